Source: an optimization exercise on an open RTL-to-GDS flow (aim: small area). Production flows keep margins and buffers that such runs may drop.
In this exercise RTL edits were held to simulation tests only and were not proved equivalent to the original.
The runs stand in the order in which they began. Some may have run side by side, so a run need not build on the results above it, and the first need not be the original design.
Not every run is shown, and edits may drop behaviour that the tests do not exercise.
Power figures rest on the tool's default switching activity, not on a simulated workload.

--- flow/run.sh ---
#!/bin/bash
# synth_recipe.tcl (not shown) runs the flow's synth.tcl, then flattens the netlist and writes it again
# the make line also repeats each setting of config.mk as NAME=value (left out here)
make -C /OpenROAD-flow-scripts/flow DESIGN_CONFIG=/design/flow/config.mk WORK_HOME=/design/flow/orfs CLKGATE_MAP_FILE= SYNTH_SCRIPT=/design/flow/synth_recipe.tcl finish
--- flow/config.mk ---
export PLATFORM = sky130hd
export DESIGN_NAME = ram
export DESIGN_NICKNAME = ram
export VERILOG_FILES = /design/flow/design.v
export SDC_FILE = /design/flow/constraint.sdc
export NUM_CORES = 4
export LEC_CHECK = 0
export CAP_MARGIN = 20
export CORE_MARGIN = 2
export CORE_UTILIZATION = 40
export SLEW_MARGIN = 20
--- flow/constraint.sdc ---
create_clock -name core_clock -period 3.0 [get_ports {clk}]
set_input_delay 0.6000 -clock core_clock [delete_from_list [all_inputs] [get_ports {clk}]]
set_output_delay 0.6000 -clock core_clock [all_outputs]
set_load 0.01 [all_outputs]
--- flow/design.v ---
`timescale 1ns / 1ps
module ram(
    input clk,
    input we,
    input rst,
    input [5:0] addr,
    input [7:0] din,
    output [7:0] dout
    );
 reg [7:0] mem [63:0];
 reg [7:0] temp;
 integer i;
 always@(posedge clk)
 begin   
    if(rst == 1'b1)
     begin
      for(i=0; i< 64; i = i + 1)
       begin
       mem[i] <= 8'h00;
       end
      temp <= 8'h00;
     end
     else
       begin
         if(we == 1'b1)
           mem[addr] <= din;
         else
           temp  <= mem[addr];     
       end   
 end   
 assign dout = temp;
endmodule
==> results of run 1 <==
## through the flow
| stage | instances | hold slack (ps) |
|---|---|---|
| CTS | 2743 | 451 |
| finish | 2743 | 493 |
| global placement | 2647 | 587 |
| detailed placement | 2647 | 565 |
| floorplan | 1811 | 491 |
| global route | 2743 | 507 |
## logic make-up after synthesis
kind of cell           Yosys count  share of synthesized area
and+or+nand+nor                754                      0.181
DFF                            520                      0.640
AOI/OAI and AO/OA              249                     0.0761
buffers and inverters          154                     0.0300
muxes                          134                     0.0727
## worst min-delay path: cells and delay by family
family,cells,cell delay [ps]
AO/OA/AOI/OAI,1,80
buffers and inverters,1,220
AND/OR/NAND/NOR,1,110
## layout make-up
class / count / share of cell area
repair buffers: 198 / 0.0628
multi-input cells: 1137 / 0.286
inverters: 10 / 0.00133
clock buffers: 67 / 0.0520
flip-flops and latches: 520 / 0.552
clock inverters: 29 / 0.0113
well taps: 782 / 0.0348
## worst max-delay path by stage
stage | start | end | slack (ps) | cells past startpoint
finish | addr[4] | mem[39][3]$_SDFFCE_PN0P_ | 580 | 6
global route | addr[5] | temp[5]$_SDFFE_PP0N_ | 530 | 8
CTS | temp[4]$_SDFFE_PP0N_ | dout[4] | 670 | 1
detailed placement | addr[1] | temp[5]$_SDFFE_PP0N_ | 90 | 8
global placement | addr[5] | mem[32][4]$_SDFFCE_PN0P_ | 90 | 5
floorplan | addr[2] | mem[0][0]$_SDFFCE_PN0P_ | 610 | 8
## cell usage in the layout, fill, tap and decap left out, types with 11 or more instances in the layout
master / n
a31oi_1: 15
or2_2: 66
o21ai_0: 24
nand2_1: 36
a22oi_1: 37
clkdlybuf4s50_1: 12
buf_12: 21
mux2_2: 40
buf_4: 157
mux4_2: 29
nand3_1: 11
a21oi_1: 33
a221oi_1: 55
clkinv_1: 12
a22o_1: 18
clkbuf_16: 57
and2_1: 516
nor2_1: 87
o22ai_1: 14
edfxtp_1: 512
mux2i_1: 62
## layer usage
metal  vias up  track usage  part of all wire
li1       6869            -                 -
met1      7958        0.328              0.42
met2       706        0.371              0.46
met3       140       0.0469             0.084
met4         2       0.0754             0.034
met5         -            0           0.00022
## sequential cells by signal (all words and copies together) (netlist names)
name and flops:
temp 8, mem 512
## power by group through the flow
stage	Clock, uW	Sequential, uW	Combinational [uW]
after CTS	6950	8510	1370
after global placement	0	8650	1360
after floorplan	0	8560	768
after detailed placement	0	8650	1370
after global routing	7210	8530	1450
final	6860	8510	1380
==> metrics.md, run 1 <==
| Metric | Value |
|---|---|
| Run status | `complete, no violations` |
| Hold-critical path depth | `3` |
| Final period util | `0.808` |
| FFs w/ async S/R, synth | `0` |
| Port-buffer cells | `24` |
| CTS root buf | `clkbuf_16` |
| Worst vdd ir | `0.000388 V` |
| Io pins | `25` |
| Clk sinks | `520` |
| Hpwl dp | `49100 um` |
| Nets | `1939` |
| Fillers | `~5400` |
| Post-CTS sizing | `0` |
| Vias in the first global route | `roughly 15000` |
| Netlist cell types | `61` |
| DRT antenna net count | `0` |
| Final Power | `approximately 17000 uW` |
| Sequential share of the synthesized area | `0.640` |
| Cell Int Power | `12900 uW` |
| Remaining Overflow, GRT | `0` |
| H-Tree Depth | `2` |
| Iteration-0 DRC Markers | `1667` |
| CP bufs+invs | `3` |
| Die height | `250 um` |
| Combinational power share | `0.083` |
| Fin. Hold Viols | `0` |
| Utilization after layout | `0.468` |
| Via count | `approximately 16000` |
| Synth Cell Area | `0.0243 mm2` |
| Die ar. | `0.0627 mm2` |
| Synth Warn # | `1` |
| Clock latency on the worst-skew pair | `610 ps` |
| R2R setup slack | `810 ps` |
| Placer Congestion | `about 0.90` |
| Data arrival time of the worst path | `2720 ps` |
| Hold path startpoint | `addr[0]` |
| DP Area | `roughly 0.026 mm2` |
| Dominant synthesized flop cell | `edfxtp_1` |
| Worst-path clk slew | `~60 ps` |
| Hold EP | `temp[5]$_SDFFE_PP0N_` |
| FF/Latch Area | `0.0155 mm2` |
| Initial antenna violation count | `2` |
| #FFs+latches synth | `520` |
| First drt pass iteration count | `5` |
| Die W | `250 um` |
| Share of the synthesized area in the top cell type | `0.633` |
| Fin. max-slew vios | `0` |
| Clk buf depth | `3` |
| N_diodes | `0` |
| Endpoint of the lowest-slack register-to-register path | `temp[5]$_SDFFE_PP0N_` |
| Switching share of power | `0.231` |
| Worst Path Max Fanout | `11` |
| Final setup vio count | `0` |
| Crit. End Element | `flop` |
| Unrepaired setup endpoints after global routing | `false` |
| Critical-path top delay cell | `clkdlybuf4s50_1` |
| Post-CTS Hold Buffers | `0` |
| Most common cell in the netlist | `and2_1` |
| Sw power | `3870 uW` |
| Multi-input gate area | `0.00803 mm2` |
| Top post-synthesis cells by count | `and2_1 (516), edfxtp_1 (512), nor2_1 (89)` |
| Final worst slack | `576 ps` |
| WL final | `73200 um` |
| Worst endpoint required time | `3290 ps` |
| Top cells by area, synth | `edfxtp_1 (63%), and2_1 (13%), mux4_2 (2.7%)` |
| Mean Syn Cell Area | `13.4 um2` |
| Row cnt | `90` |
| Hold Crit Class | `input pin to flop` |
| Reg-to-Reg Start | `mem[24][5]$_SDFFCE_PN0P_` |
| Total CTS buffers | `between 50 and 60` |
| Initial Utilization | `0.404` |
| WS Path Type | `input pin to flop` |
| Total GRT Usage | `0.235` |
| Wire per inst | `around 27 um` |
| Max_cap viols | `0` |
| Area growth syn-to-layout | `15.8%` |
| Setup TNS | `0 ps` |
| Largest net degree at the start of global routing | `65` |
| Rel. slew slack | `0.382` |
| CTS tree | `done` |
| Vias per inst | `5.71` |
| Cell mode on critical path | `buf_4` |
| Clk pwr share | `0.410` |
| Startpoint Class | `input pin` |
| Power density over the cells | `595 mW/mm2` |
| Crit path max-delay family | `simple AND/OR/NAND/NOR gates` |
| Tmin final | `2420 ps` |
| Core area | `0.0601 mm2` |
| EDFF count, synth | `around 510` |
| Synth area leader | `edfxtp_1` |
| Flop pwr share | `0.508` |
| Pre-CTS WS | `88.0 ps` |
| Fmax | `413 MHz` |
| Pleak | `0.0101 uW` |
| Crit-path cells | `clkdlybuf4s50_1 -> buf_4 -> or3b_2 -> buf_4 -> nor2_1 -> or2_2` |
| Setup bufs post-CTS | `0` |
| First-pass GRT wire length | `108000 um` |
| Layout cells sized above 1 | `0.207` |
| Setup Skew | `18.5 ps` |
| Post-route DRC | `0` |
| Synth Instances | `approximately 1800` |
| CP peak stage delay | `540 ps` |
| Cell depth of the worst flop-to-flop path | `6` |
| Worst-Margin Slew | `928 ps` |
| Fin area | `0.0281 mm2` |
==> run 2: changes to the inputs <==
==> flow/design.v (replaced) <==
`timescale 1ns / 1ps
module ram_oai22(input a1, input a2, input b1, input b2, output y);
  assign y = ~((a1 | a2) & (b1 | b2));
endmodule
module ram_aoi222(input a1, input b1, input a2, input b2, input a3, input b3,
                  output y);
  assign y = ~((a1 & b1) | (a2 & b2) | (a3 & b3));
endmodule
module ram_aoi21(input a1, input a2, input b1, output y);
  assign y = ~((a1 & a2) | b1);
endmodule
module ram_nand4(input a, input b, input c, input d, output y);
  assign y = ~(a & b & c & d);
endmodule
module ram_nand2(input a, input b, output y);
  assign y = ~(a & b);
endmodule
module ram_nor3(input a, input b, input c, output y);
  assign y = ~(a | b | c);
endmodule
module ram(
    input clk,
    input we,
    input rst,
    input [5:0] addr,
    input [7:0] din,
    output [7:0] dout
    );
  reg          p;          
  reg  [511:0] s;          
  reg  [7:0]   temp;       
  wire [7:0] hi = 8'd1 << addr[5:3];
  wire [7:0] lo = 8'd1 << addr[2:0];
  wire [7:0] whi = hi & {8{we}};
  wire [63:0] rs;          
  wire [63:0] wd;          
  wire [63:0] nwd;
  genvar w, b;
  generate
    for (w = 0; w < 64; w = w + 1) begin : g_dec
      assign rs[w] = hi[w/8] & lo[w%8];
      ram_aoi21 u_nwd (.a1(whi[w/8]), .a2(lo[w%8]), .b1(rst), .y(nwd[w]));
      assign wd[w] = ~nwd[w];
    end
  endgenerate
  wire [7:0] x = rst ? 8'hff : (din ^ {8{p}});
  wire [511:0] s_next;
  generate
    for (w = 0; w < 64; w = w + 1) begin : g_w
      for (b = 0; b < 8; b = b + 1) begin : g_b
        ram_oai22 u_nx (.a1(s[8*w+b]), .a2(wd[w]), .b1(nwd[w]), .b2(x[b]),
                        .y(s_next[8*w+b]));
      end
    end
  endgenerate
  wire [7:0] rd;
  generate
    for (b = 0; b < 8; b = b + 1) begin : g_rd
      wire [21:0] t;
      wire [5:0]  u;
      wire [1:0]  n;
      for (w = 0; w < 21; w = w + 1) begin : g_t
        ram_aoi222 u_rd (.a1(rs[3*w]),   .b1(s[8*(3*w)+b]),
                         .a2(rs[3*w+1]), .b2(s[8*(3*w+1)+b]),
                         .a3(rs[3*w+2]), .b3(s[8*(3*w+2)+b]),
                         .y(t[w]));
      end
      assign t[21] = ~(rs[63] & s[8*63+b]);
      for (w = 0; w < 5; w = w + 1) begin : g_u
        ram_nand4 u_u (.a(t[4*w]), .b(t[4*w+1]), .c(t[4*w+2]), .d(t[4*w+3]),
                       .y(u[w]));
      end
      ram_nand2 u_u5 (.a(t[20]), .b(t[21]), .y(u[5]));
      ram_nor3 u_n0 (.a(u[0]), .b(u[1]), .c(u[2]), .y(n[0]));
      ram_nor3 u_n1 (.a(u[3]), .b(u[4]), .c(u[5]), .y(n[1]));
      assign rd[b] = ~(n[0] & n[1]);
    end
  endgenerate
  always @(posedge clk) begin
    p <= ~(rst | p);
    s <= s_next;
    if (rst)
      temp <= 8'h00;
    else if (!we)
      temp <= rd ^ {8{p}};
  end
  assign dout = temp;
endmodule
==> flow/flow/run.sh (new file) <==
#!/bin/bash
# Standard ORFS flow (standard.sh, standard synthesis unchanged) with:
#  - port buffers of the smallest plain buffer instead of a delay cell,
#  - a clock tree of small clock buffers without dummy balancing loads.
set -euo pipefail
B=sky130_fd_sc_hd
bash standard.sh finish \
  "BUFFER_PORTS_ARGS=-buffer_cell ${B}__buf_1" \
  "CTS_ARGS=-sink_clustering_enable -repair_clock_nets -buf_list ${B}__clkbuf_4 -root_buf ${B}__clkbuf_8 -sink_clustering_size 16 -dont_use_dummy_load" \
  > flow_make.log 2>&1
==> flow/standard.sh (new file) <==
#!/bin/bash
# synth_recipe.tcl (not shown) runs the flow's synth.tcl, then flattens the netlist and writes it again
# the make line also repeats each setting of config.mk as NAME=value (left out here)
make -C /OpenROAD-flow-scripts/flow DESIGN_CONFIG=/design/flow/config.mk WORK_HOME=/design/flow/orfs CLKGATE_MAP_FILE= SYNTH_SCRIPT=/design/flow/synth_recipe.tcl "${@:-finish}"
--- a/flow/config.mk
+++ b/flow/config.mk
@@ -9,3 +9,5 @@
 export CORE_MARGIN = 2
 export CORE_UTILIZATION = 40
+export GPL_TIMING_DRIVEN = 0
 export SLEW_MARGIN = 20
+export SYNTH_HIERARCHICAL = 1
removed: flow/run.sh
==> run 2 against run 1 <==
Compared with the run above: the layout now fails its checks (setup timing); via count shrank 1.5%; critical endpoint is now temp[4]$_SDFFE_PP0N_; final area fell by 30%; power decreased by 14%; critical path depth increased by 2; register-to-register slack better by 130 ps; non-clock buffer count down 151; largest power group unchanged; synthesized cell count down 14%; sequential power decreased by 2.5%; worst hold slack got worse by 170 ps; sequential share of layout area down 2.3 points; area after synthesis decreased by 27%; highest routed layer is now met4; clock-buffer cell count up 65.
==> metrics.md, run 2 <==
| Metric | Value |
|---|---|
| Fillers | `between 4000 and 5000` |
| FFs w/ async S/R, synth | `0` |
| Crit-path cells | `buf_2 -> nand3b_1 -> nor2_1 -> a222oi_1 -> nand4_1 -> nor3_2 -> nor4bb_1 -> a2111oi_2` |
| Synth Instances | `1566` |
| Initial antenna violation count | `1` |
| Cells after DPL | `approximately 2200` |
| Post-CTS Hold Buffers | `0` |
| Top post-synthesis cells by count | `dfxtp_1 (521), o22ai_1 (512), a222oi_1 (168)` |
| Total GRT Usage | `0.248` |
| Clk buf depth | `3` |
| Fmax | `330 MHz` |
| Synth area leader | `dfxtp_1` |
| Multi-input gate area | `just under 0.007 mm2` |
| Hpwl dp | `36900 um` |
| First drt pass iteration count | `7` |
| Most common cell in the netlist | `dfxtp_1` |
| Sw power | `a little under 4000 uW` |
| Final setup vio count | `1` |
| Vias in the first global route | `14700` |
| Layout cells sized above 1 | `0.155` |
| Startpoint Class | `input pin` |
| Worst-Margin Slew | `1030 ps` |
| Max_cap viols | `0` |
| SO Viols | `setup timing` |
| Clk sinks | `521` |
| Pre-CTS WS | `-558 ps` |
| Setup Skew | `49.8 ps` |
| Placer Congestion | `0.880` |
| Share of the synthesized area in the top cell type | `0.592` |
| Hold Crit Class | `input pin to flop` |
| R2R setup slack | `940 ps` |
| EDFF count, synth | `0` |
| Most common cell after layout, fill and taps aside | `dfxtp_1` |
| DP Area | `around 0.019 mm2` |
| WS Path Type | `input pin to flop` |
| Port-buffer cells | `18` |
| Via count | `15400` |
| Nets | `~1700` |
| Vias per inst | `about 6.7` |
| Endpoint of the lowest-slack register-to-register path | `temp[0]$_SDFFE_PP0N_` |
| Die W | `between 200 and 250 um` |
| Dominant synthesized flop cell | `dfxtp_1` |
| Worst-path clk slew | `60 ps` |
| Tmin final | `3030 ps` |
| Rel. slew slack | `0.314` |
| Largest net degree at the start of global routing | `51` |
| Netlist cell types | `27` |
| First-pass GRT wire length | `87100 um` |
| Initial Utilization | `0.407` |
| Fin area | `0.0197 mm2` |
| #FFs+latches synth | `~520` |
| Fin. Hold Viols | `0` |
| Reg-to-Reg Start | `s[312]$_DFF_P_` |
| Critical Path End | `temp[4]$_SDFFE_PP0N_` |
| Crit. End Element | `flop` |
| Wire per inst | `roughly 25 um` |
| Io pins | `25` |
| Post-route DRC | `0` |
| Fin. max-slew vios | `0` |
| Clock latency on the worst-skew pair | `680 ps` |
| Row cnt | `76` |
| Setup bufs post-CTS | `0` |
| Power density over the cells | `~730 mW/mm2` |
| WL final | `57000 um` |
| Unrepaired setup endpoints after global routing | `false` |
| Area growth syn-to-layout | `12.0%` |
| Setup TNS | `-27.6 ps` |
| Biggest register | `s` |
| Sequential share of the synthesized area | `0.592` |
| Post-CTS sizing | `0` |
| Data arrival time of the worst path | `3560 ps` |
| Clk pwr share | `0.310` |
| Mean Syn Cell Area | `11.2 um2` |
| Biggest regs | `s (512), temp (8), p (1)` |
| Top cells by area, synth | `dfxtp_1 (59%), o22ai_1 (18%), a222oi_1 (9.6%)` |
| Run status | `finished with violations` |
| Die height | `214 um` |
| Critical-path top delay cell | `nand3b_1` |
| Pleak | `around 0.0073 uW` |
| DRT antenna net count | `0` |
| Combinational power share | `0.111` |
| Number of flip-flops in the largest register | `slightly above 500` |
| Cell depth of the worst flop-to-flop path | `5` |
| Worst endpoint required time | `between 3000 and 4000 ps` |
| Remaining Overflow, GRT | `0` |
| H-Tree Depth | `4` |
| Die ar. | `0.0457 mm2` |
| CP peak stage delay | `740 ps` |
| Final period util | `1.01` |
| Core area | `0.0433 mm2` |
| Cell Int Power | `10400 uW` |
| Worst vdd ir | `roughly 0.00037 V` |
| FF/Latch Area | `0.0104 mm2` |
| Total CTS buffers | `roughly 130` |
| Commonest cells after routing, fill and taps aside | `dfxtp_1 (521), o22ai_1 (512), a222oi_1 (168)` |
| CTS tree | `done` |
| Synth Warn # | `7` |
| Synth Cell Area | `about 0.018 mm2` |
| Final worst slack | `-27.6 ps` |
| Iteration-0 DRC Markers | `2184` |
| CTS root buf | `clkbuf_8` |
| Flop pwr share | `0.579` |
| Worst Path Max Fanout | `9` |
| Switching share of power | `0.272` |
| Post-route insts no fill | `2313` |
| Critical Path Source | `addr[1]` |
## run 2: cell types whose count changed after synthesis, moves of 64 or more
cell      change
edfxtp_1    -512
dfxtp_1     +513
or2_2        -66
clkbuf_1     -77
a222oi_1    +166
and2_1      -516
a21oi_2      +64
o22ai_1     +498
## run 2: area by class of cell
cell class,instances,share of cell area
Clock buffer,132,0.0506
Inverter,73,0.0139
Tap cell,585,0.0371
Antenna cell,1,0.000127
Timing Repair Buffer,29,0.0162
Buffer,18,0.00704
Sequential cell,521,0.529
Multi-Input combinational cell,954,0.346
## run 2: modules after synthesis (local to each module, per instance)
module,times used,cells
ram_nor3,16,1
ram_nand4,40,1
ram_aoi222,168,1
ram_oai22,512,1
ram,1,758
ram_nand2,8,1
ram_aoi21,64,1
## run 2: through the flow
step,total power (uW),hold slack (ps),util
floorplan,9320,421,-
finish,14300,321,0.456
global placement,9880,428,0.425
global route,15000,304,0.456
CTS,14400,293,0.456
detailed placement,9980,436,0.433
## run 2: critical path, delay by kind of cell
family | cells | cell delay (ps)
compound gates | 2 | 690
buf+inv | 1 | 170
simple gates | 5 | 2080
## run 2: power groups by stage
stage | Sequential [uW] | Combinational [uW] | Clock [uW]
CTS | 8280 | 1560 | 4570
floorplan | 8270 | 1060 | 0
finish | 8300 | 1590 | 4450
global route | 8380 | 1710 | 4930
global placement | 8410 | 1470 | 0
detailed placement | 8420 | 1560 | 0
## run 2: worst min path at each step
stage,from,end,depth (start not counted)
floorplan,s[0]$_DFF_P_,s[0]$_DFF_P_,1
global placement,s[220]$_DFF_P_,s[220]$_DFF_P_,1
detailed placement,s[341]$_DFF_P_,s[341]$_DFF_P_,1
CTS,rst,s[198]$_DFF_P_,3
global route,rst,s[198]$_DFF_P_,3
finish,rst,s[198]$_DFF_P_,3
## run 2: cell families (layout without fill, tap and decap cells)
logic type / Yosys count / count (layout) / share of synthesized area
AOI/OAI and AO/OA: 752 / 752 / 0.316
DFF: 521 / 521 / 0.592
and+or+nand+nor: 194 / 194 / 0.0641
buffers and inverters: 91 / 252 / 0.0235
xor gates and xnor gates: 8 / 8 / 0.00398
other: 0 / 1 / 0
## run 2: layer usage
layer  wire, um  global-route usage
met1      25600               0.351
met2      24700               0.366
met3       5250              0.0637
met4       1450              0.0833
met5          0                   0
==> run 3: changes to the inputs <==
==> flow/flow/run.sh (replaced) <==
#!/bin/bash
# Standard ORFS flow (standard.sh, standard synthesis unchanged) with:
#  - port buffers of the smallest plain buffer instead of a delay cell,
#  - a clock tree of clkbuf_8 cells on small sink clusters, without dummy
#    balancing loads,
#  - downsizing of gates off the critical paths after global routing.
# make's output goes to flow_make.log; each step's tool log is under orfs/logs.
set -euo pipefail
B=sky130_fd_sc_hd
bash standard.sh finish \
  "BUFFER_PORTS_ARGS=-buffer_cell ${B}__buf_1" \
  "CTS_ARGS=-sink_clustering_enable -repair_clock_nets -buf_list ${B}__clkbuf_8 -root_buf ${B}__clkbuf_8 -sink_clustering_size 18 -sink_clustering_max_diameter 50 -sink_buffer_max_cap_derate 1.0 -dont_use_dummy_load" \
  RECOVER_POWER=100 \
  > flow_make.log 2>&1
--- a/flow/config.mk
+++ b/flow/config.mk
@@ -8,6 +8,8 @@
 export CAP_MARGIN = 20
 export CORE_MARGIN = 2
-export CORE_UTILIZATION = 40
+export CORE_UTILIZATION = 65
 export GPL_TIMING_DRIVEN = 0
+export PLACE_DENSITY = 0.75
+export SETUP_SLACK_MARGIN = 0.2
 export SLEW_MARGIN = 20
 export SYNTH_HIERARCHICAL = 1
==> run 3 against run 2 <==
Compared with the run above: now clean on timing, DRC and antenna; worst hold slack better by 120 ps; via count down 0.80%; fmax up 8.9%; cell count down 14%; register-to-register slack worse by 140 ps; critical path depth up 1.
==> metrics.md, run 3 <==
| Metric | Value |
|---|---|
| Cell depth of the worst flop-to-flop path | `5` |
| Top post-synthesis cells by count | `dfxtp_1 (521), o22ai_1 (512), a222oi_1 (168)` |
| Initial antenna violation count | `0` |
| Netlist cell types | `27` |
| Final period util | `0.927` |
| Setup TNS | `0 ps` |
| Remaining Overflow, GRT | `0` |
| WL final | `53600 um` |
| H-Tree Depth | `2` |
| Vias per inst | `7.72` |
| Post-route insts no fill | `1984` |
| N_diodes | `0` |
| Hold-critical path depth | `1` |
| Run status | `complete, no violations` |
| First drt pass iteration count | `9` |
| Most common cell in the netlist | `dfxtp_1` |
| Initial Utilization | `0.657` |
| Number of flip-flops in the largest register | `512` |
| Clock latency on the worst-skew pair | `about 570 ps` |
| Worst-path clk slew | `~110 ps` |
| First-pass GRT wire length | `81300 um` |
| Synth Cell Area | `about 0.018 mm2` |
| Largest net degree at the start of global routing | `between 40 and 50` |
| Biggest regs | `s (512), temp (8), p (1)` |
| Synth Instances | `1566` |
| Wire per inst | `27.0 um` |
| Cell Int Power | `approximately 9600 uW` |
| DRT antenna net count | `0` |
| Most common cell after layout, fill and taps aside | `dfxtp_1` |
| Clk buf depth | `3` |
| Top cells by area, synth | `dfxtp_1 (59%), o22ai_1 (18%), a222oi_1 (9.6%)` |
| Post-Synth XOR/XNOR Area | `0.00398` |
| Tmin final | `approximately 2800 ps` |
| Power density over the cells | `698 mW/mm2` |
| Crit. End Element | `flop` |
| CTS tree | `done` |
| Max_cap viols | `0` |
| Dominant synthesized flop cell | `dfxtp_1` |
| Clk pwr share | `0.247` |
| Simple-gate share of the synthesized area | `0.0641` |
| Row cnt | `60` |
| Worst Path Max Fanout | `9` |
| Port-buffer cells | `18` |
| Via count | `15300` |
| Final worst slack | `219 ps` |
| CTS root buf | `clkbuf_8` |
| Sequential share of the synthesized area | `0.592` |
| Adder-cell share of the synthesized area | `0` |
| Die ar. | `0.0284 mm2` |
| Worst-Margin Slew | `964 ps` |
| Die height | `between 150 and 200 um` |
| Fin area | `between 0.015 and 0.02 mm2` |
| Synth area leader | `dfxtp_1` |
| Unrepaired setup endpoints after global routing | `false` |
| Proportion of synthesized area in mux cells | `0` |
| EDFF count, synth | `0` |
| Core area | `0.0268 mm2` |
| Switching share of power | `0.269` |
| DP Area | `0.0184 mm2` |
| Synth Warn # | `7` |
| Placer Congestion | `0.923` |
| Fin. max-slew vios | `0` |
| Share of the synthesized area in the top cell type | `0.592` |
| Total CTS buffers | `39` |
| Hpwl dp | `34800 um` |
| Complex-gate fraction of the synthesized area | `0.316` |
| Clk sinks | `521` |
| Fillers | `2050` |
| Biggest register | `s` |
| Fmax | `~360 MHz` |
| Hold Crit Class | `flop to flop` |
| Nets | `~1700` |
| Total GRT Usage | `0.365` |
| Cells after DPL | `1936` |
| Mean Syn Cell Area | `11.2 um2` |
| Post-route DRC | `0` |
| Rel. slew slack | `0.357` |
| FFs w/ async S/R, synth | `0` |
| Area growth syn-to-layout | `6.62%` |
| Commonest cells after routing, fill and taps aside | `dfxtp_1 (521), o22ai_1 (512), a222oi_1 (168)` |
| Flop pwr share | `0.634` |
| Io pins | `25` |
| Iteration-0 DRC Markers | `~2600` |
| #FFs+latches synth | `roughly 520` |
| WS Path Type | `input pin to flop` |
| Vias in the first global route | `14100` |
| Worst vdd ir | `0.000498 V` |
| Combinational power share | `0.119` |
| Sw power | `3530 uW` |
| Setup Skew | `41.0 ps` |
| Die W | `169 um` |
| Pleak | `about 0.0070 uW` |
| Main combinational cell family by area after synthesis | `compound AO/OA/AOI/OAI gates` |
| Layout cells sized above 1 | `0.0755` |
| Worst endpoint required time | `3460 ps` |
| Final setup vio count | `0` |
| Data arrival time of the worst path | `around 3300 ps` |
| Fin. Hold Viols | `0` |
| Final Power | `roughly 13000 uW` |
| Startpoint Class | `input pin` |
| Pre-CTS WS | `-442 ps` |
[run 3: metrics by stage]
step | utilization | hold slack (ps)
after floorplan | - | 421
after global placement | 0.675 | 428
after detailed placement | 0.687 | 436
after CTS | 0.710 | 444
after global routing | 0.700 | 456
final | 0.700 | 442
[run 3: kinds of logic after synthesis]
| kind of cell | Yosys count |
|---|---|
| simple gates | 194 |
| buf+inv | 91 |
| flops | 521 |
| compound gates | 752 |
| xor+xnor | 8 |
[run 3: power by group through the flow]
stage                     registers, uW  logic [uW]  clock network [uW]
after detailed placement           8410        1550                   0
after floorplan                    8270        1060                   0
after CTS                          8270        1550                3260
final                              8300        1560                3240
after global routing               8380        1660                3500
after global placement             8410        1450                   0
[run 3: path summary, 6_finish.rpt]
path	slack, ps	start	end
worst max register to register	800	p$_DFF_P_	s[42]$_DFF_P_
worst max-delay path	220	addr[2]	temp[2]$_SDFFE_PP0N_
worst min register to register	440	s[380]$_DFF_P_	s[380]$_DFF_P_
worst min-delay path	440	s[380]$_DFF_P_	s[380]$_DFF_P_
[run 3: layout make-up]
class                           instances  area, um2  share of cell area
Tap cell                              341        427              0.0227
Inverter                               73        274              0.0146
Clock buffer                           39        537              0.0286
Multi-Input combinational cell        954       6560               0.349
Sequential cell                       521      10400               0.556
Buffer                                 18        140             0.00747
Timing Repair Buffer                   38        404              0.0215
[run 3: repair_timing]
item / CTS / global route
hold buffers: 0 / 0
setup buffers: 5 / 4
pin swaps: 1 / 0
endpoints found under the setup margin: 3 / 182
resized for setup: 0 / 3
[run 3: worst max-delay path: stages]
cell and delay [ps]:
buf_2 160, or3_1 130, clkbuf_2 420, nor2_1 280, a222oi_1 570, nand4_1 240
nor3_1 370, nand2_1 110, a2111oi_2 360
[run 3: modules after synthesis, one instance, submodules excluded]
module | flip-flops and latches | cells
ram | 521 | 758
ram_aoi21 | 0 | 1
ram_aoi222 | 0 | 1
ram_nand2 | 0 | 1
ram_nand4 | 0 | 1
ram_nor3 | 0 | 1
ram_oai22 | 0 | 1
[run 3: routing by layer]
metal  routed length [um]  up-vias  global-route usage
met1                22000     7373               0.517
met2                23000      984               0.544
met4                 2420        0               0.157
li1                     -     6786                   -
met3                 6160      172              0.0776
met5                    0        -                   0
==> run 4: changes to the inputs <==
--- a/flow/design.v
+++ b/flow/design.v
@@ -7,7 +7,4 @@
   assign y = ~((a1 & b1) | (a2 & b2) | (a3 & b3));
 endmodule
-module ram_aoi21(input a1, input a2, input b1, output y);
-  assign y = ~((a1 & a2) | b1);
-endmodule
 module ram_nand4(input a, input b, input c, input d, output y);
   assign y = ~(a & b & c & d);
@@ -16,6 +13,15 @@
   assign y = ~(a & b);
 endmodule
-module ram_nor3(input a, input b, input c, output y);
-  assign y = ~(a | b | c);
+module ram_nand3(input a, input b, input c, output y);
+  assign y = ~(a & b & c);
+endmodule
+module ram_nor2(input a, input b, output y);
+  assign y = ~(a | b);
+endmodule
+module ram_aoi21(input a1, input a2, input b1, output y);
+  assign y = ~((a1 & a2) | b1);
+endmodule
+module ram_mux2i(input a0, input a1, input s, output y);
+  assign y = ~(s ? a1 : a0);
 endmodule
 module ram(
@@ -33,21 +39,28 @@
   wire [7:0] lo = 8'd1 << addr[2:0];
   wire [7:0] whi = hi & {8{we}};
+  wire       rstn = ~rst;
   wire [63:0] rs;          
-  wire [63:0] wd;          
-  wire [63:0] nwd;
+  wire [63:0] nw;          
+  wire [63:0] wr;          
   genvar w, b;
   generate
     for (w = 0; w < 64; w = w + 1) begin : g_dec
       assign rs[w] = hi[w/8] & lo[w%8];
-      ram_aoi21 u_nwd (.a1(whi[w/8]), .a2(lo[w%8]), .b1(rst), .y(nwd[w]));
-      assign wd[w] = ~nwd[w];
+      ram_nand2 u_nw (.a(whi[w/8]), .b(lo[w%8]), .y(nw[w]));
+      ram_nand2 u_wr (.a(nw[w]), .b(rstn), .y(wr[w]));
     end
   endgenerate
-  wire [7:0] x = rst ? 8'hff : (din ^ {8{p}});
+  wire [7:0] xn = ~(din ^ {8{p}});
+  wire [31:0] x;
+  generate
+    for (b = 0; b < 32; b = b + 1) begin : g_x
+      ram_nand2 u_x (.a(xn[b%8]), .b(rstn), .y(x[b]));
+    end
+  endgenerate
   wire [511:0] s_next;
   generate
     for (w = 0; w < 64; w = w + 1) begin : g_w
       for (b = 0; b < 8; b = b + 1) begin : g_b
-        ram_oai22 u_nx (.a1(s[8*w+b]), .a2(wd[w]), .b1(nwd[w]), .b2(x[b]),
+        ram_oai22 u_nx (.a1(s[8*w+b]), .a2(wr[w]), .b1(nw[w]), .b2(x[8*(w/16)+b]),
                         .y(s_next[8*w+b]));
       end
@@ -59,5 +72,5 @@
       wire [21:0] t;
       wire [5:0]  u;
-      wire [1:0]  n;
+      wire [2:0]  n;
       for (w = 0; w < 21; w = w + 1) begin : g_t
         ram_aoi222 u_rd (.a1(rs[3*w]),   .b1(s[8*(3*w)+b]),
@@ -72,7 +85,20 @@
       end
       ram_nand2 u_u5 (.a(t[20]), .b(t[21]), .y(u[5]));
-      ram_nor3 u_n0 (.a(u[0]), .b(u[1]), .c(u[2]), .y(n[0]));
-      ram_nor3 u_n1 (.a(u[3]), .b(u[4]), .c(u[5]), .y(n[1]));
-      assign rd[b] = ~(n[0] & n[1]);
+      for (w = 0; w < 3; w = w + 1) begin : g_n
+        ram_nor2 u_n (.a(u[2*w]), .b(u[2*w+1]), .y(n[w]));
+      end
+      ram_nand3 u_rd (.a(n[0]), .b(n[1]), .c(n[2]), .y(rd[b]));
+    end
+  endgenerate
+  wire hold = we & ~rst;
+  wire rd_p  = ~we & ~rst & p;      
+  wire rd_np = ~we & ~rst & ~p;     
+  wire [7:0] temp_n;
+  generate
+    for (b = 0; b < 8; b = b + 1) begin : g_o
+      wire c1, c0;                  
+      ram_aoi21 u_c1 (.a1(hold), .a2(temp[b]), .b1(rd_np), .y(c1));
+      ram_aoi21 u_c0 (.a1(hold), .a2(temp[b]), .b1(rd_p),  .y(c0));
+      ram_mux2i u_m  (.a0(c0), .a1(c1), .s(rd[b]), .y(temp_n[b]));
     end
   endgenerate
@@ -80,8 +106,5 @@
     p <= ~(rst | p);
     s <= s_next;
-    if (rst)
-      temp <= 8'h00;
-    else if (!we)
-      temp <= rd ^ {8{p}};
+    temp <= temp_n;
   end
   assign dout = temp;
==> run 4 against run 3 <==
Compared with the run above: still clean on timing, DRC and antenna; area after synthesis decreased by 2.0%; fmax decreased by 2.6%; first-iteration DRC count increased by 7.5%; register-to-register slack got worse by 80 ps; clock power about the same; critical endpoint is now s[216]$_DFF_P_; largest power group unchanged.
==> metrics.md, run 4 <==
| Metric | Value |
|---|---|
| Unrepaired setup endpoints after global routing | `false` |
| CTS root buf | `clkbuf_8` |
| Most common cell in the netlist | `dfxtp_1` |
| H-Tree Depth | `2` |
| Synth Instances | `1600` |
| Synth area leader | `dfxtp_1` |
| Mean Syn Cell Area | `10.8 um2` |
| Total CTS buffers | `39` |
| Top post-synthesis cells by count | `dfxtp_1 (521), o22ai_1 (512), nand2_1 (169)` |
| Die height | `167 um` |
| Critical Path Source | `addr[2]` |
| Port-buffer cells | `18` |
| Synth Cell Area | `0.0173 mm2` |
| Iteration-0 DRC Markers | `roughly 2800` |
| Utilization after layout | `0.704` |
| Area growth syn-to-layout | `6.29%` |
| Vias in the first global route | `14200` |
| Layout cells sized above 1 | `0.0476` |
| Via count | `15300` |
| Worst-path clk slew | `~90 ps` |
| Initial Utilization | `0.662` |
| Sequential share of the synthesized area | `0.604` |
| Setup Skew | `approximately 52 ps` |
| Post-CTS Hold Buffers | `0` |
| First drt pass iteration count | `7` |
| Commonest cells after routing, fill and taps aside | `dfxtp_1 (521), o22ai_1 (512), nand2_1 (169)` |
| Fillers | `2014` |
| Final setup vio count | `0` |
| Fin. max-slew vios | `0` |
| Worst endpoint required time | `3400 ps` |
| Share of the synthesized area in the top cell type | `0.604` |
| Clk pwr share | `0.265` |
| Initial antenna violation count | `0` |
| Fmax | `350 MHz` |
| Rel. slew slack | `0.364` |
| FFs w/ async S/R, synth | `0` |
| Most common cell after layout, fill and taps aside | `dfxtp_1` |
| Power density over the cells | `662 mW/mm2` |
| Worst vdd ir | `~0.00053 V` |
| Hold path startpoint | `rst` |
| Multi-input gate area | `0.00666 mm2` |
| Worst Path Max Fanout | `9` |
| Biggest register | `s` |
| Largest net degree at the start of global routing | `43` |
| Io pins | `25` |
| First-pass GRT wire length | `roughly 81000 um` |
| Combinational power share | `0.094` |
| Synth Warn # | `7` |
| #FFs+latches synth | `between 500 and 600` |
| Tmin final | `2860 ps` |
| DRT antenna net count | `0` |
| Flop pwr share | `0.641` |
| Clk buf depth | `3` |
| Setup TNS | `0 ps` |
| Number of flip-flops in the largest register | `around 500` |
| R2R setup slack | `720 ps` |
| Remaining Overflow, GRT | `0` |
| Clk sinks | `~520` |
| Core area | `0.0261 mm2` |
| Max_cap viols | `0` |
| Fin. Hold Viols | `0` |
| N_diodes | `0` |
| Total GRT Usage | `0.367` |
| Netlist cell types | `23` |
| Reg-to-Reg Start | `p$_DFF_P_` |
| Run status | `complete, no violations` |
| Row cnt | `between 50 and 60` |
| Hold Crit Class | `input pin to flop` |
| Cell Int Power | `9040 uW` |
| CTS tree | `done` |
| Die W | `167 um` |
| Top cells by area, synth | `dfxtp_1 (60%), o22ai_1 (19%), a222oi_1 (9.7%)` |
| Final period util | `0.952` |
| Post-route DRC | `0` |
| WS Path Type | `input pin to flop` |
| Hpwl dp | `roughly 35000 um` |
| Final hold slack | `383 ps` |
| Sw power | `between 3000 and 4000 uW` |
| Wire per inst | `roughly 26 um` |
| Data arrival time of the worst path | `3250 ps` |
| Crit. End Element | `flop` |
| Switching share of power | `0.255` |
| Biggest regs | `s (512), temp (8), p (1)` |
| Vias per inst | `7.66` |
| Worst-Margin Slew | `949 ps` |
| FF/Latch Area | `0.0104 mm2` |
| EDFF count, synth | `0` |
| WL final | `52700 um` |
| Nets | `1679` |
| Clock latency on the worst-skew pair | `580 ps` |
| Die ar. | `0.0279 mm2` |
| Dominant synthesized flop cell | `dfxtp_1` |
| Placer Congestion | `a little over 0.9` |
| Pleak | `0.00650 uW` |
| Startpoint Class | `input pin` |
==> run 4: cell types whose count changed after synthesis, moves of 16 or more <==
cell and delta:
nor2_1 +28, nor3_2 -16, nand2_1 +153, inv_1 -60
a21oi_2 -48
==> run 4: cells by family after synthesis <==
logic type / count (synthesis) / share of synthesized area
muxes: 8 / 0.00464
buffers and inverters: 26 / 0.0102
AOI/OAI and AO/OA: 696 / 0.291
xor gates and xnor gates: 8 / 0.00406
and+or+nand+nor: 341 / 0.0856
DFF: 521 / 0.604
==> run 4: routing by layer <==
metal	track usage	routed length (um)
met3	0.0684	5940
met4	0.154	2390
met5	0	0
met1	0.528	21600
met2	0.546	22700
==> run 4: final timing paths <==
path | endpoint | depth (start not counted)
worst min register to register | s[39]$_DFF_P_ | 1
worst max-delay path | s[216]$_DFF_P_ | 6
worst max register to register | s[435]$_DFF_P_ | 4
worst min-delay path | p$_DFF_P_ | 2
==> run 4: per-stage QoR <==
| stage | instance area [um2] | total power (uW) | std cells | setup WS, ps |
|---|---|---|---|---|
| after floorplan | 17300 | 8590 | 1600 | 632 |
| after global placement | 17700 | 8970 | 1953 | -962 |
| after detailed placement | 17800 | 9030 | 1956 | -281 |
| after CTS | 18300 | 12100 | 1995 | 258 |
| after global routing | 18300 | 12500 | 1995 | 196 |
| final | 18300 | 12100 | 1995 | 144 |
==> run 4: cell type report <==
class	count	area share
Multi-Input combinational cell	1053	0.363
Clock buffer	39	0.0293
Inverter	10	0.00232
Buffer	16	0.00743
Sequential cell	521	0.569
Timing Repair Buffer	21	0.00648
Tap cell	335	0.0228
==> run 4: power by group through the flow <==
stage | sequential [uW] | clock [uW] | combinational [uW]
2_1_floorplan | 7830 | 0 | 760
3_3_place_gp | 7910 | 0 | 1060
3_5_place_dp | 7920 | 0 | 1110
4_1_cts | 7770 | 3250 | 1100
5_1_grt | 7840 | 3490 | 1210
6_report | 7780 | 3220 | 1140
==> run 4: what timing repair did <==
action,in CTS,in global routing
setup endpoints to repair,0,32
gates resized for setup,0,1
buffers inserted,0,0
==> run 4: modules after synthesis, one instance, submodules excluded <==
module      copies in the design  flops+latches  cells  area [um2]
ram_oai22                    512              0      1        6.26
ram_mux2i                      8              0      1        10.0
ram_nand4                     40              0      1        6.26
ram_nand3                      8              0      1        5.00
ram                            1            521    656       11100
ram_aoi21                     16              0      1        8.76
ram_nand2                    168              0      1        3.75
ram_nor2                      24              0      1        3.75
ram_aoi222                   168              0      1        10.0
==> run 4: worst max-delay path, cell delays in order <==
cell and delay [ps]:
buf_6 110, nand3b_1 730, inv_1 840, nand2_1 410, nand2_1 380, o22ai_1 170
==> run 5: changes to the inputs <==
--- a/flow/flow/run.sh
+++ b/flow/flow/run.sh
@@ -4,5 +4,4 @@
 #  - a clock tree of clkbuf_8 cells on small sink clusters, without dummy
 #    balancing loads,
-#  - downsizing of gates off the critical paths after global routing.
 # make's output goes to flow_make.log; each step's tool log is under orfs/logs.
 set -euo pipefail
@@ -11,4 +10,3 @@
   "BUFFER_PORTS_ARGS=-buffer_cell ${B}__buf_1" \
   "CTS_ARGS=-sink_clustering_enable -repair_clock_nets -buf_list ${B}__clkbuf_8 -root_buf ${B}__clkbuf_8 -sink_clustering_size 18 -sink_clustering_max_diameter 50 -sink_buffer_max_cap_derate 1.0 -dont_use_dummy_load" \
-  RECOVER_POWER=100 \
   > flow_make.log 2>&1
--- a/flow/config.mk
+++ b/flow/config.mk
@@ -11,5 +11,5 @@
 export GPL_TIMING_DRIVEN = 0
 export PLACE_DENSITY = 0.75
-export SETUP_SLACK_MARGIN = 0.2
+export SETUP_SLACK_MARGIN = 0.3
 export SLEW_MARGIN = 20
 export SYNTH_HIERARCHICAL = 1
==> run 5 against run 4 <==
Compared with the run above: cell count is 0.15% higher; register-to-register slack better by 250 ps; non-clock buffer count up 3; fmax up 4.6%; final area is 0.20% higher; die area is the same; sequential cell count is the same; routed wire length increased by 0.26%; sequential share of layout area shrank 0.11 points; largest cell class unchanged.
==> metrics.md, run 5 <==
| Metric | Value |
|---|---|
| Run status | `complete, no violations` |
| Cell depth of the worst flop-to-flop path | `4` |
| Post-CTS Hold Buffers | `0` |
| Dominant synthesized flop cell | `dfxtp_1` |
| Most common cell after layout, fill and taps aside | `dfxtp_1` |
| Hold Crit Class | `input pin to flop` |
| Clock latency on the worst-skew pair | `570 ps` |
| Commonest cells after routing, fill and taps aside | `dfxtp_1 (521), o22ai_1 (512), nand2_1 (169)` |
| Cell Int Power | `~9000 uW` |
| Largest net degree at the start of global routing | `43` |
| Synth Warn # | `7` |
| Setup Skew | `46.0 ps` |
| Via count | `about 15000` |
| Worst-Margin Slew | `888 ps` |
| R2R setup slack | `970 ps` |
| Combinational power share | `0.094` |
| Switching share of power | `0.256` |
| Die height | `167 um` |
| Synth Instances | `1600` |
| Critical Path Source | `addr[0]` |
| Biggest regs | `s (512), temp (8), p (1)` |
| Fin. max-slew vios | `0` |
| CTS root buf | `clkbuf_8` |
| Cells after DPL | `1956` |
| WL final | `52800 um` |
| Sw power | `3110 uW` |
| Fin. Hold Viols | `0` |
| Fin area | `0.0184 mm2` |
| Synth area leader | `dfxtp_1` |
| Total CTS buffers | `39` |
| CTS tree | `done` |
| Pleak | `0.00653 uW` |
| Unrepaired setup endpoints after global routing | `false` |
| Endpoint of the lowest-slack register-to-register path | `s[427]$_DFF_P_` |
| First-pass GRT wire length | `81300 um` |
| FFs w/ async S/R, synth | `0` |
| Fillers | `2006` |
| Clk sinks | `521` |
| Most common cell in the netlist | `dfxtp_1` |
| Clk pwr share | `0.265` |
| Tmin final | `approximately 2700 ps` |
| Worst vdd ir | `about 0.00053 V` |
| Clk buf depth | `3` |
| Final period util | `0.910` |
| Die W | `167 um` |
| Vias per inst | `7.69` |
| N_diodes | `0` |
| Worst-path clk slew | `100 ps` |
| Worst Path Max Fanout | `8` |
| Placer Congestion | `about 0.93` |
| Area growth syn-to-layout | `6.50%` |
| Post-route insts no fill | `1998` |
| Worst endpoint required time | `between 3000 and 4000 ps` |
| Crit. End Element | `flop` |
| Initial antenna violation count | `0` |
| DRT antenna net count | `0` |
| Hpwl dp | `approximately 35000 um` |
| Port-buffer cells | `18` |
| Rel. slew slack | `0.406` |
| Final setup vio count | `0` |
| DP Area | `between 0.015 and 0.02 mm2` |
| Sequential share of the synthesized area | `0.604` |
| Total GRT Usage | `0.367` |
| Startpoint Class | `input pin` |
| Data arrival time of the worst path | `3210 ps` |
| Initial Utilization | `0.662` |
| Post-route DRC | `0` |
| Setup TNS | `0 ps` |
| Mean Syn Cell Area | `approximately 11 um2` |
| Vias in the first global route | `14200` |
| H-Tree Depth | `2` |
| Io pins | `25` |
| Layout cells sized above 1 | `0.0499` |
| #FFs+latches synth | `between 500 and 600` |
| Row cnt | `~60` |
| Reg-to-Reg Start | `p$_DFF_P_` |
| Critical Path End | `temp[5]$_DFF_P_` |
| Number of flip-flops in the largest register | `512` |
| Netlist cell types | `23` |
| Synth Cell Area | `0.0173 mm2` |
| WS Path Type | `input pin to flop` |
| Core area | `0.0261 mm2` |
| Remaining Overflow, GRT | `0` |
| Nets | `about 1700` |
| Share of the synthesized area in the top cell type | `0.604` |
| Die ar. | `0.0279 mm2` |
| Fmax | `366 MHz` |
| First drt pass iteration count | `10` |
| Wire per inst | `26.4 um` |
| Iteration-0 DRC Markers | `2872` |
| Biggest register | `s` |
| EDFF count, synth | `0` |
| Power density over the cells | `661 mW/mm2` |
| Top cells by area, synth | `dfxtp_1 (60%), o22ai_1 (19%), a222oi_1 (9.7%)` |
| Max_cap viols | `0` |
| Flop pwr share | `0.641` |
| Top post-synthesis cells by count | `dfxtp_1 (521), o22ai_1 (512), nand2_1 (169)` |
-- run 5: cell counts after synthesis --
No cell type changed its count.
-- run 5: worst max-delay path: stages --
cell and delay [ps]:
buf_6 110, nand3_1 660, nor2_1 340, a222oi_1 700, nand4_1 260, nor2_1 270, nand3_1 130, mux2i_1 130
-- run 5: cells by family (layout without fill, tap and decap cells) --
kind of cell | after synthesis | count (layout) | synth area share
muxes | 8 | 8 | 0.00464
AOI/OAI and AO/OA | 696 | 696 | 0.291
xor gates and xnor gates | 8 | 8 | 0.00406
DFF | 521 | 521 | 0.604
buffers and inverters | 26 | 89 | 0.0102
and+or+nand+nor | 341 | 341 | 0.0856
-- run 5: how the worst min path moves through the flow --
stage                   start        endpoint  slack [ps]  depth (start not counted)
6_report                  rst       p$_DFF_P_         410                          2
5_1_grt                   rst       p$_DFF_P_         400                          2
4_1_cts                   rst       p$_DFF_P_         370                          2
3_5_place_dp   s[481]$_DFF_P_  s[481]$_DFF_P_         440                          1
3_3_place_gp   s[495]$_DFF_P_  s[495]$_DFF_P_         430                          1
2_1_floorplan  s[507]$_DFF_P_  s[507]$_DFF_P_         410                          1
-- run 5: Yosys stat by module (local to each module, per instance), excerpt --
module	area, um2	flops+latches	cells
ram_nand3	5.00	0	1
ram_aoi222	10.0	0	1
ram_aoi21	8.76	0	1
ram_nand4	6.26	0	1
ram_nor2	3.75	0	1
ram	11100	521	656
ram_mux2i	10.0	0	1
-- run 5: per-layer routing --
layer  vias to the layer above  global-route usage  part of all wire
li1                       6841                   -                 -
met2                       984               0.545              0.43
met4                         0               0.156             0.046
met5                         -                   0                 0
met3                       182              0.0680              0.11
met1                      7367               0.528              0.41
-- run 5: cell type report --
cell class / count / area (um2) / share of cell area
Sequential cell: 521 / 10400 / 0.567
Timing Repair Buffer: 24 / 154 / 0.00837
Buffer: 16 / 138 / 0.00749
Clock buffer: 39 / 537 / 0.0292
Tap cell: 335 / 419 / 0.0228
Multi-Input combinational cell: 1053 / 6660 / 0.362
Inverter: 10 / 42.5 / 0.00231
-- run 5: power by group through the flow --
stage	clock [uW]	combinational, uW	sequential [uW]
2_1_floorplan	0	760	7830
5_1_grt	3490	1210	7830
4_1_cts	3250	1100	7770
3_5_place_dp	0	1110	7920
3_3_place_gp	0	1060	7910
6_report	3220	1140	7780
-- run 5: repair_timing --
| item | CTS | global route |
|---|---|---|
| setup endpoints to repair | 17 | 16 |
| endpoints found under the hold margin | 0 | 0 |
| buffers inserted | 0 | 3 |
| pin swaps | 0 | 1 |
| gates resized for setup | 1 | 0 |
-- run 5: through the flow --
step / util / total power (uW) / hold slack, ps / worst slack, ps
after CTS: 0.704 / 12100 / 374 / 380
final: 0.705 / 12100 / 407 / 270
after global routing: 0.705 / 12500 / 401 / 361
after detailed placement: 0.683 / 9030 / 436 / -281
after floorplan: - / 8590 / 415 / 632
after global placement: 0.681 / 8970 / 429 / -962
==> run 6: changes to the inputs <==
--- a/flow/flow/run.sh
+++ b/flow/flow/run.sh
@@ -4,4 +4,5 @@
 #  - a clock tree of clkbuf_8 cells on small sink clusters, without dummy
 #    balancing loads,
+#  - downsizing of gates off the critical paths after global routing.
 # make's output goes to flow_make.log; each step's tool log is under orfs/logs.
 set -euo pipefail
@@ -10,3 +11,4 @@
   "BUFFER_PORTS_ARGS=-buffer_cell ${B}__buf_1" \
   "CTS_ARGS=-sink_clustering_enable -repair_clock_nets -buf_list ${B}__clkbuf_8 -root_buf ${B}__clkbuf_8 -sink_clustering_size 18 -sink_clustering_max_diameter 50 -sink_buffer_max_cap_derate 1.0 -dont_use_dummy_load" \
+  RECOVER_POWER=100 \
   > flow_make.log 2>&1
--- a/flow/config.mk
+++ b/flow/config.mk
@@ -6,5 +6,5 @@
 export NUM_CORES = 4
 export LEC_CHECK = 0
-export CAP_MARGIN = 20
+export CAP_MARGIN = 0
 export CORE_MARGIN = 2
 export CORE_UTILIZATION = 65
@@ -12,4 +12,4 @@
 export PLACE_DENSITY = 0.75
 export SETUP_SLACK_MARGIN = 0.3
-export SLEW_MARGIN = 20
+export SLEW_MARGIN = 0
 export SYNTH_HIERARCHICAL = 1
==> run 6 against run 5 <==
Compared with the run above: first-iteration DRC count fell by 2.8%; core utilization fell by 0.19 points; die area did not move; clock skew rose by 3.1 ps; area after synthesis did not move; largest cell class unchanged.
==> metrics.md, run 6 <==
| Metric | Value |
|---|---|
| Clock latency on the worst-skew pair | `600 ps` |
| Crit. End Element | `flop` |
| Post-CTS Hold Buffers | `0` |
| Power density over the cells | `662 mW/mm2` |
| Area growth syn-to-layout | `6.21%` |
| Startpoint Class | `input pin` |
| CTS root buf | `clkbuf_8` |
| Cell depth of the worst flop-to-flop path | `4` |
| Worst-path clk slew | `90 ps` |
| Vias per inst | `7.76` |
| FFs w/ async S/R, synth | `0` |
| CP peak stage delay | `790 ps` |
| Endpoint of the lowest-slack register-to-register path | `s[435]$_DFF_P_` |
| Crit-path cells | `clkbuf_1 -> nand3b_1 -> nor2_1 -> a222oi_1 -> nand4_1 -> nor2_1 -> nand3_1 -> mux2i_1` |
| Die height | `167 um` |
| Top cells by area, synth | `dfxtp_1 (60%), o22ai_1 (19%), a222oi_1 (9.7%)` |
| Max_cap viols | `0` |
| H-Tree Depth | `2` |
| CTS tree | `done` |
| Setup Skew | `around 49 ps` |
| Unrepaired setup endpoints after global routing | `true` |
| Biggest register | `s` |
| Core area | `between 0.02 and 0.03 mm2` |
| EDFF count, synth | `0` |
| WS Path Type | `input pin to flop` |
| Netlist cell types | `23` |
| Initial antenna violation count | `0` |
| Synth Cell Area | `0.0173 mm2` |
| Data arrival time of the worst path | `between 3000 and 4000 ps` |
| DRT antenna net count | `0` |
| Setup bufs post-CTS | `0` |
| N_diodes | `0` |
| Row cnt | `between 50 and 60` |
| Total CTS buffers | `39` |
| Initial Utilization | `0.662` |
| Final hold slack | `419 ps` |
| Largest net degree at the start of global routing | `43` |
| #FFs+latches synth | `521` |
| Pre-CTS WS | `-291 ps` |
| Post-route DRC | `0` |
| Vias in the first global route | `14200` |
| Worst-Margin Slew | `roughly 1000 ps` |
| Hold EP | `p$_DFF_P_` |
| Worst Path Max Fanout | `9` |
| Critical-path top delay cell | `nand3b_1` |
| Worst vdd ir | `0.000547 V` |
| Dominant synthesized flop cell | `dfxtp_1` |
| Mean Syn Cell Area | `10.8 um2` |
| Total GRT Usage | `0.369` |
| Final setup vio count | `0` |
| Placer Congestion | `0.925` |
| Final worst slack | `99.1 ps` |
| Number of flip-flops in the largest register | `roughly 500` |
| Layout cells sized above 1 | `0.0470` |
| Fmax | `345 MHz` |
| Synth Warn # | `7` |
| Iteration-0 DRC Markers | `2793` |
| Remaining Overflow, GRT | `0` |
| Port-buffer cells | `18` |
| Run status | `complete, no violations` |
| Synth area leader | `dfxtp_1` |
| Reg-to-Reg Start | `p$_DFF_P_` |
| Hold Crit Class | `input pin to flop` |
| Sequential share of the synthesized area | `0.604` |
| Pleak | `0.00648 uW` |
| Most common cell in the netlist | `dfxtp_1` |
| First-pass GRT wire length | `81700 um` |
| R2R setup slack | `740 ps` |
| Worst endpoint required time | `3460 ps` |
| Share of the synthesized area in the top cell type | `0.604` |
| Setup TNS | `0 ps` |
| Die W | `around 170 um` |
| Clk buf depth | `3` |
| Cell mode on critical path | `nor2_1` |
| Biggest regs | `s (512), temp (8), p (1)` |
| CP bufs+invs | `1` |
| Die ar. | `0.0279 mm2` |
| Synth Instances | `1600` |
| Top post-synthesis cells by count | `dfxtp_1 (521), o22ai_1 (512), nand2_1 (169)` |
| Clk sinks | `around 520` |
| Crit path max-delay family | `simple AND/OR/NAND/NOR gates` |
| Final Power | `12100 uW` |
| Wire per inst | `approximately 27 um` |
| Fin. Hold Viols | `0` |
| Most common cell after layout, fill and taps aside | `dfxtp_1` |
| Rel. slew slack | `0.322` |
| Io pins | `25` |
| Hold-critical path depth | `2` |
| Fillers | `2040` |
| Commonest cells after routing, fill and taps aside | `dfxtp_1 (521), o22ai_1 (512), nand2_1 (169)` |
| Final period util | `0.967` |
| Hold path startpoint | `rst` |
| Via count | `15500` |
| Tmin final | `2900 ps` |
| WL final | `53100 um` |
| First drt pass iteration count | `7` |
| Nets | `1678` |
| Fin. max-slew vios | `0` |
| Hpwl dp | `35000 um` |
## run 6: per-module statistics from Yosys, one instance, submodules excluded
module | area (um2) | cells inside
ram_nand4 | 6.26 | 1
ram_nand2 | 3.75 | 1
ram_mux2i | 10.0 | 1
ram_aoi21 | 8.76 | 1
ram | 11100 | 656
ram_nor2 | 3.75 | 1
ram_oai22 | 6.26 | 1
ram_nand3 | 5.00 | 1
ram_aoi222 | 10.0 | 1
## run 6: routing by layer
layer,wire (um),track usage,vias to the layer above,part of all wire
met1,22100,0.540,7506,0.42
met3,5680,0.0518,152,0.11
met5,0,0,-,0
li1,-,-,6849,-
met2,23000,0.550,959,0.43
met4,2320,0.153,0,0.044
## run 6: through the flow
stage          area [um2]   util  cells
3_5_place_dp        17800  0.683   1955
5_1_grt             18300  0.703   1994
2_1_floorplan       17300      -   1600
4_1_cts             18300  0.703   1994
3_3_place_gp        17700  0.681   1953
6_report            18300  0.703   1994
## run 6: area by class of cell
type / count / area [um2] / area share
Sequential cell: 521 / 10400 / 0.569
Timing Repair Buffer: 20 / 108 / 0.00587
Tap cell: 335 / 419 / 0.0229
Multi-Input combinational cell: 1053 / 6660 / 0.363
Clock buffer: 39 / 537 / 0.0293
Buffer: 16 / 129 / 0.00703
Inverter: 10 / 50.0 / 0.00273
## run 6: worst max-delay path by stage
stage	start	to	slack, ps	cells past startpoint
after global placement	rst	s[403]$_DFF_P_	-960	4
after CTS	addr[2]	s[222]$_DFF_P_	330	6
after floorplan	rst	temp[0]$_DFF_P_	630	4
after detailed placement	addr[0]	s[442]$_DFF_P_	-290	6
final	addr[0]	temp[7]$_DFF_P_	100	8
after global routing	addr[0]	temp[4]$_DFF_P_	140	8
## run 6: cells by family after synthesis
kind of cell              share of synthesized area
and+or+nand+nor                              0.0856
xor gates and xnor gates                    0.00406
DFF                                           0.604
buffers and inverters                        0.0102
AOI/OAI and AO/OA                             0.291
muxes                                       0.00464
## run 6: worst reg2reg max path, stage by stage (launching register included)
cell      delay [ps]
dfxtp_1          330
clkbuf_1         560
xnor2_1          320
nand2_1          690
o22ai_1          210
## run 6: where the power goes
part,internal [uW],switching [uW]
Sequential,7460,323
Combinational,401,741
Clock,1170,2040
Total,9030,3110
## run 6: timing repair
item	4_1_cts	5_1_grt
setup endpoints to repair	7	12
pin swaps	0	0
resized for setup	1	2
==> run 7: changes to the inputs <==
--- a/flow/design.v
+++ b/flow/design.v
@@ -2,4 +2,13 @@
 module ram_oai22(input a1, input a2, input b1, input b2, output y);
   assign y = ~((a1 | a2) & (b1 | b2));
+endmodule
+module ram_word_nx(input [7:0] q, input wr, input nw, input [7:0] x,
+                   output [7:0] y);
+  genvar b;
+  generate
+    for (b = 0; b < 8; b = b + 1) begin : g_b
+      ram_oai22 u_nx (.a1(q[b]), .a2(wr), .b1(nw), .b2(x[b]), .y(y[b]));
+    end
+  endgenerate
 endmodule
 module ram_aoi222(input a1, input b1, input a2, input b2, input a3, input b3,
@@ -34,5 +43,4 @@
     );
   reg          p;          
-  reg  [511:0] s;          
   reg  [7:0]   temp;       
   wire [7:0] hi = 8'd1 << addr[5:3];
@@ -40,29 +48,32 @@
   wire [7:0] whi = hi & {8{we}};
   wire       rstn = ~rst;
-  wire [63:0] rs;          
-  wire [63:0] nw;          
-  wire [63:0] wr;          
+  wire [7:0] xn = ~(din ^ {8{p}});
+  wire [7:0] x0, x1, x2, x3;
   genvar w, b;
   generate
-    for (w = 0; w < 64; w = w + 1) begin : g_dec
-      assign rs[w] = hi[w/8] & lo[w%8];
-      ram_nand2 u_nw (.a(whi[w/8]), .b(lo[w%8]), .y(nw[w]));
-      ram_nand2 u_wr (.a(nw[w]), .b(rstn), .y(wr[w]));
+    for (b = 0; b < 8; b = b + 1) begin : g_x
+      ram_nand2 u_x0 (.a(xn[b]), .b(rstn), .y(x0[b]));
+      ram_nand2 u_x1 (.a(xn[b]), .b(rstn), .y(x1[b]));
+      ram_nand2 u_x2 (.a(xn[b]), .b(rstn), .y(x2[b]));
+      ram_nand2 u_x3 (.a(xn[b]), .b(rstn), .y(x3[b]));
     end
   endgenerate
-  wire [7:0] xn = ~(din ^ {8{p}});
-  wire [31:0] x;
-  generate
-    for (b = 0; b < 32; b = b + 1) begin : g_x
-      ram_nand2 u_x (.a(xn[b%8]), .b(rstn), .y(x[b]));
-    end
-  endgenerate
-  wire [511:0] s_next;
   generate
     for (w = 0; w < 64; w = w + 1) begin : g_w
-      for (b = 0; b < 8; b = b + 1) begin : g_b
-        ram_oai22 u_nx (.a1(s[8*w+b]), .a2(wr[w]), .b1(nw[w]), .b2(x[8*(w/16)+b]),
-                        .y(s_next[8*w+b]));
-      end
+      reg  [7:0] q;
+      wire [7:0] q_next;
+      wire [7:0] x;
+      wire       rs = hi[w/8] & lo[w%8];    
+      wire       nw;                        
+      wire       wr;                        
+      if (w < 16)      begin : g_q0 assign x = x0; end
+      else if (w < 32) begin : g_q1 assign x = x1; end
+      else if (w < 48) begin : g_q2 assign x = x2; end
+      else             begin : g_q3 assign x = x3; end
+      ram_nand2 u_nw (.a(whi[w/8]), .b(lo[w%8]), .y(nw));
+      ram_nand2 u_wr (.a(nw), .b(rstn), .y(wr));
+      ram_word_nx u_nx (.q(q), .wr(wr), .nw(nw), .x(x), .y(q_next));
+      always @(posedge clk)
+        q <= q_next;
     end
   endgenerate
@@ -74,10 +85,10 @@
       wire [2:0]  n;
       for (w = 0; w < 21; w = w + 1) begin : g_t
-        ram_aoi222 u_rd (.a1(rs[3*w]),   .b1(s[8*(3*w)+b]),
-                         .a2(rs[3*w+1]), .b2(s[8*(3*w+1)+b]),
-                         .a3(rs[3*w+2]), .b3(s[8*(3*w+2)+b]),
+        ram_aoi222 u_rd (.a1(g_w[3*w].rs),   .b1(g_w[3*w].q[b]),
+                         .a2(g_w[3*w+1].rs), .b2(g_w[3*w+1].q[b]),
+                         .a3(g_w[3*w+2].rs), .b3(g_w[3*w+2].q[b]),
                          .y(t[w]));
       end
-      assign t[21] = ~(rs[63] & s[8*63+b]);
+      assign t[21] = ~(g_w[63].rs & g_w[63].q[b]);
       for (w = 0; w < 5; w = w + 1) begin : g_u
         ram_nand4 u_u (.a(t[4*w]), .b(t[4*w+1]), .c(t[4*w+2]), .d(t[4*w+3]),
@@ -105,5 +116,4 @@
   always @(posedge clk) begin
     p <= ~(rst | p);
-    s <= s_next;
     temp <= temp_n;
   end
==> run 7 against run 6 <==
Compared with the run above: critical path depth is the same; worst hold slack lost 23 ps; highest routed layer unchanged; global-route usage grew 0.64 points; critical endpoint unchanged; largest power group unchanged; routed wire length grew 2.3%; sequential cell count is the same; core utilization grew 0.11 points; synthesized cell count is the same; cell count is essentially flat; die area is the same; sequential power is essentially flat; still clean; largest cell class unchanged; setup slack lost 6.0 ps; area after synthesis is the same.
==> metrics.md, run 7 <==
| Metric | Value |
|---|---|
| Run status | `complete, no violations` |
| Most common cell after layout, fill and taps aside | `dfxtp_1` |
| N_diodes | `0` |
| Hpwl dp | `35600 um` |
| Fin area | `~0.018 mm2` |
| Crit-path cells | `clkbuf_1 -> nand3b_1 -> nor2_1 -> a222oi_1 -> nand4_1 -> nor2_1 -> nand3_1 -> mux2i_1` |
| Die ar. | `0.0279 mm2` |
| CP bufs+invs | `1` |
| Row cnt | `59` |
| Dominant synthesized flop cell | `dfxtp_1` |
| Layout cells sized above 1 | `0.0470` |
| Worst vdd ir | `0.000547 V` |
| Top cells by area, synth | `dfxtp_1 (60%), o22ai_1 (19%), a222oi_1 (9.7%)` |
| Io pins | `25` |
| Tmin final | `2910 ps` |
| Area growth syn-to-layout | `6.37%` |
| Hold-critical path depth | `2` |
| Cells after DPL | `1955` |
| First drt pass iteration count | `8` |
| Worst endpoint required time | `3440 ps` |
| CTS root buf | `clkbuf_8` |
| Wire per inst | `between 20 and 30 um` |
| Total CTS buffers | `38` |
| Clock latency on the worst-skew pair | `570 ps` |
| Sequential share of the synthesized area | `0.604` |
| Vias per inst | `7.71` |
| Unrepaired setup endpoints after global routing | `true` |
| Number of flip-flops in the largest register | `512` |
| Crit. End Element | `flop` |
| Iteration-0 DRC Markers | `between 3000 and 4000` |
| Biggest regs | `g_w.q (512), temp (8), p (1)` |
| Setup Skew | `34.9 ps` |
| Total GRT Usage | `0.375` |
| WL final | `54300 um` |
| Worst-path clk slew | `110 ps` |
| First-pass GRT wire length | `about 83000 um` |
| Crit path max-delay family | `simple AND/OR/NAND/NOR gates` |
| Clk sinks | `521` |
| Final Power | `12200 uW` |
| Remaining Overflow, GRT | `0` |
| Commonest cells after routing, fill and taps aside | `dfxtp_1 (521), o22ai_1 (512), nand2_1 (169)` |
| Fmax | `roughly 340 MHz` |
| DP Area | `roughly 0.018 mm2` |
| Synth Cell Area | `0.0173 mm2` |
| Initial antenna violation count | `0` |
| Max_cap viols | `0` |
| Biggest register | `g_w.q` |
| EDFF count, synth | `0` |
| Worst Path Max Fanout | `9` |
| Power density over the cells | `662 mW/mm2` |
| Via count | `15400` |
| Die W | `167 um` |
| Rel. slew slack | `0.317` |
| Post-route DRC | `0` |
| DRT antenna net count | `0` |
| CTS tree | `done` |
| Final setup vio count | `0` |
| Die height | `167 um` |
| Netlist cell types | `23` |
| FFs w/ async S/R, synth | `0` |
| CP peak stage delay | `720 ps` |
| Worst-Margin Slew | `just over 1000 ps` |
| Cell mode on critical path | `nor2_1` |
| Synth Instances | `1600` |
| Initial Utilization | `0.662` |
| Largest net degree at the start of global routing | `55` |
| Fin. Hold Viols | `0` |
| Hold Crit Class | `input pin to flop` |
| Post-route insts no fill | `1995` |
| H-Tree Depth | `2` |
| Nets | `1679` |
| Core area | `between 0.02 and 0.03 mm2` |
| WS Path Type | `input pin to flop` |
| Post-CTS Hold Buffers | `0` |
| Worst path depth | `8` |
| Critical-path top delay cell | `a222oi_1` |
| Data arrival time of the worst path | `3350 ps` |
| Final hold slack | `396 ps` |
| Mean Syn Cell Area | `around 11 um2` |
| Port-buffer cells | `18` |
| Startpoint Class | `input pin` |
| Placer Congestion | `0.971` |
| Setup TNS | `0 ps` |
| Pleak | `0.00651 uW` |
| Share of the synthesized area in the top cell type | `0.604` |
| Synth Warn # | `7` |
| Top post-synthesis cells by count | `dfxtp_1 (521), o22ai_1 (512), nand2_1 (169)` |
| Final period util | `0.969` |
| Clk buf depth | `3` |
| Vias in the first global route | `14300` |
| #FFs+latches synth | `521` |
| Fin. max-slew vios | `0` |
| Most common cell in the netlist | `dfxtp_1` |
| Cell depth of the worst flop-to-flop path | `4` |
| Synth area leader | `dfxtp_1` |
## run 7: cell counts after synthesis
No cell type changed its count.
## run 7: timing repair
action                     CTS  global route
resized for setup            1             0
buffers inserted             0             2
setup endpoints to repair   60            13
pin swaps                    0             2
## run 7: kinds of logic (layout without fill, tap and decap cells)
kind of cell,Yosys count,count (layout),synth area share
AO/OA/AOI/OAI,696,696,0.291
XOR/XNOR,8,8,0.00406
buffers and inverters,26,86,0.0102
flip-flops,521,521,0.604
multiplexers,8,8,0.00464
AND/OR/NAND/NOR,341,341,0.0856
## run 7: layout make-up
class | instances | area, um2
tap | 335 | 419
sequential | 521 | 10400
fill | 2050 | 7700
timing repair buffer | 22 | 148
buffer | 16 | 135
clock buffer | 38 | 523
multi-input combinational | 1053 | 6660
inverter | 10 | 42.5
## run 7: path summary, 6_finish.rpt
kind / from / endpoint / slack (ps)
worst min register to register: g_w[22].q[3]$_DFF_P_ / g_w[22].q[3]$_DFF_P_ / 440
worst max-delay path: addr[1] / temp[7]$_DFF_P_ / 90
worst min-delay path: rst / p$_DFF_P_ / 400
worst max register to register: p$_DFF_P_ / g_w[17].q[4]$_DFF_P_ / 730
## run 7: Yosys stat by module, one instance, submodules excluded, a selection
module      cell area, um2  times used  cells inside
ram_mux2i             10.0           8             1
ram_aoi21             8.76          16             1
ram_nor2              3.75          24             1
ram_nand3             5.00           8             1
ram_aoi222            10.0         168             1
ram_oai22             6.26         512             1
ram_nand2             3.75         168             1
ram_nand4             6.26          40             1
ram                  11100           1           656
## run 7: power by group
part	internal, uW	switching (uW)	total (uW)
Clock	1140	2070	3210
Combinational	406	757	1160
Sequential	7460	318	7780
## run 7: worst reg2reg max path: stages, from the launching register on
cell	delay [ps]
dfxtp_1	340
clkbuf_1	530
xnor2_1	340
nand2_1	640
o22ai_1	320
## run 7: through the flow
step,setup WS (ps),util
after floorplan,632,-
after global placement,-1220,0.681
after detailed placement,-421,0.683
after CTS,367,0.703
after global routing,170,0.704
final,93.1,0.704
## run 7: routing by layer
metal / track usage / up-vias / routed length, um
met4: 0.182 / 0 / 2820
li1: - / 6843 / -
met3: 0.0732 / 170 / 6340
met2: 0.556 / 1024 / 23200
met5: 0 / - / 0
met1: 0.528 / 7340 / 21900
==> run 8: changes to the inputs <==
--- a/flow/design.v
+++ b/flow/design.v
@@ -106,9 +106,10 @@
   wire rd_np = ~we & ~rst & ~p;     
   wire [7:0] temp_n;
+  wire [7:0] ht = temp & {8{hold}};
   generate
     for (b = 0; b < 8; b = b + 1) begin : g_o
       wire c1, c0;                  
-      ram_aoi21 u_c1 (.a1(hold), .a2(temp[b]), .b1(rd_np), .y(c1));
-      ram_aoi21 u_c0 (.a1(hold), .a2(temp[b]), .b1(rd_p),  .y(c0));
+      ram_nor2 u_c1 (.a(ht[b]), .b(rd_np), .y(c1));
+      ram_nor2 u_c0 (.a(ht[b]), .b(rd_p),  .y(c0));
       ram_mux2i u_m  (.a0(c0), .a1(c1), .s(rd[b]), .y(temp_n[b]));
     end
--- a/flow/flow/run.sh
+++ b/flow/flow/run.sh
@@ -1,4 +1,6 @@
 #!/bin/bash
 # Standard ORFS flow (standard.sh, standard synthesis unchanged) with:
+#  - the buffers ABC put into the netlist removed at floorplan (the resizer
+#    re-buffers where timing or slew needs it),
 #  - port buffers of the smallest plain buffer instead of a delay cell,
 #  - a clock tree of clkbuf_8 cells on small sink clusters, without dummy
@@ -9,4 +11,5 @@
 B=sky130_fd_sc_hd
 bash standard.sh finish \
+  REMOVE_ABC_BUFFERS=1 \
   "BUFFER_PORTS_ARGS=-buffer_cell ${B}__buf_1" \
   "CTS_ARGS=-sink_clustering_enable -repair_clock_nets -buf_list ${B}__clkbuf_8 -root_buf ${B}__clkbuf_8 -sink_clustering_size 18 -sink_clustering_max_diameter 50 -sink_buffer_max_cap_derate 1.0 -dont_use_dummy_load" \
==> run 8 against run 7 <==
Compared with the run above: non-clock buffer count up 1; setup slack better by 80 ps; synthesized cell count is 0.44% higher; clock skew increased by 6.5 ps; largest power group unchanged.
==> metrics.md, run 8 <==
| Metric | Value |
|---|---|
| R2R setup slack | `860 ps` |
| Main combinational cell family by area after synthesis | `compound AO/OA/AOI/OAI gates` |
| Hold-critical path depth | `2` |
| Biggest register | `g_w.q` |
| Placer Congestion | `0.921` |
| Io pins | `25` |
| Pleak | `0.00647 uW` |
| Fmax | `354 MHz` |
| Adder-cell share of the synthesized area | `0` |
| Number of flip-flops in the largest register | `512` |
| Worst vdd ir | `0.000569 V` |
| Post-Synth XOR/XNOR Area | `0.00407` |
| Post-route insts no fill | `2004` |
| Simple-gate share of the synthesized area | `0.0917` |
| Mean Syn Cell Area | `10.7 um2` |
| Hold path startpoint | `rst` |
| Die W | `167 um` |
| Total GRT Usage | `0.371` |
| Critical Path Source | `addr[1]` |
| Cells after DPL | `1951` |
| Synth Warn # | `7` |
| Post-route DRC | `0` |
| Fin. max-slew vios | `0` |
| Clk sinks | `521` |
| Hold Crit Class | `input pin to flop` |
| CTS tree | `done` |
| Power density over the cells | `~660 mW/mm2` |
| Crit path max-delay family | `simple AND/OR/NAND/NOR gates` |
| Tmin final | `2830 ps` |
| Initial Utilization | `0.661` |
| Hold EP | `p$_DFF_P_` |
| Complex-gate fraction of the synthesized area | `0.284` |
| Worst Path Max Fanout | `9` |
| Setup Skew | `41.5 ps` |
| Iteration-0 DRC Markers | `2895` |
| Cell depth of the worst flop-to-flop path | `3` |
| Fillers | `2071` |
| Critical-path top delay cell | `clkinvlp_2` |
| Vias in the first global route | `14200` |
| Startpoint Class | `input pin` |
| Final setup vio count | `0` |
| WL final | `53800 um` |
| Vias per inst | `7.72` |
| Nets | `1687` |
| Run status | `complete, no violations` |
| Max_cap viols | `0` |
| Endpoint of the lowest-slack register-to-register path | `g_w[43].q[4]$_DFF_P_` |
| Most common cell after layout, fill and taps aside | `dfxtp_1` |
| Cell mode on critical path | `nand2_1` |
| #FFs+latches synth | `between 500 and 600` |
| Most common cell in the netlist | `dfxtp_1` |
| CTS root buf | `clkbuf_8` |
| First drt pass iteration count | `9` |
| Unrepaired setup endpoints after global routing | `true` |
| Dominant synthesized flop cell | `dfxtp_1` |
| Clock latency on the worst-skew pair | `580 ps` |
| Sequential share of the synthesized area | `0.606` |
| Worst endpoint required time | `about 3500 ps` |
| FFs w/ async S/R, synth | `0` |
| Crit-path cells | `buf_1 -> or3b_2 -> clkinvlp_2 -> nand2_1 -> nand2_1 -> o22ai_1` |
| Row cnt | `59` |
| Final hold slack | `314 ps` |
| Layout cells sized above 1 | `0.0408` |
| First-pass GRT wire length | `81400 um` |
| Top cells by area, synth | `dfxtp_1 (61%), o22ai_1 (19%), a222oi_1 (9.8%)` |
| Setup TNS | `0 ps` |
| Share of the synthesized area in the top cell type | `0.606` |
| Hpwl dp | `35200 um` |
| Final period util | `0.942` |
| Synth Instances | `1607` |
| Crit. End Element | `flop` |
| Post-CTS Hold Buffers | `0` |
| Die height | `167 um` |
| Area growth syn-to-layout | `6.25%` |
| Reg-to-Reg Start | `p$_DFF_P_` |
| Clk buf depth | `3` |
| CP bufs+invs | `2` |
| Proportion of synthesized area in mux cells | `0.00465` |
| Netlist cell types | `22` |
| Worst-path clk slew | `100 ps` |
| Rel. slew slack | `0.408` |
| Fin. Hold Viols | `0` |
| Data arrival time of the worst path | `about 3300 ps` |
| EDFF count, synth | `0` |
| Synth Cell Area | `about 0.017 mm2` |
| CP peak stage delay | `800 ps` |
| DRT antenna net count | `0` |
| WS Path Type | `input pin to flop` |
| Wire per inst | `~27 um` |
| Largest net degree at the start of global routing | `51` |
| Die ar. | `between 0.02 and 0.03 mm2` |
| Port-buffer cells | `24` |
| Remaining Overflow, GRT | `0` |
| Core area | `0.0261 mm2` |
| H-Tree Depth | `2` |
| Commonest cells after routing, fill and taps aside | `dfxtp_1 (521), o22ai_1 (512), a222oi_1 (168), nand2_1 (168), nor2_1 (109)` |
| Worst-Margin Slew | `between 800 and 900 ps` |
| Initial antenna violation count | `1` |
| Total CTS buffers | `38` |
| Biggest regs | `g_w.q (512), temp (8), p (1)` |
| Synth area leader | `dfxtp_1` |
| Top post-synthesis cells by count | `dfxtp_1 (521), o22ai_1 (512), a222oi_1 (168), nand2_1 (168), nor2_1 (110)` |
| Via count | `roughly 15000` |
[run 8: cell count changes in the layout (fill, tap and decap cells not counted), moves of 5 or more]
| cell | change |
|---|---|
| a21oi_2 | -16 |
| nor2_1 | +16 |
| buf_4 | +11 |
| buf_6 | -9 |
| and2_1 | +8 |
| buf_1 | +5 |
[run 8: worst reg2reg max path, delay by kind of cell (launching register included)]
| family | cells | cell delay [ps] |
|---|---|---|
| DFF | 1 | 500 |
| AOI/OAI and AO/OA | 1 | 340 |
| and+or+nand+nor | 1 | 680 |
| xor gates and xnor gates | 1 | 530 |
[run 8: where the power goes]
| group | internal, uW | total, uW | switching (uW) | leakage (uW) |
|---|---|---|---|---|
| combinational | 399 | 1140 | 745 | 0.00183 |
| sequential | 7460 | 7780 | 323 | 0.00437 |
| clock | 1140 | 3180 | 2040 | 0.000273 |
| total | 9000 | 12100 | 3100 | 0.00647 |
[run 8: worst max-delay path by stage]
| stage | to | slack, ps | cells past startpoint |
|---|---|---|---|
| floorplan | g_w[0].q[0]$_DFF_P_ | 110 | 3 |
| global placement | g_w[39].q[4]$_DFF_P_ | -1910 | 4 |
| detailed placement | g_w[63].q[0]$_DFF_P_ | -510 | 6 |
| CTS | temp[4]$_DFF_P_ | 320 | 8 |
| global route | g_w[20].q[3]$_DFF_P_ | 130 | 6 |
| finish | g_w[60].q[6]$_DFF_P_ | 170 | 6 |
[run 8: per-stage QoR]
step	instance area, um2	worst slack, ps	total power (uW)	utilization
floorplan	17100	108	8560	-
global placement	17600	-1910	8950	0.675
detailed placement	17600	-511	9010	0.676
CTS	18200	316	12100	0.699
global route	18300	131	12500	0.702
finish	18300	173	12100	0.702
[run 8: repair_timing]
action	4_1_cts	5_1_grt
pin swaps	0	1
gates resized for setup	3	11
setup endpoints to repair	95	171
buffers inserted	7	7
[run 8: per-module statistics from Yosys, one instance, submodules excluded, excerpt]
module / cells inside / flops+latches
ram: 663 / 521
ram_aoi222: 1 / 0
ram_mux2i: 1 / 0
ram_nand2: 1 / 0
ram_nand3: 1 / 0
ram_nand4: 1 / 0
[run 8: final cells by class]
type                    count  area, um2  area share
repair buffers             39        240      0.0131
diodes                      1       2.50    0.000137
multi-input cells        1060       6630       0.362
inverters                  10       53.8     0.00294
well taps                 335        419      0.0229
clock buffers              38        523      0.0286
flip-flops and latches    521      10400       0.570
[run 8: cell families after synthesis]
| kind of cell | count (synthesis) |
|---|---|
| buf+inv | 26 |
| flops | 521 |
| xor+xnor | 8 |
| compound gates | 680 |
| mux | 8 |
| simple gates | 364 |
[run 8: metal layers]
| layer | track usage | vias to the layer above | wire length (um) |
|---|---|---|---|
| met3 | 0.0877 | 183 | 6360 |
| met4 | 0.167 | 0 | 2470 |
| li1 | - | 6871 | - |
| met5 | 0 | - | 0 |
| met1 | 0.515 | 7363 | 21600 |
| met2 | 0.554 | 1052 | 23400 |
==> run 9: changes to the inputs <==
--- a/flow/config.mk
+++ b/flow/config.mk
@@ -11,5 +11,5 @@
 export GPL_TIMING_DRIVEN = 0
 export PLACE_DENSITY = 0.75
-export SETUP_SLACK_MARGIN = 0.3
+export SETUP_SLACK_MARGIN = 0.2
 export SLEW_MARGIN = 0
 export SYNTH_HIERARCHICAL = 1
==> run 9 against run 8 <==
Compared with the run above: clock-buffer cell count is the same; still clean; register-to-register slack is essentially flat; critical path type unchanged; largest power group unchanged; cell count is essentially flat; first-iteration DRC count grew 1.3%; fmax shrank 0.80%.
==> metrics.md, run 9 <==
| Metric | Value |
|---|---|
| Run status | `complete, no violations` |
| Vias in the first global route | `14200` |
| Iteration-0 DRC Markers | `a little under 3000` |
| Worst-Margin Slew | `899 ps` |
| Hold Crit Class | `input pin to flop` |
| Wire per inst | `27.0 um` |
| Clock latency on the worst-skew pair | `580 ps` |
| Hpwl dp | `35200 um` |
| Fin. max-slew vios | `0` |
| Area growth syn-to-layout | `5.95%` |
| Worst endpoint required time | `3420 ps` |
| Sequential share of the synthesized area | `0.606` |
| Crit. End Element | `flop` |
| Clk buf depth | `3` |
| Biggest regs | `g_w.q (512), temp (8), p (1)` |
| Io pins | `25` |
| Rel. slew slack | `0.399` |
| Most common cell in the netlist | `dfxtp_1` |
| EDFF count, synth | `0` |
| DRT antenna net count | `0` |
| Number of flip-flops in the largest register | `around 510` |
| Worst vdd ir | `0.000569 V` |
| Remaining Overflow, GRT | `0` |
| Setup TNS | `0 ps` |
| First-pass GRT wire length | `about 81000 um` |
| Row cnt | `59` |
| Main combinational cell family by area after synthesis | `compound AO/OA/AOI/OAI gates` |
| Worst-path clk slew | `100 ps` |
| Synth Cell Area | `0.0172 mm2` |
| Max_cap viols | `0` |
| Die ar. | `0.0278 mm2` |
| Synth area leader | `dfxtp_1` |
| Layout cells sized above 1 | `0.0360` |
| Via count | `15500` |
| Top post-synthesis cells by count | `dfxtp_1 (521), o22ai_1 (512), a222oi_1 (168), nand2_1 (168), nor2_1 (110)` |
| Post-route insts no fill | `2002` |
| Final hold slack | `317 ps` |
| Post-route DRC | `0` |
| Placer Congestion | `0.921` |
| Total CTS buffers | `38` |
| Core area | `between 0.02 and 0.03 mm2` |
| H-Tree Depth | `2` |
| Fin. Hold Viols | `0` |
| Largest net degree at the start of global routing | `51` |
| Vias per inst | `7.75` |
| Die W | `167 um` |
| Top cells by area, synth | `dfxtp_1 (61%), o22ai_1 (19%), a222oi_1 (9.8%)` |
| Fmax | `351 MHz` |
| Total GRT Usage | `0.370` |
| #FFs+latches synth | `approximately 520` |
| First drt pass iteration count | `14` |
| Nets | `1685` |
| Complex-gate fraction of the synthesized area | `0.284` |
| Post-Synth XOR/XNOR Area | `0.00407` |
| Final period util | `0.950` |
| Data arrival time of the worst path | `3270 ps` |
| Adder-cell share of the synthesized area | `0` |
| Synth Instances | `1607` |
| CTS tree | `done` |
| Netlist cell types | `22` |
| Port-buffer cells | `24` |
| Mean Syn Cell Area | `10.7 um2` |
| CTS root buf | `clkbuf_8` |
| Final setup vio count | `0` |
| Commonest cells after routing, fill and taps aside | `dfxtp_1 (521), o22ai_1 (512), a222oi_1 (168), nand2_1 (168), nor2_1 (110)` |
| Proportion of synthesized area in mux cells | `0.00465` |
| FFs w/ async S/R, synth | `0` |
| Simple-gate share of the synthesized area | `0.0917` |
| Multi-input gate area | `0.00663 mm2` |
| FF/Latch Area | `roughly 0.010 mm2` |
| Power density over the cells | `664 mW/mm2` |
| Dominant synthesized flop cell | `dfxtp_1` |
| Post-CTS Hold Buffers | `0` |
| Worst Path Max Fanout | `9` |
| Initial Utilization | `0.661` |
| Unrepaired setup endpoints after global routing | `false` |
| Die height | `167 um` |
| Initial antenna violation count | `1` |
| Fillers | `2067` |
| Clk sinks | `521` |
| Pleak | `around 0.0065 uW` |
| Synth Warn # | `7` |
| Startpoint Class | `input pin` |
| Most common cell after layout, fill and taps aside | `dfxtp_1` |
| WS Path Type | `input pin to flop` |
| Biggest register | `g_w.q` |
| Tmin final | `2850 ps` |
| Cells after DPL | `around 2000` |
| Setup Skew | `43.7 ps` |
| Share of the synthesized area in the top cell type | `0.606` |
| WL final | `between 50000 and 60000 um` |
run 9: cell counts after synthesis:
Identical to the previous run, type by type.
run 9: logic make-up after synthesis:
group,after synthesis
simple gates,364
xor+xnor,8
flops,521
mux,8
compound gates,680
buf+inv,26
run 9: layer usage:
metal  wire (um)  GRT usage
met5           0          0
met4        2510      0.165
met3        6350     0.0875
met2       23700      0.554
met1       21500      0.514
run 9: power by group:
part | internal [uW] | total (uW) | switching [uW]
Sequential | 7460 | 7780 | 322
Combinational | 394 | 1140 | 746
Clock | 1140 | 3200 | 2050
Total | 9000 | 12100 | 3120
run 9: final timing paths:
kind	slack, ps	depth (start not counted)	end	start
worst min-delay path	320	2	p$_DFF_P_	rst
worst max register to register	870	3	g_w[45].q[4]$_DFF_P_	p$_DFF_P_
worst max-delay path	150	6	g_w[11].q[4]$_DFF_P_	addr[3]
worst min register to register	440	1	g_w[37].q[1]$_DFF_P_	g_w[37].q[1]$_DFF_P_
run 9: Yosys stat by module, one instance, submodules excluded, excerpt:
module	flip-flops and latches	times used
ram_nand3	0	8
ram_aoi222	0	168
ram	521	1
ram_nand4	0	40
ram_nor2	0	40
ram_mux2i	0	8
ram_nand2	0	168
ram_oai22	0	512
run 9: cell type report:
class / count / share of cell area
Tap cell: 335 / 0.0230
Antenna cell: 1 / 0.000137
Inverter: 10 / 0.00267
Clock buffer: 38 / 0.0287
Timing Repair Buffer: 37 / 0.0110
Multi-Input combinational cell: 1060 / 0.363
Sequential cell: 521 / 0.572
run 9: through the flow:
| step | instance area (um2) | util | setup slack, ps | total power (uW) |
|---|---|---|---|---|
| 4_1_cts | 18100 | 0.696 | 221 | 12100 |
| 3_5_place_dp | 17600 | 0.676 | -511 | 9010 |
| 5_1_grt | 18200 | 0.700 | 119 | 12500 |
| 3_3_place_gp | 17600 | 0.675 | -1910 | 8950 |
| 2_1_floorplan | 17100 | - | 108 | 8560 |
| 6_report | 18200 | 0.700 | 150 | 12100 |
run 9: repair_timing:
action / in CTS / in global routing
buffers inserted: 0 / 12
setup endpoints to repair: 64 / 144
gates resized for setup: 1 / 8
pin swaps: 0 / 1
run 9: worst max-delay path, cell delays in order:
cell	delay (ps)
clkbuf_1	400
or3b_1	630
nor2_1	690
nand2_1	410
nand2_1	380
o22ai_1	140

static timing again, ports no longer ideal:
How much do the figures lean on ideal ports? The routed layouts below were timed once more, with nothing changed but the port constraints. Step 1, drivers: a clkbuf_16 drives clk and a buf_2 each remaining input, both assumed. Step 2, shift: input delay + t, output delay - t, t = (earliest + latest rising clock arrival at the registers) / 2. This alone moves slack from input paths to output paths. a / b / c = ideal ports / drivers / drivers and shift; a / b = the first two.
| run | t, ns | setup WS [ns] | hold WS [ns] | worst setup path at the end | latest minus earliest clock arrival (ns) |
|---|---|---|---|---|---|
| run 1 | 0.661 | 0.576 / 0.571 / -0.090 | 0.493 / 0.459 / 0.593 | input to register | 0.020 / 0.020 |
| run 2 | 0.702 | -0.028 / 0.000 / -0.702 | 0.321 / 0.302 / 0.442 | input to register | 0.061 / 0.061 |
| run 3 | 0.603 | 0.219 / 0.244 / -0.359 | 0.442 / 0.442 / 0.442 | input to register | 0.051 / 0.051 |
| run 4 | 0.605 | 0.144 / 0.157 / -0.447 | 0.383 / 0.355 / 0.445 | input to register | 0.061 / 0.061 |
| run 5 | 0.603 | 0.270 / 0.287 / -0.316 | 0.407 / 0.379 / 0.446 | input to register | 0.053 / 0.054 |
| run 6 | 0.609 | 0.099 / 0.125 / -0.484 | 0.419 / 0.390 / 0.445 | input to register | 0.071 / 0.071 |
| run 7 | 0.605 | 0.093 / 0.109 / -0.496 | 0.396 / 0.370 / 0.445 | input to register | 0.036 / 0.036 |
| run 8 | 0.601 | 0.173 / 0.179 / -0.422 | 0.314 / 0.335 / 0.442 | input to register | 0.051 / 0.051 |
| run 9 | 0.601 | 0.150 / 0.165 / -0.436 | 0.317 / 0.337 / 0.442 | input to register | 0.060 / 0.059 |
With both steps, setup timing fails in 8 of these runs, where it was met with ideal ports. For run 2, which loses most, drivers alone change the setup slack by +0.028 ns; drivers and shift together by -0.674 ns.
